Context: an optimization exercise on an open-source flow, tuned for small area, a short achievable clock period and few clock cycles. The choices shown serve that exercise and are no tape-out recipe. Where RTL was checked, it was by simulation tests only, not by an equivalence proof against the original. Order is by start time. A run may have started before the one above it ended, and the first run may already hold edits. The series may have gaps, and a smaller design here may also do less where the tests do not look. No functional check of the RTL was part of runs 4, 5 and 7. Power and IR drop assume default switching activity.

==> flow/design.v <==
module conv(
    input rst,
    input clk, 
    output reg M0_R_req, 
    output reg [31:0]M0_addr, 
    input [31:0]M0_R_data, 
    output reg [3:0]M0_W_req, 
    output [31:0]M0_W_data,
    output reg M1_R_req, 
    output reg [31:0]M1_addr, 
    input [31:0]M1_R_data, 
    output reg [3:0]M1_W_req, 
    output reg [31:0]M1_W_data,
    input start,
    output reg finish
);
    reg [31:0]window[8:0];
    reg [31:0]weight[8:0];
    reg [31:0]bias;
    reg [3:0]state;
    reg [4:0]weight_index;
    reg [5:0]window_index;
    reg [2:0]array_index;
    reg [9:0]window_head;
    reg [2:0]move_state;
    reg [2:0]cal_state;
    reg signed [63:0]product[8:0];
    reg signed [31:0]ans;
    reg [9:0]write_back_index;
    reg stall;
    reg send;
    integer i;
    assign M0_W_data = 32'd0;
    always@(posedge clk)begin
        if(rst)begin
            state <= 0;
            finish <= 0;
            M0_R_req <= 0;
            M0_W_req <= 0;
            M1_R_req <= 0;
            M1_W_req <= 0;
        end else begin
        if(start==1&&state==0)begin
            state <= 1;
            array_index <= 0;
            window_index <= 0;
            weight_index <= 0;
            window_head <= 0;
            move_state <= 0;
            cal_state <= 0;
            write_back_index <= 0;
            send <= 1;
            stall <= 1;
        end 
        if(state==1&&start==0)begin
            if(weight_index>=10)begin
                state <= 2;
                send <= 1;
            end else if(send)begin
                M0_R_req <= 1;
                M0_W_req <= 0;
                M0_addr <= (784+weight_index)*4;
                send <= 0;
            end else begin
                M0_R_req <= 0;
                M0_W_req <= 0;
                weight_index <= weight_index + 1;
                weight[weight_index-1] <= M0_R_data;
                send <= 1;
            end
        end else if(state==2)begin
            if(send)begin
                M0_R_req <= 1;
                M0_W_req <= 0;
                M0_addr <= 793*4;
                send <= 0;
            end else begin
                bias <= M0_R_data;
                send <= 1;
                state <= 3;
            end
        end else if(state==3)begin
            if(window_index>=58)begin
                send <= 1;
                state <= 4;
                window_index <= 0;
            end else if(send)begin
                M0_R_req <= 1;
                M0_W_req <= 0;
                M0_addr <= window_index*4;
                send <= 0;
            end else begin
                if(stall)begin
                    stall <= 0;
                end else begin
                if(window_index==1)begin
                    window_index <= 28;
                    array_index <= 3;
                end else if(window_index==29)begin
                    window_index <= 56;
                    array_index <= 6;
                end else begin
                    window_index <= window_index + 1;
                    array_index <= array_index + 1;
                end
                M0_R_req <= 0;
                window[array_index] = M0_R_data;
                send <= 1;
                stall <= 1;
                end
            end
        end else if(state==4)begin
            if(send==1)begin
                if(move_state==0)begin
                    M0_addr <= (window_head+2)*4;
                end else if(move_state==1)begin
                    M0_addr <= (window_head+30)*4;
                end else begin
                    M0_addr <= (window_head+58)*4;
                end               
                M0_R_req <= 1;
                M0_W_req <= 0;
                send <= 0;
            end else begin 
                if(stall)begin
                    stall <= 0;
                end else begin
                if(move_state==0)begin
                    window[2] <= M0_R_data;
                    move_state <= move_state + 1;
                end else if(move_state==1)begin
                    window[5] <= M0_R_data;
                    move_state <= move_state + 1;
                end else begin
                    window[8] <= M0_R_data;
                    move_state <= 0;
                    state <= 5;
                end
                send <= 1;
                stall <= 1;
                end
            end
        end else if(state==5)begin
            if(cal_state==0)begin
                for(i=0; i<9; i=i+1)begin
                    product[i] <= $signed(window[i])*$signed(weight[i]);
                end
                cal_state <= 1;
            end else if(cal_state==1)begin
                for(i=0; i<9; i=i+1)begin
                    product[i][31:0] <= product[i][47:16];
                end
                cal_state <= 2;
            end else begin
                ans <= $signed(product[0][31:0])+$signed(product[1][31:0])+
                        $signed(product[2][31:0])+$signed(product[3][31:0])+
                        $signed(product[4][31:0])+$signed(product[5][31:0])+
                        $signed(product[6][31:0])+$signed(product[7][31:0])+
                        $signed(product[8][31:0]);
                cal_state <= 0;
                state <= 6;
            end
        end else if(state==6)begin
            M1_R_req <= 1;
            M1_W_req <= 4'b1111;
            M1_addr <= write_back_index*4;
            M1_W_data <= ans;
            state <= 7;
            write_back_index <= write_back_index + 1;
        end else if(state==7)begin
            if(write_back_index>=676)begin
                finish <= 1;
            end else begin
                window[0] <= window[1];
                window[1] <= window[2];
                window[3] <= window[4];
                window[4] <= window[5];
                window[6] <= window[7];
                window[7] <= window[8];
                if(window_head%28 >= 25)begin
                    window_head <= window_head + 3;
                    state <= 8;
                end else begin 
                    window_head <= window_head + 1;
                    state <= 4;
                end
            end
        end else if(state==8)begin
            if(window_index>=58)begin
                send <= 1;
                state <= 4;
                window_index <= 0;
            end else begin
                if(send)begin
                    M0_R_req <= 1;
                    M0_W_req <= 0;
                    M0_addr <= (window_head+window_index)*4;
                    send <= 0;
                end else begin
                    if(stall)begin
                        stall <= 0;
                    end else begin
                    if(window_index==1)begin
                        window_index <= 28;
                        array_index <= 3;
                    end else if(window_index==29)begin
                        window_index <= 56;
                        array_index <= 6;
                    end else begin
                        window_index <= window_index + 1;
                        array_index <= array_index + 1;
                    end
                    M0_R_req <= 0;
                    window[array_index] <= M0_R_data;
                    send <= 1;
                    stall <= 1;
                    end
                end
            end
        end
    end
    end
endmodule
==> flow/run.sh <==
#!/bin/bash
# synth_recipe.tcl (not shown) runs the flow's synth.tcl, then flattens the netlist and writes it again
# the make line also repeats each setting of config.mk as NAME=value (left out here)
make -C /OpenROAD-flow-scripts/flow DESIGN_CONFIG=/design/flow/config.mk WORK_HOME=/design/flow/orfs CLKGATE_MAP_FILE= SYNTH_SCRIPT=/design/flow/synth_recipe.tcl finish
==> flow/config.mk <==
export PLATFORM = sky130hd
export DESIGN_NAME = conv
export DESIGN_NICKNAME = conv
export VERILOG_FILES = /design/flow/design.v
export SDC_FILE = /design/flow/constraint.sdc
export NUM_CORES = 8
export LEC_CHECK = 0
export CAP_MARGIN = 20
export CORE_MARGIN = 2
export CORE_UTILIZATION = 40
export SLEW_MARGIN = 20
==> flow/constraint.sdc <==
create_clock -name core_clock -period 12.0 [get_ports {clk}]
set_input_delay 2.4000 -clock core_clock [delete_from_list [all_inputs] [get_ports {clk}]]
set_output_delay 2.4000 -clock core_clock [all_outputs]
set_load 0.01 [all_outputs]
==> impl_metrics.toml, run 1 <==
[status]
status = "no timing/DRC/antenna violations"

[timing]
worst_slew_margin_rel = 0.08498
setup_slack_ns = 2.461
tightest_slew_ns = 1.363
slew_violations = 0
setup_tns_ns = 0
rsz0062_at_grt = "no"
hold_ws_ns = 0.4074
hold_viol = 0
period_share = 0.7949
finalSetupViolCount = 0
fmax_mhz = 104.8
period_minus_slack_ns = 9.539
fin_worst_skew_ns = 0.1209

[placed_design]
dp_hpwl_um = 766400
placed_cell_area_sq_um = 319900
dp_slack_ns = 2.431
place_congestion = 0.9765
io_buffers = 98
dp_cells = 42240

[floorplanning]
io_pins = 206
initial_utilization = 0.4008
chipHeight_um = 881.2
dieWidth_um = 881.2
die_area_sq_um = 776500
core_area_sq_um = 767900
rows = 322

[yosys]
avgSynthCellArea_sq_um = 9.325
seq_area_frac_synth = 0.1114
synth_top_cell_by_area = "fa_1"
ys.flop_type = "edfxtp_1"
netlist.area_leader.share = 0.5052
syn_area_sq_um = 307800
synth_cells = 33010
netlist-cell-type-count = 87
yosysWarnings = 3
ys_async_sr_fraction = 0
ys_top_cells_by_area = "fa_1 (51%), edfxtp_1 (11%), inv_1 (10%)"
ys_ff_latch = 1146
synth_enable_flop_cells = 1135

[cells_and_area]
final_cell_mix = "inv_1 (8544), fa_1 (7767), nand2_1 (7281), and2_1 (1748), ha_1 (1566)"
drive_gt1_frac = 0.03154
syn2layout_area_growth_pct = 5.716
final_area_sq_um = 325400
fin_util = 0.4237
fin_cells = 42670
fin_nets = 41590
layout_commonest_cell = "inv_1"

[clocking]
insertion_delay_ns = 0.95
numCtsBuffers = 147
clockRootBuffer = "clkbuf_16"
cts_max_path_buffers = 4
cts.sinks = 1146
clk_pin_slew_ns = 0.07
cts_tree = "yes"
ctsResizeCount = 0
htree_levels = 4
post_cts_buffers = 0
holdBufCountCts = 0

[power_and_ir_drop]
fin_total_pwr_mw = 40.20
pwr-share-seq = 0.140
swShare = 0.4941
p_sw_mw = 19.86
worst_ir_drop_vdd_v = 0.0007094
clockPowerShare = 0.121
internal-power_mw = 20.34
power.density_nw_per_um2 = 123.5
leakage_nw = 164.3
p_comb_frac = 0.739

[job]
maxCapViolations = 0

[global_route]
antenna_found_initial = 121
grt_max_degree = 157
grt_pass1_wl_um = 1511000
gr-total-overflow = 0
grtUsageTotal = 0.2602
grt_pass1_vias = 238900

[worst_setup_path]
crit_fanout = 26
cp-end-kind = "flop"
criticalPathCategory = "flop to flop"
cp_slowest_cell = "a2111oi_1"
cp.required_ns = 12.62
cpMostUsedCell = "fa_1"
critPathMaxStageDelay_ns = 0.77
worstPathArrival_ns = 10.16
cp-start-kind = "flop"
path_buf_inv = 6
critPathTopFamily = "adder cells"

[detailed_routing]
viasPerCell = 5.181
ant_nets = 0
wl_per_cell_um = 23.18
drc = 0
totalWireLength_um = 989000
via_count = 221100
firstDrtPassIters = 9
drtIter0Drc = 18140

[worst_hold_path]
hp-class = "flop to flop"
## layout make-up
type	count	area (sq um)
Fill cell	75060	442500
Multi-Input combinational cell	21600	234900
Sequential cell	1146	34300
Inverter	8545	32070
Tap cell	10210	12770
Timing Repair Buffer	753	6010
Clock buffer	160	3769
Clock inverter	106	1200
Antenna cell	158	395.4
## power by group through the flow
| stage | sequential (mW) | combinational [mW] | clock [mW] |
|---|---|---|---|
| after floorplan | 5.64 | 21.0 | 0 |
| after global placement | 5.69 | 29.1 | 0 |
| after detailed placement | 5.69 | 29.3 | 0 |
| after CTS | 5.61 | 29.6 | 4.93 |
| after global routing | 5.62 | 32.9 | 5.04 |
| final | 5.61 | 29.7 | 4.86 |
## cells in the mapped netlist (all sizes together), types with 35 or more instances
master,n
a211oi,44
a21o,192
a21oi,379
a31oi,35
and2,1755
and3,35
buf,113
clkbuf,1678
edfxtp,1135
fa,7767
ha,1566
inv,8545
nand2,7293
nand2b,211
nand3,102
nor2,259
nor2b,64
nor3,77
o21a,83
o21ai,446
o21bai,58
xnor2,591
xor2,216
## logic make-up (layout without fill, tap and decap cells)
kind of cell | Yosys count | count (layout) | share of synthesized area
buffers and inverters | 10340 | 9564 | 0.1271
adder cells (fa/ha/maj) | 9333 | 9333 | 0.5688
multiplexers | 6 | 6 | 0.0002195
AND/OR/NAND/NOR | 9902 | 9902 | 0.1394
other | 1 | 233 | 0.00001218
XOR/XNOR | 807 | 807 | 0.02296
flip-flops | 1146 | 1146 | 0.1114
AO/OA/AOI/OAI | 1477 | 1477 | 0.02999
## flip-flops by register name (all words and copies together) (netlist names), 3 cells and up
register and count:
window 288, product 432, M0_W_req 4, state 4
M1_addr 10, window_index 6, write_back_index 10, window_head 10
M0_addr 11, weight_index 5, move_state 3, M1_W_data 32
array_index 3, cal_state 3, weight 288, ans 32
## worst paths after layout
kind                               start                       end  slack (ns)  depth (start not counted)
setup reg to reg  window[4][5]$_DFFE_PP_  product[4][46]$_DFFE_PP_        2.46                         26
setup / recovery  window[4][5]$_DFFE_PP_  product[4][46]$_DFFE_PP_        2.46                         26
hold reg to reg         ans[2]$_DFFE_PP_    M1_W_data[2]$_DFFE_PP_        0.41                          0
hold / removal          ans[2]$_DFFE_PP_    M1_W_data[2]$_DFFE_PP_        0.41                          0
## layer usage
metal / GRT usage / routed length (um) / up-vias
met3: 0.06623 / 99190 / 2030
li1: - / - / 92490
met1: 0.3326 / 376500 / 116600
met2: 0.4112 / 455200 / 9897
met4: 0.1316 / 57490 / 68
met5: 0.001846 / 644 / -
## worst register-to-register path, stage by stage (launching register included)
cell and delay, ns:
edfxtp_1 0.74, buf_4 0.50, nand2_1 0.16, fa_1 0.52, inv_1 0.06, fa_1 0.45
fa_1 0.53, fa_1 0.55, inv_1 0.05, fa_1 0.50, inv_1 0.04, ha_1 0.26
inv_1 0.05, fa_1 0.53, inv_1 0.05, fa_1 0.51, ha_1 0.38, a21o_1 0.20
a2111oi_1 0.77, a31oi_1 0.48, o21ai_1 0.48, o31a_1 0.25, o21ai_0 0.15, or4_1 0.46
a31o_2 0.26, a21oi_1 0.17, xnor2_1 0.08
Testbench counts, summed over its fixed seeds: cycles 319,424.
## Run 2: large edit since run 1, in outline
flow/design.v: 223 -> 2986 lines; modules unchanged: 0
  conv: edited, 223 -> 143 lines
  conv_mac: new, 2843 lines, shown in part
==> module conv as of run 2 <==
module conv(
    input rst,
    input clk,
    output M0_R_req,
    output [31:0] M0_addr,
    input [31:0] M0_R_data,
    output [3:0] M0_W_req,
    output [31:0] M0_W_data,
    output M1_R_req,
    output [31:0] M1_addr,
    input [31:0] M1_R_data,
    output [3:0] M1_W_req,
    output [31:0] M1_W_data,
    input start,
    output finish
);
    localparam ST_IDLE = 2'd0, ST_W = 2'd1, ST_P = 2'd2, ST_END = 2'd3;
    reg  [1:0]  st;
    reg         rreq;
    reg  [9:0]  ra;           
    reg  [3:0]  wk;           
    reg  [1:0]  ph;           
    reg  [4:0]  col;          
    reg         t1_w, t1_pz, t1_wf;
    reg         t2_pz, t2_wf, t3_wf;
    reg         wreq;
    reg  [9:0]  wa;           
    reg         fin;
    reg  [31:0] wdata;
    assign M0_R_req  = rreq;
    assign M0_addr   = {20'd0, ra, 2'b00};
    assign M0_W_req  = 4'd0;
    assign M0_W_data = 32'd0;
    assign M1_R_req  = wreq;
    assign M1_W_req  = {4{wreq}};
    assign M1_addr   = {20'd0, wa, 2'b00};
    assign M1_W_data = wdata;
    assign finish    = fin;
    reg [9:0] wtab;
    always @(*) begin
        case (wk)
            4'd1: wtab = 10'd784;
            4'd2: wtab = 10'd787;
            4'd3: wtab = 10'd791;
            4'd4: wtab = 10'd785;
            4'd5: wtab = 10'd788;
            4'd6: wtab = 10'd792;
            4'd7: wtab = 10'd786;
            default: wtab = 10'd789;
        endcase
    end
    always @(posedge clk) begin
        if (rst) begin
            st    <= ST_IDLE;
            rreq  <= 1'b0;
            t1_w  <= 1'b0;
            t1_wf <= 1'b0;
            t2_wf <= 1'b0;
            t3_wf <= 1'b0;
            wreq  <= 1'b0;
            fin   <= 1'b0;
        end else begin
            case (st)
                ST_IDLE: if (start) begin
                    st   <= ST_W;
                    rreq <= 1'b1;
                    ra   <= 10'd790;
                    wk   <= 4'd1;
                end
                ST_W: begin
                    if (wk == 4'd9) begin
                        st  <= ST_P;
                        ra  <= 10'd0;
                        ph  <= 2'd0;
                        col <= 5'd0;
                    end else begin
                        ra <= wtab;
                        wk <= wk + 4'd1;
                    end
                end
                ST_P: begin
                    if (ra == 10'd783 && ph == 2'd2) begin
                        st   <= ST_END;
                        rreq <= 1'b0;
                    end else if (ph == 2'd2) begin
                        ra  <= ra - 10'd55;
                        ph  <= 2'd0;
                        col <= (col == 5'd27) ? 5'd0 : col + 5'd1;
                    end else begin
                        ra <= ra + 10'd28;
                        ph <= ph + 2'd1;
                    end
                end
                default: ;
            endcase
            t1_w  <= (st == ST_W);
            t1_pz <= (st == ST_P) && (ph == 2'd0);
            t1_wf <= (st == ST_P) && (ph == 2'd2) && (col >= 5'd2);
            t2_pz <= t1_pz;
            t2_wf <= t1_wf;
            t3_wf <= t2_wf;
            wreq  <= t3_wf;
            if (st == ST_IDLE) wa <= 10'h3ff;
            else if (t3_wf) wa <= wa + 10'd1;
            if (wreq && wa == 10'd675) fin <= 1'b1;
        end
    end
    wire [32:0] x = {M0_R_data, 1'b0};
    reg  [15:0] bneg, bone, btwo;
    integer k;
    always @(posedge clk) begin
        for (k = 0; k < 16; k = k + 1) begin
            bneg[k] <= x[2*k+2];
            bone[k] <= x[2*k+1] ^ x[2*k];
            btwo[k] <= (x[2*k+2] ^ x[2*k+1]) & ~(x[2*k+1] ^ x[2*k]);
        end
    end
    reg [31:0] q00, q01, q02, q10, q11, q12, q20, q21, q22;
    always @(posedge clk) begin
        q00 <= q01; q01 <= q02; q02 <= t1_w ? q10 : q00;
        q10 <= q11; q11 <= q12; q12 <= t1_w ? q20 : q10;
        q20 <= q21; q21 <= q22; q22 <= t1_w ? M0_R_data : q20;
    end
    reg  [31:0] s0, c0, s1, c1, s2, c2;
    reg         k0, k1, k2;
    wire [31:0] ns0, nc0, ns1, nc1, ns2, nc2;
    wire        nk0, nk1, nk2;
    conv_mac m0(.neg(bneg), .one(bone), .two(btwo), .w(q00),
        .as(t2_pz ? 32'h00030000 : s0), .ac(t2_pz ? 32'd0 : c0), .ki(t2_pz ? 1'b0 : k0),
        .os(ns0), .oc(nc0), .ko(nk0));
    conv_mac m1(.neg(bneg), .one(bone), .two(btwo), .w(q10),
        .as(t2_pz ? s0 : s1), .ac(t2_pz ? c0 : c1), .ki(t2_pz ? k0 : k1),
        .os(ns1), .oc(nc1), .ko(nk1));
    conv_mac m2(.neg(bneg), .one(bone), .two(btwo), .w(q20),
        .as(t2_pz ? s1 : s2), .ac(t2_pz ? c1 : c2), .ki(t2_pz ? k1 : k2),
        .os(ns2), .oc(nc2), .ko(nk2));
    always @(posedge clk) begin
        s0 <= ns0; c0 <= nc0; k0 <= nk0;
        s1 <= ns1; c1 <= nc1; k1 <= nk1;
        s2 <= ns2; c2 <= nc2; k2 <= nk2;
        wdata <= s2 + c2 + {31'd0, k2};
    end
endmodule
==> module conv_mac as of run 2, first 136 of 2843 lines <==
module conv_mac(
  input [15:0] neg, input [15:0] one, input [15:0] two,
  input [31:0] w, input [31:0] as, input [31:0] ac, input ki,
  output [31:0] os, output [31:0] oc, output ko);
  wire t1;
  wire t2;
  wire t3;
  wire t4;
  wire t5;
  wire t6;
  wire t7;
  wire t8;
  wire t9;
  wire t10;
  wire t11;
  wire t12;
  wire t13;
  wire t14;
  wire t15;
  wire t16;
  wire t17;
  wire t18;
  wire t19;
  wire t20;
  wire t21;
  wire t22;
  wire t23;
  wire t24;
  wire t25;
  wire t26;
  wire t27;
  wire t28;
  wire t29;
  wire t30;
  wire t31;
  wire t32;
  wire t33;
  wire t34;
  wire t35;
  wire t36;
  wire t37;
  wire t38;
  wire t39;
  wire t40;
  wire t41;
  wire t42;
  wire t43;
  wire t44;
  wire t45;
  wire t46;
  wire t47;
  wire t48;
  wire t49;
  wire t50;
  wire t51;
  wire t52;
  wire t53;
  wire t54;
  wire t55;
  wire t56;
  wire t57;
  wire t58;
  wire t59;
  wire t60;
  wire t61;
  wire t62;
  wire t63;
  wire t64;
  wire t65;
  wire t66;
  wire t67;
  wire t68;
  wire t69;
  wire t70;
  wire t71;
  wire t72;
  wire t73;
  wire t74;
  wire t75;
  wire t76;
  wire t77;
  wire t78;
  wire t79;
  wire t80;
  wire t81;
  wire t82;
  wire t83;
  wire t84;
  wire t85;
  wire t86;
  wire t87;
  wire t88;
  wire t89;
  wire t90;
  wire t91;
  wire t92;
  wire t93;
  wire t94;
  wire t95;
  wire t96;
  wire t97;
  wire t98;
  wire t99;
  wire t100;
  wire t101;
  wire t102;
  wire t103;
  wire t104;
  wire t105;
  wire t106;
  wire t107;
  wire t108;
  wire t109;
  wire t110;
  wire t111;
  wire t112;
  wire t113;
  wire t114;
  wire t115;
  wire t116;
  wire t117;
  wire t118;
  wire t119;
  wire t120;
  wire t121;
  wire t122;
  wire t123;
  wire t124;
  wire t125;
  wire t126;
  wire t127;
  wire t128;
  wire t129;
  wire t130;
  wire t131;
  wire t132;
==> run 2 against run 1 <==
Compared with the run above: sequential cell count fell by 541; clock-buffer cell count shrank 68; final area is 75% lower; core utilization grew 0.58 points; synthesized cell count shrank 77%; area after synthesis shrank 75%; setup slack gained 3.4 ns; sequential share of layout area is 5.1 points higher; clock skew fell by 0.038 ns; first-iteration DRC count is 60% lower; critical path type unchanged; highest routed layer unchanged.
==> impl_metrics.toml, run 2 <==
[status]
status = "no timing/DRC/antenna violations"

[floorplanning]
chipHeight_um = 439.3
io_pins = 206
core_area_sq_um = 188000
die_area_sq_um = 193000
rows = 159
dieWidth_um = 439.3
initial_utilization = 0.4031

[yosys]
ys.flop_type = "dfxtp_1"
seq_area_frac_synth = 0.1642
synth_common_cells = "a22oi_1 (1317), fa_1 (1274), xor2_1 (963), inv_1 (864), clkbuf_1 (660)"
synth_cells = 7442
synth-simple-area-share = 0.02226
netlist.area_leader.share = 0.3365
ys_top_cells_by_area = "fa_1 (34%), dfxtp_1 (15%), a22oi_1 (13%)"
synth_xor_area_frac = 0.1716
ys_ff_latch = 605
yosysWarnings = 1
synth_fa_ha_area_frac = 0.3682
ys_async_sr_fraction = 0
syn_area_sq_um = 75780
yosysMostFrequentCell = "a22oi_1"
synth_compound_area_frac = 0.1478
synth_top_cell_by_area = "fa_1"
synth_top_family_by_area = "adder cells"
synth_mux_area_frac = 0.03391
avgSynthCellArea_sq_um = 10.18
netlist-cell-type-count = 66
synth_enable_flop_cells = 33

[clocking]
clockRootBuffer = "clkbuf_16"
insertion_delay_ns = 0.78
post_cts_buffers = 0
numCtsBuffers = 75
htree_levels = 3
ctsResizeCount = 0
clk_pin_slew_ns = 0.06
cts.sinks = 605
cts_max_path_buffers = 3
cts_tree = "yes"
holdBufCountCts = 0

[timing]
hold_viol = 0
finalSetupViolCount = 0
rsz0062_at_grt = "no"
period_share = 0.5113
period_minus_slack_ns = 6.135
worst_slew_margin_rel = 0.2185
slew_violations = 0
fin_worst_skew_ns = 0.08251
tightest_slew_ns = 1.172
setup_tns_ns = 0
fmax_mhz = 163.0

[cells_and_area]
drive_gt1_frac = 0.07771
fin_nets = 8509
multi_input_area_sq_um = 56670
syn2layout_area_growth_pct = 6.555
final_cell_mix = "a22oi_1 (1317), fa_1 (1274), xor2_1 (963), inv_1 (864), xnor2_1 (522)"
fillers = 17780
final-seq-area_sq_um = 12610
layout_commonest_cell = "a22oi_1"

[placed_design]
place_congestion = 0.9388
io_buffers = 93
dp_hpwl_um = 173500

[worst_setup_path]
crit_fanout = 40
worstPathArrival_ns = 6.73
cp-end-kind = "flop"
cp.required_ns = 12.60
cp-start-kind = "flop"
criticalPathCategory = "flop to flop"

[job]
maxCapViolations = 0

[global_route]
gr-total-overflow = 0
grt_pass1_vias = 63190
grt_max_degree = 86
grt_pass1_wl_um = 427400
grtUsageTotal = 0.2992
antenna_found_initial = 2

[worst_hold_path]
hp-class = "flop to flop"

[detailed_routing]
firstDrtPassIters = 8
drc = 0
ant_nets = 0
viasPerCell = 6.223
wl_per_cell_um = 30.40
via_count = 59350
drtIter0Drc = 7206
totalWireLength_um = 289900
==> run 2: cell count changes after synthesis, moves of 747 or more <==
| cell | previous run | this run |
|---|---|---|
| inv_1 | 8545 | 864 |
| nand2_1 | 7293 | 120 |
| fa_1 | 7767 | 1274 |
| and2_1 | 1755 | 10 |
| ha_1 | 1566 | 192 |
| a22oi_1 | 10 | 1317 |
| edfxtp_1 | 1135 | 33 |
| clkbuf_1 | 1678 | 660 |
| xor2_1 | 216 | 963 |
==> run 2: area by class of cell <==
type	count	share of cell area
Tap cell	2495	0.03866
Antenna cell	3	0.00009297
Inverter	865	0.04024
Clock inverter	48	0.008475
Sequential cell	605	0.1562
Multi-Input combinational cell	5146	0.7018
Clock buffer	92	0.02478
Timing Repair Buffer	283	0.02981
==> run 2: layer usage <==
| layer | track usage | share of wire |
|---|---|---|
| met5 | 0 | 0.00037 |
| met4 | 0.1389 | 0.056 |
| met3 | 0.1058 | 0.15 |
| met2 | 0.4518 | 0.43 |
| met1 | 0.3822 | 0.37 |
==> run 2: logic make-up (layout without fill, tap and decap cells) <==
family	count (synthesis)	in the layout
buffers and inverters	1770	1288
AO/OA/AOI/OAI	1530	1530
other	1	83
multiplexers	237	237
adder cells (fa/ha/maj)	1466	1466
AND/OR/NAND/NOR	348	348
XOR/XNOR	1485	1485
flip-flops	605	605
==> run 2: worst paths after layout <==
path                   startpoint               to  slack [ns]  cells after the start
setup / recovery  bneg[2]$_DFF_P_    s1[9]$_DFF_P_        5.86                     12
hold / removal    q02[31]$_DFF_P_  q01[31]$_DFF_P_        0.29                      0
setup reg to reg  bneg[2]$_DFF_P_    s1[9]$_DFF_P_        5.86                     12
hold reg to reg   q02[31]$_DFF_P_  q01[31]$_DFF_P_        0.29                      0
==> run 2: critical path: stages, from the launching register on <==
cell,delay [ns]
dfxtp_4,0.73
buf_4,0.86
buf_4,0.78
xor2_1,0.18
fa_1,0.53
inv_1,0.06
fa_1,0.52
inv_1,0.08
fa_1,0.57
fa_1,0.45
fa_1,0.62
inv_1,0.08
fa_1,0.45
==> run 2: through the flow <==
stage	setup slack [ns]	hold WS [ns]	area, sq um	std cells	utilization
2_1_floorplan	7.150	0.3096	76080	7521	-
4_1_cts	5.977	0.2755	80720	9533	0.4294
5_1_grt	5.864	0.3078	80740	9534	0.4295
3_3_place_gp	6.106	0.3097	78040	9393	0.4151
3_5_place_dp	6.059	0.3120	78040	9393	0.4151
6_report	5.865	0.2861	80750	9537	0.4295
Testbench counts for the RTL of run 2, summed over its fixed seeds: cycles 70,336.
Power of run 2 is left out: the tool's default activity adds up to more than one toggle a clock period on the data nets, which glitch-free logic cannot reach.
## Run 3: large edit since run 2, in outline
flow/design.v: 2986 -> 2595 lines; modules unchanged: 0
  conv: edited, 143 -> 163 lines
  conv_mac_h: new, 910 lines, not shown
  conv_mac_l: new, 1522 lines, shown in part
  removed: conv_mac
==> module conv as of run 3 <==
module conv(
    input rst,
    input clk,
    output M0_R_req,
    output [31:0] M0_addr,
    input [31:0] M0_R_data,
    output [3:0] M0_W_req,
    output [31:0] M0_W_data,
    output M1_R_req,
    output [31:0] M1_addr,
    input [31:0] M1_R_data,
    output [3:0] M1_W_req,
    output [31:0] M1_W_data,
    input start,
    output finish
);
    localparam ST_IDLE = 2'd0, ST_W = 2'd1, ST_P = 2'd2, ST_END = 2'd3;
    reg  [1:0]  st;
    reg         rreq;
    reg  [9:0]  ra;           
    reg  [3:0]  wk;           
    reg  [1:0]  ph;           
    reg  [4:0]  col;          
    reg         t1_w, t1_pz, t1_wf;
    reg         t2_pz, t2_wf, t3_pz, t3_wf, t4_wf;
    reg         wreq;
    reg  [9:0]  wa;           
    reg         fin;
    reg  [31:0] wdata;
    assign M0_R_req  = rreq;
    assign M0_addr   = {20'd0, ra, 2'b00};
    assign M0_W_req  = 4'd0;
    assign M0_W_data = 32'd0;
    assign M1_R_req  = wreq;
    assign M1_W_req  = {4{wreq}};
    assign M1_addr   = {20'd0, wa, 2'b00};
    assign M1_W_data = wdata;
    assign finish    = fin;
    reg [9:0] wtab;
    always @(*) begin
        case (wk)
            4'd1: wtab = 10'd784;
            4'd2: wtab = 10'd787;
            4'd3: wtab = 10'd791;
            4'd4: wtab = 10'd785;
            4'd5: wtab = 10'd788;
            4'd6: wtab = 10'd792;
            4'd7: wtab = 10'd786;
            default: wtab = 10'd789;
        endcase
    end
    always @(posedge clk) begin
        if (rst) begin
            st    <= ST_IDLE;
            rreq  <= 1'b0;
            t1_w  <= 1'b0;
            t1_wf <= 1'b0;
            t2_wf <= 1'b0;
            t3_wf <= 1'b0;
            t4_wf <= 1'b0;
            wreq  <= 1'b0;
            fin   <= 1'b0;
        end else begin
            case (st)
                ST_IDLE: if (start) begin
                    st   <= ST_W;
                    rreq <= 1'b1;
                    ra   <= 10'd790;
                    wk   <= 4'd1;
                end
                ST_W: begin
                    if (wk == 4'd9) begin
                        st  <= ST_P;
                        ra  <= 10'd0;
                        ph  <= 2'd0;
                        col <= 5'd0;
                    end else begin
                        ra <= wtab;
                        wk <= wk + 4'd1;
                    end
                end
                ST_P: begin
                    if (ra == 10'd783 && ph == 2'd2) begin
                        st   <= ST_END;
                        rreq <= 1'b0;
                    end else if (ph == 2'd2) begin
                        ra  <= ra - 10'd55;
                        ph  <= 2'd0;
                        col <= (col == 5'd27) ? 5'd0 : col + 5'd1;
                    end else begin
                        ra <= ra + 10'd28;
                        ph <= ph + 2'd1;
                    end
                end
                default: ;
            endcase
            t1_w  <= (st == ST_W);
            t1_pz <= (st == ST_P) && (ph == 2'd0);
            t1_wf <= (st == ST_P) && (ph == 2'd2) && (col >= 5'd2);
            t2_pz <= t1_pz;
            t2_wf <= t1_wf;
            t3_pz <= t2_pz;
            t3_wf <= t2_wf;
            t4_wf <= t3_wf;
            wreq  <= t4_wf;
            if (st == ST_IDLE) wa <= 10'h3ff;
            else if (t4_wf) wa <= wa + 10'd1;
            if (wreq && wa == 10'd675) fin <= 1'b1;
        end
    end
    wire [32:0] x = {M0_R_data, 1'b0};
    reg  [15:0] bneg, bone, btwo;
    reg  [7:0]  lneg, lone, ltwo;
    integer k;
    always @(posedge clk) begin
        for (k = 0; k < 16; k = k + 1) begin
            bneg[k] <= x[2*k+2];
            bone[k] <= x[2*k+1] ^ x[2*k];
            btwo[k] <= (x[2*k+2] ^ x[2*k+1]) & ~(x[2*k+1] ^ x[2*k]);
        end
        lneg <= bneg[7:0];
        lone <= bone[7:0];
        ltwo <= btwo[7:0];
    end
    wire [15:0] hneg = {bneg[15:8], 8'd0}, hone = {bone[15:8], 8'd0}, htwo = {btwo[15:8], 8'd0};
    wire [15:0] gneg = {8'd0, lneg}, gone = {8'd0, lone}, gtwo = {8'd0, ltwo};
    reg [31:0] q00, q01, q02, q10, q11, q12, q20, q21, q22;
    always @(posedge clk) begin
        q00 <= q01; q01 <= q02; q02 <= t1_w ? q10 : q00;
        q10 <= q11; q11 <= q12; q12 <= t1_w ? q20 : q10;
        q20 <= q21; q21 <= q22; q22 <= t1_w ? M0_R_data : q20;
    end
    reg  [31:0] hs0, hc0, hs1, hc1, hs2, hc2;
    wire [31:0] nhs0, nhc0, nhs1, nhc1, nhs2, nhc2;
    conv_mac_h h0(.neg(hneg), .one(hone), .two(htwo), .w(q00), .os(nhs0), .oc(nhc0));
    conv_mac_h h1(.neg(hneg), .one(hone), .two(htwo), .w(q10), .os(nhs1), .oc(nhc1));
    conv_mac_h h2(.neg(hneg), .one(hone), .two(htwo), .w(q20), .os(nhs2), .oc(nhc2));
    reg  [31:0] s0, c0, s1, c1, s2, c2;
    reg  [3:0]  g0, p0, g1, p1, g2, p2;
    wire [31:0] ns0, nc0, ns1, nc1, ns2, nc2;
    wire [3:0]  ng0, np0, ng1, np1, ng2, np2;
    wire k0 = g0[3] | (p0[3] & g0[2]) | (p0[3] & p0[2] & g0[1]) | (p0[3] & p0[2] & p0[1] & g0[0]);
    wire k1 = g1[3] | (p1[3] & g1[2]) | (p1[3] & p1[2] & g1[1]) | (p1[3] & p1[2] & p1[1] & g1[0]);
    wire k2 = g2[3] | (p2[3] & g2[2]) | (p2[3] & p2[2] & g2[1]) | (p2[3] & p2[2] & p2[1] & g2[0]);
    conv_mac_l m0(.neg(gneg), .one(gone), .two(gtwo), .w(q02), .x0(hs0), .x1(hc0),
        .x2(t3_pz ? 32'h00030000 : s0), .x3(t3_pz ? 32'd0 : c0), .ki(t3_pz ? 1'b0 : k0),
        .os(ns0), .oc(nc0), .og(ng0), .op(np0));
    conv_mac_l m1(.neg(gneg), .one(gone), .two(gtwo), .w(q12), .x0(hs1), .x1(hc1),
        .x2(t3_pz ? s0 : s1), .x3(t3_pz ? c0 : c1), .ki(t3_pz ? k0 : k1),
        .os(ns1), .oc(nc1), .og(ng1), .op(np1));
    conv_mac_l m2(.neg(gneg), .one(gone), .two(gtwo), .w(q22), .x0(hs2), .x1(hc2),
        .x2(t3_pz ? s1 : s2), .x3(t3_pz ? c1 : c2), .ki(t3_pz ? k1 : k2),
        .os(ns2), .oc(nc2), .og(ng2), .op(np2));
    always @(posedge clk) begin
        hs0 <= nhs0; hc0 <= nhc0;
        hs1 <= nhs1; hc1 <= nhc1;
        hs2 <= nhs2; hc2 <= nhc2;
        s0 <= ns0; c0 <= nc0; g0 <= ng0; p0 <= np0;
        s1 <= ns1; c1 <= nc1; g1 <= ng1; p1 <= np1;
        s2 <= ns2; c2 <= nc2; g2 <= ng2; p2 <= np2;
        wdata <= s2 + c2 + {31'd0, k2};
    end
endmodule
==> module conv_mac_l as of run 3, first 131 of 1522 lines <==
module conv_mac_l(
  input [15:0] neg, input [15:0] one, input [15:0] two,
  input [31:0] w, input [31:0] x0, input [31:0] x1, input [31:0] x2, input [31:0] x3, input ki,
  output [31:0] os, output [31:0] oc, output [3:0] og, output [3:0] op);
  wire t1;
  wire t2;
  wire t3;
  wire t4;
  wire t5;
  wire t6;
  wire t7;
  wire t8;
  wire t9;
  wire t10;
  wire t11;
  wire t12;
  wire t13;
  wire t14;
  wire t15;
  wire t16;
  wire t17;
  wire t18;
  wire t19;
  wire t20;
  wire t21;
  wire t22;
  wire t23;
  wire t24;
  wire t25;
  wire t26;
  wire t27;
  wire t28;
  wire t29;
  wire t30;
  wire t31;
  wire t32;
  wire t33;
  wire t34;
  wire t35;
  wire t36;
  wire t37;
  wire t38;
  wire t39;
  wire t40;
  wire t41;
  wire t42;
  wire t43;
  wire t44;
  wire t45;
  wire t46;
  wire t47;
  wire t48;
  wire t49;
  wire t50;
  wire t51;
  wire t52;
  wire t53;
  wire t54;
  wire t55;
  wire t56;
  wire t57;
  wire t58;
  wire t59;
  wire t60;
  wire t61;
  wire t62;
  wire t63;
  wire t64;
  wire t65;
  wire t66;
  wire t67;
  wire t68;
  wire t69;
  wire t70;
  wire t71;
  wire t72;
  wire t73;
  wire t74;
  wire t75;
  wire t76;
  wire t77;
  wire t78;
  wire t79;
  wire t80;
  wire t81;
  wire t82;
  wire t83;
  wire t84;
  wire t85;
  wire t86;
  wire t87;
  wire t88;
  wire t89;
  wire t90;
  wire t91;
  wire t92;
  wire t93;
  wire t94;
  wire t95;
  wire t96;
  wire t97;
  wire t98;
  wire t99;
  wire t100;
  wire t101;
  wire t102;
  wire t103;
  wire t104;
  wire t105;
  wire t106;
  wire t107;
  wire t108;
  wire t109;
  wire t110;
  wire t111;
  wire t112;
  wire t113;
  wire t114;
  wire t115;
  wire t116;
  wire t117;
  wire t118;
  wire t119;
  wire t120;
  wire t121;
  wire t122;
  wire t123;
  wire t124;
  wire t125;
  wire t126;
  wire t127;
removed: flow/run.sh
==> flow/flow/run.sh (new file) <==
#!/bin/bash
# Layout flow: the standard synthesis, then a netlist pass that removes
# the inverters Yosys leaves between full-adder cells (fixpol.py, checked by
# random simulation against the synthesized netlist in nlsim.py), then the
# standard ORFS layout with timing repair asked to leave extra setup slack.
set -euo pipefail
W=$(pwd)
R=$W/orfs/results/$FLOW_PLATFORM/conv/base
MARGIN=${MARGIN:-8}
bash standard.sh synth > synth.log 2>&1
cp "$R/1_2_yosys.v" "$W/synth_standard.v"
python3 flow/fixpol.py "$W/synth_standard.v" "$W/synth_fixpol.v" 200 > fixpol.log 2>&1
python3 flow/nlsim.py "$W/synth_standard.v" "$W/synth_fixpol.v" 1024 > nlsim.log 2>&1
cp "$W/synth_fixpol.v" "$R/1_2_yosys.v"
rm -f "$R/1_synth.odb"
export SETUP_SLACK_MARGIN=$MARGIN
bash standard.sh > layout.log 2>&1
==> flow/flow/fixpol.py (new file) <==
#!/usr/bin/env python3
"""Remove inverters between full adders in a Yosys netlist of sky130hd cells.

A full adder with all inputs complemented gives complemented outputs, so each
fa cell may be used in either polarity. This picks polarities (and the
polarity of xor/xnor gates) to minimise the signals that need an inverter,
drops the netlist's inverters and buffers, and inserts one inverter per
signal that is still needed in complemented form.

usage: fixpol.py IN.v OUT.v
"""
import re, sys, random

P = "sky130_fd_sc_hd__"
OUTPINS = {"X", "Y", "Q", "Q_N", "SUM", "COUT", "HI", "LO"}
# complementary cell: base -> (complement base, its output pin, its drive strengths)
COMP = {
    'a2111o': ('a2111oi', 'Y', ['0', '1', '2', '4']),
    'a2111oi': ('a2111o', 'X', ['1', '2', '4']),
    'a211o': ('a211oi', 'Y', ['1', '2', '4']),
    'a211oi': ('a211o', 'X', ['1', '2', '4']),
    'a21bo': ('a21boi', 'Y', ['0', '1', '2', '4']),
    'a21boi': ('a21bo', 'X', ['1', '2', '4']),
    'a21o': ('a21oi', 'Y', ['1', '2', '4']),
    'a21oi': ('a21o', 'X', ['1', '2', '4']),
    'a221o': ('a221oi', 'Y', ['1', '2', '4']),
    'a221oi': ('a221o', 'X', ['1', '2', '4']),
    'a22o': ('a22oi', 'Y', ['1', '2', '4']),
    'a22oi': ('a22o', 'X', ['1', '2', '4']),
    'a2bb2o': ('a2bb2oi', 'Y', ['1', '2', '4']),
    'a2bb2oi': ('a2bb2o', 'X', ['1', '2', '4']),
    'a311o': ('a311oi', 'Y', ['1', '2', '4']),
    'a311oi': ('a311o', 'X', ['1', '2', '4']),
    'a31o': ('a31oi', 'Y', ['1', '2', '4']),
    'a31oi': ('a31o', 'X', ['1', '2', '4']),
    'a32o': ('a32oi', 'Y', ['1', '2', '4']),
    'a32oi': ('a32o', 'X', ['1', '2', '4']),
    'a41o': ('a41oi', 'Y', ['1', '2', '4']),
    'a41oi': ('a41o', 'X', ['1', '2', '4']),
    'and2': ('nand2', 'Y', ['1', '2', '4', '8']),
    'nand2': ('and2', 'X', ['0', '1', '2', '4']),
    'and2b': ('nand2b', 'Y', ['1', '2', '4']),
    'nand2b': ('and2b', 'X', ['1', '2', '4']),
    'and3': ('nand3', 'Y', ['1', '2', '4']),
    'nand3': ('and3', 'X', ['1', '2', '4']),
    'and3b': ('nand3b', 'Y', ['1', '2', '4']),
    'nand3b': ('and3b', 'X', ['1', '2', '4']),
    'and4': ('nand4', 'Y', ['1', '2', '4']),
    'nand4': ('and4', 'X', ['1', '2', '4']),
    'and4b': ('nand4b', 'Y', ['1', '2', '4']),
    'nand4b': ('and4b', 'X', ['1', '2', '4']),
    'and4bb': ('nand4bb', 'Y', ['1', '2', '4']),
    'nand4bb': ('and4bb', 'X', ['1', '2', '4']),
    'or2': ('nor2', 'Y', ['1', '2', '4', '8']),
    'nor2': ('or2', 'X', ['0', '1', '2', '4']),
    'or2b': ('nor2b', 'Y', ['1', '2', '4']),
    'nor2b': ('or2b', 'X', ['1', '2', '4']),
    'or3': ('nor3', 'Y', ['1', '2', '4']),
    'nor3': ('or3', 'X', ['1', '2', '4']),
    'or3b': ('nor3b', 'Y', ['1', '2', '4']),
    'nor3b': ('or3b', 'X', ['1', '2', '4']),
    'or4': ('nor4', 'Y', ['1', '2', '4']),
    'nor4': ('or4', 'X', ['1', '2', '4']),
    'or4b': ('nor4b', 'Y', ['1', '2', '4']),
    'nor4b': ('or4b', 'X', ['1', '2', '4']),
    'or4bb': ('nor4bb', 'Y', ['1', '2', '4']),
    'nor4bb': ('or4bb', 'X', ['1', '2', '4']),
    'o2111a': ('o2111ai', 'Y', ['1', '2', '4']),
    'o2111ai': ('o2111a', 'X', ['1', '2', '4']),
    'o211a': ('o211ai', 'Y', ['1', '2', '4']),
    'o211ai': ('o211a', 'X', ['1', '2', '4']),
    'o21a': ('o21ai', 'Y', ['0', '1', '2', '4']),
    'o21ai': ('o21a', 'X', ['1', '2', '4']),
    'o21ba': ('o21bai', 'Y', ['1', '2', '4']),
    'o21bai': ('o21ba', 'X', ['1', '2', '4']),
    'o221a': ('o221ai', 'Y', ['1', '2', '4']),
    'o221ai': ('o221a', 'X', ['1', '2', '4']),
    'o22a': ('o22ai', 'Y', ['1', '2', '4']),
    'o22ai': ('o22a', 'X', ['1', '2', '4']),
    'o2bb2a': ('o2bb2ai', 'Y', ['1', '2', '4']),
    'o2bb2ai': ('o2bb2a', 'X', ['1', '2', '4']),
    'o311a': ('o311ai', 'Y', ['0', '1', '2', '4']),
    'o311ai': ('o311a', 'X', ['1', '2', '4']),
    'o31a': ('o31ai', 'Y', ['1', '2', '4']),
    'o31ai': ('o31a', 'X', ['1', '2', '4']),
    'o32a': ('o32ai', 'Y', ['1', '2', '4']),
    'o32ai': ('o32a', 'X', ['1', '2', '4']),
    'o41a': ('o41ai', 'Y', ['1', '2', '4']),
    'o41ai': ('o41a', 'X', ['1', '2', '4']),
    'mux2': ('mux2i', 'Y', ['1', '2', '4']),
    'mux2i': ('mux2', 'X', ['1', '2', '4', '8']),
    'xor2': ('xnor2', 'Y', ['1', '2', '4']),
    'xnor2': ('xor2', 'X', ['1', '2', '4']),
    'xor3': ('xnor3', 'X', ['1', '2', '4']),
    'xnor3': ('xor3', 'X', ['1', '2', '4']),
}



def esc(n):
    return n + " " if n.startswith("\\") else n


def main():
    src = open(sys.argv[1]).read()
    m = re.search(r"^\s*%s" % P, src, re.M)
    head = src[:m.start()]
    body = src[m.start():]
    tail_i = body.rindex("endmodule")
    tail = body[tail_i:]
    body = body[:tail_i]
    cells = []
    for cm in re.finditer(r"(?:\(\*.*?\*\)\s*)*(%s\w+)\s+(\\\S+ |\S+)\s*\((.*?)\);" % P, body, re.S):
        typ, name, pins = cm.group(1), cm.group(2), cm.group(3)
        pl = [(a, b.strip()) for a, b in re.findall(r"\.(\w+)\(\s*(\\\S+ |[^()\s]+)\s*\)", pins)]
        cells.append([typ, name, pl])
    assert "assign" not in re.sub(r"\(\*.*?\*\)", "", body)
    outports = set()
    for mm in re.finditer(r"^\s*output\s+(?:\[(\d+):(\d+)\]\s+)?(\S+);", head, re.M):
        if mm.group(1):
            for i in range(int(mm.group(2)), int(mm.group(1)) + 1):
                outports.add("%s[%d]" % (mm.group(3), i))
        else:
            outports.add(mm.group(3))

    def base(t):
        return re.sub(r"_\d+$", "", t[len(P):])

    drv = {}
    for ci, (t, n, pl) in enumerate(cells):
        for p, net in pl:
            if p in OUTPINS:
                drv[net] = (ci, p)
    transparent = {}
    for ci, (t, n, pl) in enumerate(cells):
        b = base(t)
        if b in ("inv", "buf", "clkbuf", "clkinv"):
            d = dict(pl)
            o = d.get("Y", d.get("X"))
            if o in outports:
                continue
            transparent[ci] = (d["A"], 1 if b in ("inv", "clkinv") else 0)

    memo = {}

    def root(net):
        if net in memo:
            return memo[net]
        d = drv.get(net)
        if d is None or d[0] not in transparent:
            r = (net, 0)
        else:
            a, par = transparent[d[0]]
            ra, pa = root(a)
            r = (ra, pa ^ par)
        memo[net] = r
        return r

    # loads: (cell, pinindex, root, parity)
    loads = []
    rootloads = {}
    for ci, (t, n, pl) in enumerate(cells):
        if ci in transparent:
            continue
        for pi, (p, net) in enumerate(pl):
            if p in OUTPINS or p == "CLK" or not (net in drv):
                continue
            r, par = root(net)
            li = len(loads)
            loads.append((ci, pi, r, par))
            rootloads.setdefault(r, []).append(li)
    # output ports driven through transparent cells are kept: their inputs are loads
    flip = {}   # ci -> 0/1 for fa cells and xor/xnor
    fa = [ci for ci, c in enumerate(cells) if base(c[0]) == "fa"]
    xo = [ci for ci, c in enumerate(cells) if base(c[0]) in COMP]
    for ci in fa + xo:
        flip[ci] = 0
    isfa = set(fa)

    def xdrv(r):
        d = drv.get(r)
        if d is None:
            return 0
        return flip.get(d[0], 0)

    def need(li):
        ci, pi, r, par = loads[li]
        v = par ^ xdrv(r)
        if ci in isfa:
            v ^= flip[ci]
        return v

    def rcost(r):
        return 1 if any(need(li) for li in rootloads.get(r, [])) else 0

    def touched(ci):
        rs = set()
        t, n, pl = cells[ci]
        for p, net in pl:
            if p in OUTPINS:
                rs.add(net)
            elif ci in isfa and net in drv:
                rs.add(root(net)[0])
        return rs

    allroots = set(rootloads)
    cost0 = sum(rcost(r) for r in allroots)
    order = fa + xo
    # simulated annealing on single flips
    rng = random.Random(1)
    cur = cost0
    best = cur
    bestflip = dict(flip)
    T = 2.0
    steps = int(sys.argv[3]) * len(order) if len(sys.argv) > 3 else 200 * len(order)
    for s in range(steps):
        T = 2.0 * (1 - s / steps) + 0.01
        ci = order[rng.randrange(len(order))]
        rs = touched(ci)
        before = sum(rcost(r) for r in rs)
        flip[ci] ^= 1
        after = sum(rcost(r) for r in rs)
        d = after - before
        if d <= 0 or rng.random() < pow(2.718, -d / T):
            cur += d
            if cur < best:
                best = cur
                bestflip = dict(flip)
        else:
            flip[ci] ^= 1
    flip.update(bestflip)
    cost1 = sum(rcost(r) for r in allroots)
    ninv_old = sum(1 for ci in transparent if transparent[ci][1])
    sys.stderr.write("fixpol: %d fa, %d xor; transparent cells %d (%d inverters); "
                     "inverted signals before %d after %d\n"
                     % (len(fa), len(xo), len(transparent), ninv_old, cost0, cost1))
    # rewrite
    newwires = []
    invnet = {}
    out = []
    k = 0
    for r in sorted(allroots):
        if any(need(li) for li in rootloads[r]):
            k += 1
            w = "_polinv_%d_" % k
            invnet[r] = w
            newwires.append(w)
            out.append("  %sinv_1 _polinvc_%d_ (\n    .A(%s),\n    .Y(%s)\n  );" % (P, k, esc(r), w))
    conn = {}
    for li in range(len(loads)):
        ci, pi, r, par = loads[li]
        conn[(ci, pi)] = invnet[r] if need(li) else r
    for ci, (t, n, pl) in enumerate(cells):
        if ci in transparent:
            continue
        b = base(t)
        oldout = None
        if flip.get(ci) and b != "fa":
            cb, cout, sizes = COMP[b]
            sz = t.rsplit("_", 1)[1]
            if sz not in sizes:
                sz = "1" if "1" in sizes else sizes[0]
            t = P + cb + "_" + sz
            oldout = [p for p, net in pl if p in OUTPINS]
            assert len(oldout) == 1
            oldout = oldout[0]
        pins = []
        for pi, (p, net) in enumerate(pl):
            if p == oldout:
                p = cout
            pins.append("    .%s(%s)" % (p, esc(conn.get((ci, pi), net))))
        out.append("  %s %s (\n%s\n  );" % (t, n, ",\n".join(pins)))
    decl = "".join("  wire %s;\n" % w for w in newwires)
    open(sys.argv[2], "w").write(head + decl + "\n".join(out) + "\n" + tail)


main()
==> flow/flow/nlsim.py (new file) <==
#!/usr/bin/env python3
"""Compare two sky130hd gate netlists of the same module by random simulation of
their combinational logic, with flip-flop outputs (matched by instance name)
and primary inputs as free variables.

usage: nlsim.py A.v B.v [npatterns]
"""
import re, sys, random

LIB = "/OpenROAD-flow-scripts/flow/platforms/sky130hd/lib/sky130_fd_sc_hd__tt_025C_1v80.lib"


def load_lib():
    txt = open(LIB).read()
    funcs = {}
    for cm in re.finditer(r'\n\s*cell\s*\(\s*"?(sky130_fd_sc_hd__\w+)"?\s*\)', txt):
        name = cm.group(1)
        start = cm.end()
        nxt = txt.find("\n    cell (", start)
        body = txt[start: nxt if nxt > 0 else len(txt)]
        f = {}
        for pm in re.finditer(r'pin\s*\(\s*"?(\w+)"?\s*\)\s*\{', body):
            seg = body[pm.end(): pm.end() + 3000]
            fm = re.search(r'function\s*:\s*"([^"]*)"', seg.split("pin (")[0])
            if fm and re.search(r'direction\s*:\s*"?output', seg.split("pin (")[0]):
                f[pm.group(1)] = fm.group(1)
        funcs[name] = f
    return funcs


def pyexpr(e):
    e = e.replace("!", " ~").replace("&", " & ").replace("|", " | ").replace("^", " ^ ")
    e = re.sub(r"\b([A-Za-z_]\w*)\b", r"v['\1']", e)
    e = re.sub(r"\)\s+v\[", ") & v[", e)  # implicit and
    e = re.sub(r"(v\['\w+'\])\s+(?=v\[|\(|~)", r"\1 & ", e)
    return e


def parse(fn):
    src = open(fn).read()
    cells = []
    for cm in re.finditer(r"(sky130_fd_sc_hd__\w+)\s+(\\\S+ |\S+)\s*\((.*?)\);", src, re.S):
        pl = [(a, b.strip()) for a, b in re.findall(r"\.(\w+)\(\s*(\\\S+ |[^()\s]+)\s*\)", cm.group(3))]
        cells.append((cm.group(1), cm.group(2).strip(), pl))
    return cells


def simulate(cells, funcs, pats, N):
    mask = (1 << N) - 1
    val = {"1'h0": 0, "1'h1": mask, "1'b0": 0, "1'b1": mask}
    ffq = {}
    drv = {}
    for ci, (t, n, pl) in enumerate(cells):
        for p, net in pl:
            if p in funcs.get(t, {}) or p in ("Q", "Q_N"):
                drv[net] = ci
    outs = {}
    # flops: Q is a free variable keyed by instance name
    for ci, (t, n, pl) in enumerate(cells):
        d = dict(pl)
        if "CLK" in d:
            q = d.get("Q")
            val[q] = pats(n)
    memo = {}

    def get(net):
        if net in val:
            return val[net]
        if net not in drv:
            val[net] = pats("in:" + net)
            return val[net]
        ci = drv[net]
        t, n, pl = cells[ci]
        d = dict(pl)
        v = {}
        for p, x in pl:
            if p not in funcs[t]:
                v[p] = get(x)
        for p, x in pl:
            if p in funcs[t]:
                val[x] = eval(pyexpr(funcs[t][p]), {"v": v}) & mask
        return val[net]

    sys.setrecursionlimit(100000)
    res = {}
    for ci, (t, n, pl) in enumerate(cells):
        d = dict(pl)
        if "CLK" in d:
            for p in ("D", "DE"):
                if p in d:
                    res[n + "." + p] = get(d[p])
    return res, get


def main():
    funcs = load_lib()
    N = int(sys.argv[3]) if len(sys.argv) > 3 else 2048
    a = parse(sys.argv[1]); b = parse(sys.argv[2])
    seeds = {}

    def pats(key):
        if key not in seeds:
            seeds[key] = random.Random(key).getrandbits(N)
        return seeds[key]

    ra, ga = simulate(a, funcs, pats, N)
    rb, gb = simulate(b, funcs, pats, N)
    bad = 0
    for k in ra:
        if k not in rb or ra[k] != rb[k]:
            bad += 1
            if bad < 10:
                print("MISMATCH", k)
    # primary outputs
    src = open(sys.argv[1]).read()
    pos = []
    for mm in re.finditer(r"^\s*output\s+(?:\[(\d+):(\d+)\]\s+)?(\S+);", src, re.M):
        if mm.group(1):
            pos += ["%s[%d]" % (mm.group(3), i) for i in range(int(mm.group(2)), int(mm.group(1)) + 1)]
        else:
            pos.append(mm.group(3))
    for p in pos:
        try:
            if ga(p) != gb(p):
                bad += 1
                print("MISMATCH port", p)
        except KeyError:
            pass
    print("compared %d flop inputs, %d ports, %d mismatches" % (len(ra), len(pos), bad))
    sys.exit(1 if bad else 0)


main()
==> flow/standard.sh (new file) <==
#!/bin/bash
# synth_recipe.tcl (not shown) runs the flow's synth.tcl, then flattens the netlist and writes it again
# the make line also repeats each setting of config.mk as NAME=value (left out here)
make -C /OpenROAD-flow-scripts/flow DESIGN_CONFIG=/design/flow/config.mk WORK_HOME=/design/flow/orfs CLKGATE_MAP_FILE= SYNTH_SCRIPT=/design/flow/synth_recipe.tcl "${@:-finish}"
==> run 3 against run 2 <==
Compared with the run above: die area down 1.2%; largest cell class unchanged; routed wire length shrank 4.8%; setup slack improved by 2.2 ns; clock skew decreased by 0.026 ns; first-iteration DRC count about the same; via count decreased by 3.1%; clock-buffer cell count rose by 31; global-route usage decreased by 1.8 points; area after synthesis is 1.2% lower; critical path type unchanged; sequential share of layout area rose by 4.3 points.
==> impl_metrics.toml, run 3 <==
[cells_and_area]
syn2layout_area_growth_pct = 16.06
layout_commonest_cell = "a22oi_1"
drive_gt1_frac = 0.1344
fin_nets = 8120
final_area_sq_um = 86890
fillers = 16780
final_cell_mix = "a22oi_1 (1321), xnor2_1 (1320), fa_1 (1100), dfxtp_1 (673), ha_1 (202)"

[timing]
rsz0062_at_grt = "yes"
fin_worst_skew_ns = 0.05609
period_share = 0.3303
period_minus_slack_ns = 3.963
hold_viol = 0
slew_violations = 0
worst_slew_margin_rel = 0.3218
finalSetupViolCount = 0
setup_tns_ns = 0
tightest_slew_ns = 1.016
fmax_mhz = 252.3

[worst_setup_path]
cp-startpoint = "lneg[1]$_DFF_P_"
cp-end-kind = "flop"
worstPathArrival_ns = 4.58
cp-start-kind = "flop"
cp-endpoint = "s0[18]$_DFF_P_"
cp.required_ns = 12.61
r2r_slack_ns = 8.04
crit_fanout = 34
regToRegStartpoint = "lneg[1]$_DFF_P_"
criticalPathCategory = "flop to flop"
r2r_end = "s0[18]$_DFF_P_"
reg2reg_depth = 8

[detailed_routing]
drtIter0Drc = 7203
totalWireLength_um = 275900
viasPerCell = 6.289
wl_per_cell_um = 30.16
wl_met3_um = 33840
ant_nets = 0
firstDrtPassIters = 7
dr_wl_met2_um = 120000
drc = 0
met1_length_um = 103300
via_count = 57530
top_layer_used = "met5"

[placed_design]
io_buffers = 93
dp_hpwl_um = 162200
placed_cell_area_sq_um = 80250
place_congestion = 0.8762

[yosys]
synth_cells = 6133
yosysWarnings = 1
syn_area_sq_um = 74870
avgSynthCellArea_sq_um = 12.21

[clocking]
cts_tree = "yes"
clockRootBuffer = "clkbuf_16"
numCtsBuffers = 98
htree_levels = 3
insertion_delay_ns = 0.78
holdBufCountCts = 0
cts_max_path_buffers = 3
clk_pin_slew_ns = 0.07
cts.sinks = 833

[global_route]
grt_pass1_vias = 61390
grt_pass1_wl_um = 403300
antenna_found_initial = 5
grtUsageTotal = 0.2810
grt_max_degree = 70
gr-total-overflow = 0

[floorplanning]
io_pins = 206
chipHeight_um = 436.6
core_area_sq_um = 185600
die_area_sq_um = 190600
initial_utilization = 0.4033
dieWidth_um = 436.6
rows = 158

[worst_hold_path]
hp-class = "flop to flop"

[job]
maxCapViolations = 0

[status]
status = "no timing/DRC/antenna violations"
[run 3: area by class of cell]
type	instances	area, sq um	share of cell area
Antenna cell	3	7.507	0.00008640
Clock buffer	123	2668	0.03070
Clock inverter	61	858.3	0.009878
Inverter	84	315.3	0.003629
Multi-Input combinational cell	5211	57860	0.6660
Sequential cell	833	17280	0.1989
Tap cell	2480	3103	0.03571
Timing Repair Buffer	353	4791	0.05514
[run 3: what timing repair did]
item / 4_1_cts / 5_1_grt
gates cloned: 17 / 8
pin swaps: 1 / 0
endpoints found under the setup margin: 384 / 132
endpoints found under the hold margin: 0 / 0
resized for setup: 258 / 77
setup buffers: 89 / 30
[run 3: per-stage QoR]
step | worst slack (ns) | hold WS, ns | util | std cells
2_1_floorplan | 5.411 | 0.3089 | - | 6212
3_3_place_gp | 6.791 | 0.3092 | 0.4323 | 8817
3_5_place_dp | 6.747 | 0.3118 | 0.4323 | 8817
4_1_cts | 8.000 | 0.3115 | 0.4641 | 9107
5_1_grt | 7.866 | 0.3169 | 0.4680 | 9145
6_report | 8.037 | 0.3177 | 0.4681 | 9148
[run 3: worst min-delay path by stage]
stage | from | to | slack (ns) | cells after the start
6_report | q21[23]$_DFF_P_ | q20[23]$_DFF_P_ | 0.32 | 0
5_1_grt | q21[3]$_DFF_P_ | q20[3]$_DFF_P_ | 0.32 | 0
4_1_cts | q01[5]$_DFF_P_ | q00[5]$_DFF_P_ | 0.31 | 0
3_5_place_dp | bneg[7]$_DFF_P_ | lneg[7]$_DFF_P_ | 0.31 | 0
3_3_place_gp | bone[2]$_DFF_P_ | lone[2]$_DFF_P_ | 0.31 | 0
2_1_floorplan | bneg[0]$_DFF_P_ | lneg[0]$_DFF_P_ | 0.31 | 0
[run 3: critical path: stages (launching register included)]
cell	delay, ns
dfxtp_4	0.38
buf_16	0.25
buf_16	0.29
xor2_1	0.26
fa_1	0.50
fa_2	0.59
fa_1	0.43
fa_2	0.55
fa_2	0.43
[run 3: metal layers]
layer | up-vias | track usage
li1 | 22790 | -
met1 | 29590 | 0.3616
met2 | 4144 | 0.4207
met3 | 997 | 0.08452
met4 | 5 | 0.1570
met5 | - | 0.001260
Testbench counts for the RTL of run 3, summed over its fixed seeds: cycles 70,368.
Power of run 3 is left out for the same reason.
==> run 4, diff against run 3 <==
--- a/flow/design.v
+++ b/flow/design.v
@@ -21,8 +21,14 @@
     reg  [3:0]  wk;           
     reg  [1:0]  ph;           
     reg  [4:0]  col;          
-    reg         t1_w, t1_pz, t1_wf;
-    reg         t2_pz, t2_wf, t3_pz, t3_wf, t4_wf;
+    reg  [3:0]  p9;           
+    reg         t1_w;
+    reg  [2:0]  sq0;          
+    reg  [3:0]  sq1;
+    reg  [4:0]  sq2;
+    reg  [3:0]  fq0;          
+    reg  [4:0]  fq1;
+    reg  [5:0]  fq2;
     reg         wreq;
     reg  [9:0]  wa;           
     reg         fin;
@@ -39,33 +45,34 @@
     reg [9:0] wtab;
     always @(*) begin
         case (wk)
-            4'd1: wtab = 10'd784;
-            4'd2: wtab = 10'd787;
-            4'd3: wtab = 10'd791;
-            4'd4: wtab = 10'd785;
-            4'd5: wtab = 10'd788;
-            4'd6: wtab = 10'd792;
-            4'd7: wtab = 10'd786;
-            default: wtab = 10'd789;
+            4'd1: wtab = 10'd787;
+            4'd2: wtab = 10'd790;
+            4'd3: wtab = 10'd785;
+            4'd4: wtab = 10'd788;
+            4'd5: wtab = 10'd791;
+            4'd6: wtab = 10'd786;
+            4'd7: wtab = 10'd789;
+            default: wtab = 10'd792;
         endcase
     end
+    wire pix = (st == ST_P);
+    wire wf  = pix && (ph == 2'd2) && (col >= 5'd2);
     always @(posedge clk) begin
         if (rst) begin
-            st    <= ST_IDLE;
-            rreq  <= 1'b0;
-            t1_w  <= 1'b0;
-            t1_wf <= 1'b0;
-            t2_wf <= 1'b0;
-            t3_wf <= 1'b0;
-            t4_wf <= 1'b0;
-            wreq  <= 1'b0;
-            fin   <= 1'b0;
+            st   <= ST_IDLE;
+            rreq <= 1'b0;
+            t1_w <= 1'b0;
+            fq0  <= 4'd0;
+            fq1  <= 5'd0;
+            fq2  <= 6'd0;
+            wreq <= 1'b0;
+            fin  <= 1'b0;
         end else begin
             case (st)
                 ST_IDLE: if (start) begin
                     st   <= ST_W;
                     rreq <= 1'b1;
-                    ra   <= 10'd790;
+                    ra   <= 10'd784;
                     wk   <= 4'd1;
                 end
                 ST_W: begin
@@ -74,12 +81,14 @@
                         ra  <= 10'd0;
                         ph  <= 2'd0;
                         col <= 5'd0;
+                        p9  <= 4'd0;
                     end else begin
                         ra <= wtab;
                         wk <= wk + 4'd1;
                     end
                 end
                 ST_P: begin
+                    p9 <= (p9 == 4'd8) ? 4'd0 : p9 + 4'd1;
                     if (ra == 10'd783 && ph == 2'd2) begin
                         st   <= ST_END;
                         rreq <= 1'b0;
@@ -94,47 +103,49 @@
                 end
                 default: ;
             endcase
-            t1_w  <= (st == ST_W);
-            t1_pz <= (st == ST_P) && (ph == 2'd0);
-            t1_wf <= (st == ST_P) && (ph == 2'd2) && (col >= 5'd2);
-            t2_pz <= t1_pz;
-            t2_wf <= t1_wf;
-            t3_pz <= t2_pz;
-            t3_wf <= t2_wf;
-            t4_wf <= t3_wf;
-            wreq  <= t4_wf;
+            t1_w <= (st == ST_W);
+            fq0  <= {fq0[2:0], wf && (p9 == 4'd8)};
+            fq1  <= {fq1[3:0], wf && (p9 == 4'd2)};
+            fq2  <= {fq2[4:0], wf && (p9 == 4'd5)};
+            wreq <= fq0[3] | fq1[4] | fq2[5];
             if (st == ST_IDLE) wa <= 10'h3ff;
-            else if (t4_wf) wa <= wa + 10'd1;
+            else if (fq0[3] | fq1[4] | fq2[5]) wa <= wa + 10'd1;
             if (wreq && wa == 10'd675) fin <= 1'b1;
         end
     end
+    always @(posedge clk) begin
+        sq0 <= {sq0[1:0], pix && (p9 == 4'd0)};
+        sq1 <= {sq1[2:0], pix && (p9 == 4'd3)};
+        sq2 <= {sq2[3:0], pix && (p9 == 4'd6)};
+    end
+    wire st0 = sq0[2], st1 = sq1[3], st2 = sq2[4];
     wire [32:0] x = {M0_R_data, 1'b0};
-    reg  [15:0] bneg, bone, btwo;
-    reg  [7:0]  lneg, lone, ltwo;
+    reg  [15:0] e0n, e0o, e0t, e1n, e1o, e1t, e2n, e2o, e2t;
+    reg  [7:0]  e3n, e3o, e3t;
     integer k;
     always @(posedge clk) begin
         for (k = 0; k < 16; k = k + 1) begin
-            bneg[k] <= x[2*k+2];
-            bone[k] <= x[2*k+1] ^ x[2*k];
-            btwo[k] <= (x[2*k+2] ^ x[2*k+1]) & ~(x[2*k+1] ^ x[2*k]);
+            e0n[k] <= x[2*k+2];
+            e0o[k] <= x[2*k+1] ^ x[2*k];
+            e0t[k] <= (x[2*k+2] ^ x[2*k+1]) & ~(x[2*k+1] ^ x[2*k]);
         end
-        lneg <= bneg[7:0];
-        lone <= bone[7:0];
-        ltwo <= btwo[7:0];
-    end
-    wire [15:0] hneg = {bneg[15:8], 8'd0}, hone = {bone[15:8], 8'd0}, htwo = {btwo[15:8], 8'd0};
-    wire [15:0] gneg = {8'd0, lneg}, gone = {8'd0, lone}, gtwo = {8'd0, ltwo};
-    reg [31:0] q00, q01, q02, q10, q11, q12, q20, q21, q22;
+        e1n <= e0n; e1o <= e0o; e1t <= e0t;
+        e2n <= e1n; e2o <= e1o; e2t <= e1t;
+        e3n <= e2n[7:0]; e3o <= e2o[7:0]; e3t <= e2t[7:0];
+    end
+    reg [31:0] r0, r1, r2, r3, r4, r5, r6, r7, r8;
     always @(posedge clk) begin
-        q00 <= q01; q01 <= q02; q02 <= t1_w ? q10 : q00;
-        q10 <= q11; q11 <= q12; q12 <= t1_w ? q20 : q10;
-        q20 <= q21; q21 <= q22; q22 <= t1_w ? M0_R_data : q20;
+        r0 <= r1; r1 <= r2; r2 <= r3; r3 <= r4; r4 <= r5;
+        r5 <= r6; r6 <= r7; r7 <= r8; r8 <= t1_w ? M0_R_data : r0;
     end
     reg  [31:0] hs0, hc0, hs1, hc1, hs2, hc2;
     wire [31:0] nhs0, nhc0, nhs1, nhc1, nhs2, nhc2;
-    conv_mac_h h0(.neg(hneg), .one(hone), .two(htwo), .w(q00), .os(nhs0), .oc(nhc0));
-    conv_mac_h h1(.neg(hneg), .one(hone), .two(htwo), .w(q10), .os(nhs1), .oc(nhc1));
-    conv_mac_h h2(.neg(hneg), .one(hone), .two(htwo), .w(q20), .os(nhs2), .oc(nhc2));
+    conv_mac_h h0(.neg({e0n[15:8], 8'd0}), .one({e0o[15:8], 8'd0}), .two({e0t[15:8], 8'd0}),
+        .w(r8), .os(nhs0), .oc(nhc0));
+    conv_mac_h h1(.neg({e1n[15:8], 8'd0}), .one({e1o[15:8], 8'd0}), .two({e1t[15:8], 8'd0}),
+        .w(r4), .os(nhs1), .oc(nhc1));
+    conv_mac_h h2(.neg({e2n[15:8], 8'd0}), .one({e2o[15:8], 8'd0}), .two({e2t[15:8], 8'd0}),
+        .w(r0), .os(nhs2), .oc(nhc2));
     reg  [31:0] s0, c0, s1, c1, s2, c2;
     reg  [3:0]  g0, p0, g1, p1, g2, p2;
     wire [31:0] ns0, nc0, ns1, nc1, ns2, nc2;
@@ -142,15 +153,22 @@
     wire k0 = g0[3] | (p0[3] & g0[2]) | (p0[3] & p0[2] & g0[1]) | (p0[3] & p0[2] & p0[1] & g0[0]);
     wire k1 = g1[3] | (p1[3] & g1[2]) | (p1[3] & p1[2] & g1[1]) | (p1[3] & p1[2] & p1[1] & g1[0]);
     wire k2 = g2[3] | (p2[3] & g2[2]) | (p2[3] & p2[2] & g2[1]) | (p2[3] & p2[2] & p2[1] & g2[0]);
-    conv_mac_l m0(.neg(gneg), .one(gone), .two(gtwo), .w(q02), .x0(hs0), .x1(hc0),
-        .x2(t3_pz ? 32'h00030000 : s0), .x3(t3_pz ? 32'd0 : c0), .ki(t3_pz ? 1'b0 : k0),
+    conv_mac_l m0(.neg({8'd0, e1n[7:0]}), .one({8'd0, e1o[7:0]}), .two({8'd0, e1t[7:0]}),
+        .w(r7), .x0(hs0), .x1(hc0),
+        .x2(st0 ? 32'h00030000 : s0), .x3(st0 ? 32'd0 : c0), .ki(st0 ? 1'b0 : k0),
         .os(ns0), .oc(nc0), .og(ng0), .op(np0));
-    conv_mac_l m1(.neg(gneg), .one(gone), .two(gtwo), .w(q12), .x0(hs1), .x1(hc1),
-        .x2(t3_pz ? s0 : s1), .x3(t3_pz ? c0 : c1), .ki(t3_pz ? k0 : k1),
+    conv_mac_l m1(.neg({8'd0, e2n[7:0]}), .one({8'd0, e2o[7:0]}), .two({8'd0, e2t[7:0]}),
+        .w(r3), .x0(hs1), .x1(hc1),
+        .x2(st1 ? 32'h00030000 : s1), .x3(st1 ? 32'd0 : c1), .ki(st1 ? 1'b0 : k1),
         .os(ns1), .oc(nc1), .og(ng1), .op(np1));
-    conv_mac_l m2(.neg(gneg), .one(gone), .two(gtwo), .w(q22), .x0(hs2), .x1(hc2),
-        .x2(t3_pz ? s1 : s2), .x3(t3_pz ? c1 : c2), .ki(t3_pz ? k1 : k2),
+    conv_mac_l m2(.neg({8'd0, e3n}), .one({8'd0, e3o}), .two({8'd0, e3t}),
+        .w(r8), .x0(hs2), .x1(hc2),
+        .x2(st2 ? 32'h00030000 : s2), .x3(st2 ? 32'd0 : c2), .ki(st2 ? 1'b0 : k2),
         .os(ns2), .oc(nc2), .og(ng2), .op(np2));
+    wire f0 = fq0[3], f1 = fq1[4], f2 = fq2[5];
+    wire [31:0] os = ({32{f0}} & s0) | ({32{f1}} & s1) | ({32{f2}} & s2);
+    wire [31:0] oc = ({32{f0}} & c0) | ({32{f1}} & c1) | ({32{f2}} & c2);
+    wire        ok = (f0 & k0) | (f1 & k1) | (f2 & k2);
     always @(posedge clk) begin
         hs0 <= nhs0; hc0 <= nhc0;
         hs1 <= nhs1; hc1 <= nhc1;
@@ -158,7 +176,7 @@
         s0 <= ns0; c0 <= nc0; g0 <= ng0; p0 <= np0;
         s1 <= ns1; c1 <= nc1; g1 <= ng1; p1 <= np1;
         s2 <= ns2; c2 <= nc2; g2 <= ng2; p2 <= np2;
-        wdata <= s2 + c2 + {31'd0, k2};
+        wdata <= os + oc + {31'd0, ok};
     end
 endmodule
 module conv_mac_h(
--- a/flow/config.mk
+++ b/flow/config.mk
@@ -8,4 +8,6 @@
 export CAP_MARGIN = 20
 export CORE_MARGIN = 2
 export CORE_UTILIZATION = 40
+export CTS_CLUSTER_DIAMETER = 120
+export CTS_CLUSTER_SIZE = 22
 export SLEW_MARGIN = 20
==> run 4 against run 3 <==
Compared with the run above: sequential share of layout area grew 3.3 points; clock skew rose by 0.0074 ns; clock-buffer cell count is 68 lower; via count increased by 1.8%; die area grew 2.9%; setup slack worse by 0.058 ns; routed wire length up 6.6%; first-iteration DRC count is 7.6% higher; area after synthesis increased by 2.9%; core utilization fell by 2.4 points; critical path type unchanged; critical endpoint is now wdata[25]$_DFF_P_.
==> impl_metrics.toml, run 4 <==
[status]
status = "no timing/DRC/antenna violations"

[worst_setup_path]
cp.required_ns = 12.59
worstPathArrival_ns = 4.61
crit_chain = "buf_8 > a222oi_1 > inv_1 > ha_1 > nand3_1 > nor4_4 > o311a_4 > or3_4 > and2_2 > a21o_1 > xor2_2"
critPathTopFamily = "simple AND/OR/NAND/NOR gates"
cp-startpoint = "fq0[3]$_SDFF_PP0_"
r2r_end = "wdata[25]$_DFF_P_"
critPathMaxStageDelay_ns = 0.63
cp-start-kind = "flop"
cp-end-kind = "flop"
cp-endpoint = "wdata[25]$_DFF_P_"
regToRegStartpoint = "fq0[3]$_SDFF_PP0_"
cp_slowest_cell = "nor4_4"
criticalPathCategory = "flop to flop"
path_buf_inv = 2
r2r_slack_ns = 7.98
path_depth = 11
reg2reg_depth = 11
crit_fanout = 67

[clocking]
clk_pin_slew_ns = 0.09
insertion_delay_ns = 0.76
cts_tree = "yes"
clockRootBuffer = "clkbuf_16"
htree_levels = 2
holdBufCountCts = 0
cts.sinks = 953
numCtsBuffers = 52
cts_max_path_buffers = 3

[placed_design]
dp_hpwl_um = 191500
io_buffers = 93
place_congestion = 0.9308
dp_slack_ns = 7.369

[global_route]
grt_pass1_wl_um = 422800
gr-total-overflow = 0
grtUsageTotal = 0.2895
antenna_found_initial = 21
grt_max_degree = 68
grt_pass1_vias = 62170

[cells_and_area]
multi_input_area_sq_um = 56960
fillers = 17600
final-seq-area_sq_um = 19740
final_cell_mix = "xnor2_1 (1352), a22oi_1 (1326), fa_1 (1266), dfxtp_1 (767), ha_1 (207)"
fin_nets = 8248
syn2layout_area_growth_pct = 10.66
fin_util = 0.4441
layout_commonest_cell = "xnor2_1"
drive_gt1_frac = 0.07784

[timing]
period_minus_slack_ns = 4.021
fin_worst_skew_ns = 0.06352
setup_tns_ns = 0
tightest_slew_ns = 1.193
worst_slew_margin_rel = 0.2050
fmax_mhz = 248.7
rsz0062_at_grt = "yes"
slew_violations = 0
setup_slack_ns = 7.979
finalSetupViolCount = 0
hold_viol = 0
period_share = 0.3351

[floorplanning]
io_pins = 206
dieWidth_um = 442.9
core_area_sq_um = 192000
die_area_sq_um = 196100
chipHeight_um = 442.9
rows = 161
initial_utilization = 0.4013

[detailed_routing]
viasPerCell = 6.317
drtIter0Drc = 7747
drc = 0
wl_per_cell_um = 31.75
firstDrtPassIters = 10
ant_nets = 0
totalWireLength_um = 294300
via_count = 58540

[job]
maxCapViolations = 0

[worst_hold_path]
hp-class = "flop to flop"
min-delay-start = "e0t[5]$_DFF_P_"
hold_depth = 0

[yosys]
yosysWarnings = 1
avgSynthCellArea_sq_um = 12.15
synth_cells = 6340
syn_area_sq_um = 77050
-- run 4: worst min-delay path by stage --
| stage | end | slack, ns |
|---|---|---|
| finish | e1t[5]$_DFF_P_ | 0.30 |
| global route | e1t[5]$_DFF_P_ | 0.32 |
| CTS | e1t[5]$_DFF_P_ | 0.29 |
| detailed placement | e1n[6]$_DFF_P_ | 0.31 |
| global placement | r0[7]$_DFF_P_ | 0.31 |
| floorplan | e1n[0]$_DFF_P_ | 0.31 |
-- run 4: cell type report --
cell class	count	share of cell area
Clock buffer	55	0.01539
Timing Repair Buffer	317	0.03833
Multi-Input combinational cell	5237	0.6681
Antenna cell	22	0.0006457
Clock inverter	12	0.002539
Sequential cell	953	0.2315
Inverter	145	0.006384
Tap cell	2526	0.03707
-- run 4: per-stage QoR --
| step | instance area [sq um] | cells | hold slack, ns |
|---|---|---|---|
| floorplan | 77370 | 6419 | 0.3095 |
| global placement | 82220 | 9129 | 0.3100 |
| detailed placement | 82220 | 9129 | 0.3120 |
| CTS | 84100 | 9213 | 0.2893 |
| global route | 85230 | 9254 | 0.3173 |
| finish | 85260 | 9267 | 0.2968 |
-- run 4: layer usage --
metal | GRT usage | wire length [um] | share of wire | up-vias
li1 | - | - | - | 23160
met4 | 0.1801 | 21890 | 0.074 | 8
met2 | 0.4395 | 128200 | 0.44 | 4052
met3 | 0.08682 | 36070 | 0.12 | 1019
met5 | 0 | 57 | 0.00019 | -
met1 | 0.3608 | 108000 | 0.37 | 30300
-- run 4: timing repair --
action / 4_1_cts / 5_1_grt
cloned: 0 / 7
endpoints found under the setup margin: 218 / 115
setup buffers: 17 / 25
pin swaps: 3 / 14
resized for setup: 167 / 167
-- run 4: worst register-to-register path, cell delays in order, from the launching register on --
cell and delay [ns]:
dfxtp_2 0.33, buf_8 0.18, a222oi_1 0.57, inv_1 0.09, ha_1 0.44, nand3_1 0.30
nor4_4 0.63, o311a_4 0.38, or3_4 0.24, and2_2 0.21, a21o_1 0.19, xor2_2 0.34
Power of run 4 is left out for the same reason.
==> run 5, diff against run 4 <==
--- a/flow/design.v
+++ b/flow/design.v
@@ -169,6 +169,7 @@
     wire [31:0] os = ({32{f0}} & s0) | ({32{f1}} & s1) | ({32{f2}} & s2);
     wire [31:0] oc = ({32{f0}} & c0) | ({32{f1}} & c1) | ({32{f2}} & c2);
     wire        ok = (f0 & k0) | (f1 & k1) | (f2 & k2);
+    wire [32:0] osum = {os, 1'b1} + {oc, ok};
     always @(posedge clk) begin
         hs0 <= nhs0; hc0 <= nhc0;
         hs1 <= nhs1; hc1 <= nhc1;
@@ -176,7 +177,7 @@
         s0 <= ns0; c0 <= nc0; g0 <= ng0; p0 <= np0;
         s1 <= ns1; c1 <= nc1; g1 <= ng1; p1 <= np1;
         s2 <= ns2; c2 <= nc2; g2 <= ng2; p2 <= np2;
-        wdata <= os + oc + {31'd0, ok};
+        wdata <= osum[32:1];
     end
 endmodule
 module conv_mac_h(
==> flow/flow/run.sh (replaced) <==
#!/bin/bash
# Layout flow: the standard synthesis, then a netlist pass that removes
# the inverters Yosys leaves between full-adder cells (fixpol.py; the result
# is compared with the synthesized netlist by random simulation in
# nlsim.py), then the standard ORFS layout. Timing repair is asked to leave
# extra setup slack (so the achieved period shrinks) and ports are buffered
# with buf_4 cells.
set -euo pipefail
W=$(pwd)
R=$W/orfs/results/$FLOW_PLATFORM/conv/base
MARGIN=8
PORTBUF=sky130_fd_sc_hd__buf_4
if [[ -f flow/params.sh ]]; then source flow/params.sh; fi
bash standard.sh synth > synth.log 2>&1
cp "$R/1_2_yosys.v" "$W/synth_standard.v"
python3 flow/fixpol.py "$W/synth_standard.v" "$W/synth_fixpol.v" 200 > fixpol.log 2>&1
python3 flow/nlsim.py "$W/synth_standard.v" "$W/synth_fixpol.v" 1024 > nlsim.log 2>&1
cp "$W/synth_fixpol.v" "$R/1_2_yosys.v"
rm -f "$R/1_synth.odb"
export SETUP_SLACK_MARGIN=$MARGIN
export BUFFER_PORTS_ARGS="-buffer_cell $PORTBUF"
bash standard.sh > layout.log 2>&1
==> flow/flow/params.sh (new file) <==
MARGIN=8.3
==> run 5 against run 4 <==
Compared with the run above: critical path depth decreased by 2; hold slack got worse by 0.030 ns; non-clock buffer count increased by 292; final area increased by 7.0%; area after synthesis increased by 0.27%; routed wire length increased by 13%; setup slack improved by 0.22 ns; clock skew increased by 0.023 ns; critical path type unchanged; largest cell class unchanged; first-iteration DRC count increased by 15%; register-to-register slack improved by 0.22 ns.
==> impl_metrics.toml, run 5 <==
[cells_and_area]
drive_gt1_frac = 0.1637
layout_commonest_cell = "xnor2_1"
final_cell_mix = "xnor2_1 (1340), fa_1 (1233), a22oi_1 (1210), dfxtp_1 (707), buf_4 (328)"
fin_util = 0.4746
syn2layout_area_growth_pct = 18.05
fin_nets = 8589

[yosys]
syn_area_sq_um = 77250
avgSynthCellArea_sq_um = 12.09
yosysWarnings = 1
synth_cells = 6388

[worst_setup_path]
reg2reg_depth = 9
cpMostUsedCell = "fa_1"
cp.required_ns = 12.64
r2r_end = "s1[16]$_DFF_P_"
regToRegStartpoint = "e2o[6]$_DFF_P_"
critPathMaxStageDelay_ns = 0.59
criticalPathCategory = "flop to flop"
r2r_slack_ns = 8.20
crit_chain = "buf_4 > buf_12 > a22oi_1 > xnor2_1 > fa_1 > fa_1 > fa_1 > fa_1 > fa_1"
cp-end-kind = "flop"
cp_slowest_cell = "fa_1"
cp-start-kind = "flop"
crit_fanout = 8
worstPathArrival_ns = 4.45

[timing]
finalSetupViolCount = 0
setup_tns_ns = 0
rsz0062_at_grt = "yes"
slew_violations = 0
fin_worst_skew_ns = 0.08642
tightest_slew_ns = 1.297
fmax_mhz = 262.9
period_share = 0.3169
hold_viol = 0
worst_slew_margin_rel = 0.1352
period_minus_slack_ns = 3.803

[floorplanning]
chipHeight_um = 443.5
initial_utilization = 0.4020
rows = 161
dieWidth_um = 443.5
die_area_sq_um = 196700
io_pins = 206
core_area_sq_um = 192200

[global_route]
grtUsageTotal = 0.3229
antenna_found_initial = 34
grt_pass1_vias = 64530
gr-total-overflow = 0
grt_max_degree = 70
grt_pass1_wl_um = 461600

[worst_hold_path]
min-delay-start = "e0t[2]$_DFF_P_"
whs_endpoint = "e1t[2]$_DFF_P_"
hold_depth = 0
hp-class = "flop to flop"

[detailed_routing]
totalWireLength_um = 331100
drtIter0Drc = 8914
via_count = 62340
viasPerCell = 6.485
firstDrtPassIters = 10
wl_per_cell_um = 34.44
drc = 0
ant_nets = 0

[status]
status = "no timing/DRC/antenna violations"

[clocking]
holdBufCountCts = 0
cts_tree = "yes"
insertion_delay_ns = 0.78
htree_levels = 2
clk_pin_slew_ns = 0.10
cts.sinks = 953
cts_max_path_buffers = 3
numCtsBuffers = 53
clockRootBuffer = "clkbuf_16"

[placed_design]
io_buffers = 93
place_congestion = 0.9405
dp_hpwl_um = 198000

[job]
maxCapViolations = 0
## run 5: cell types whose count changed in the layout (fill, tap and decap cells not counted), moves of 22 or more
cell             change
a22oi_1            -116
buf_16              +22
buf_12             +137
dfxtp_1             -60
clkdlybuf4s50_1     -34
dfxtp_4             +79
fa_2                +32
buf_4              +192
fa_1                -33
a22oi_2            +117
dlygate4sd2_1       -57
xnor2_2             +28
## run 5: worst max path at each step
stage	start	end	slack (ns)	depth (start not counted)
6_report	e2o[6]$_DFF_P_	s1[16]$_DFF_P_	8.20	9
5_1_grt	e2o[6]$_DFF_P_	s1[16]$_DFF_P_	8.16	9
4_1_cts	wa[9]$_SDFFCE_PP1P_	M1_addr[11]	8.22	1
3_5_place_dp	fq1[4]$_SDFF_PP0_	wdata[23]$_DFF_P_	7.33	16
3_3_place_gp	fq1[4]$_SDFF_PP0_	wdata[23]$_DFF_P_	7.34	16
2_1_floorplan	e0n[10]$_DFF_P_	hs0[31]$_DFF_P_	8.30	10
## run 5: worst max-delay path: cells and delay by family (launching register included)
family,cells,cell delay (ns)
adder cells (fa/ha/maj),5,2.54
flip-flops,1,0.42
buffers and inverters,2,0.30
AO/OA/AOI/OAI,1,0.24
XOR/XNOR,1,0.15
## run 5: per-stage QoR
stage                     instances  hold slack [ns]  cell area [sq um]  setup slack, ns
after floorplan                6467           0.3095              77680            8.302
after global placement         9161           0.3099              82130            7.337
after detailed placement       9161           0.3120              82140            7.333
after CTS                      9419           0.2778              87650            8.223
after global routing           9603           0.2890              91170            8.158
final                          9613           0.2667              91200            8.197
## run 5: repair_timing
item	CTS	global route
gates resized for setup	360	358
cloned	7	16
pin swaps	44	241
endpoints found under the setup margin	238	197
buffers inserted	175	159
## run 5: layout make-up
class                           count  area [sq um]
Inverter                          148         555.5
Timing Repair Buffer              609          7729
Clock inverter                     14         209.0
Antenna cell                       19         47.55
Multi-Input combinational cell   5282         58100
Clock buffer                       62          1380
Fill cell                       17100        101000
Sequential cell                   953         20010
Tap cell                         2526          3161
## run 5: routing by layer
layer  up-vias  wire, um  GRT usage
met3      1552     43900    0.09792
met1     31680    114700     0.3960
met4        18     33270     0.2571
met2      5138    138900     0.4714
li1      23950         -          -
met5         -       328          0
Power of run 5 is left out for the same reason.
==> run 6, diff against run 5 <==
--- a/flow/design.v
+++ b/flow/design.v
@@ -57,60 +57,61 @@
     end
     wire pix = (st == ST_P);
     wire wf  = pix && (ph == 2'd2) && (col >= 5'd2);
+    reg  [1:0]  st_n;
+    always @(*) begin
+        st_n = st;
+        case (st)
+            ST_IDLE: if (start) st_n = ST_W;
+            ST_W:    if (wk == 4'd9) st_n = ST_P;
+            ST_P:    if (ra == 10'd783 && ph == 2'd2) st_n = ST_END;
+            default: ;
+        endcase
+        if (rst) st_n = ST_IDLE;
+    end
+    wire winc = fq0[3] | fq1[4] | fq2[5];
     always @(posedge clk) begin
+        st   <= st_n;
+        rreq <= (st_n == ST_W) || (st_n == ST_P);
+        case (st)
+            ST_IDLE: begin
+                ra <= 10'd784;
+                wk <= 4'd1;
+            end
+            ST_W: begin
+                ra  <= (wk == 4'd9) ? 10'd0 : wtab;
+                wk  <= wk + 4'd1;
+                ph  <= 2'd0;
+                col <= 5'd0;
+                p9  <= 4'd0;
+            end
+            default: begin
+                p9 <= (p9 == 4'd8) ? 4'd0 : p9 + 4'd1;
+                if (ph == 2'd2) begin
+                    ra  <= ra - 10'd55;
+                    ph  <= 2'd0;
+                    col <= (col == 5'd27) ? 5'd0 : col + 5'd1;
+                end else begin
+                    ra <= ra + 10'd28;
+                    ph <= ph + 2'd1;
+                end
+            end
+        endcase
         if (rst) begin
-            st   <= ST_IDLE;
-            rreq <= 1'b0;
             t1_w <= 1'b0;
             fq0  <= 4'd0;
             fq1  <= 5'd0;
             fq2  <= 6'd0;
             wreq <= 1'b0;
+            wa   <= 10'h3ff;
             fin  <= 1'b0;
         end else begin
-            case (st)
-                ST_IDLE: if (start) begin
-                    st   <= ST_W;
-                    rreq <= 1'b1;
-                    ra   <= 10'd784;
-                    wk   <= 4'd1;
-                end
-                ST_W: begin
-                    if (wk == 4'd9) begin
-                        st  <= ST_P;
-                        ra  <= 10'd0;
-                        ph  <= 2'd0;
-                        col <= 5'd0;
-                        p9  <= 4'd0;
-                    end else begin
-                        ra <= wtab;
-                        wk <= wk + 4'd1;
-                    end
-                end
-                ST_P: begin
-                    p9 <= (p9 == 4'd8) ? 4'd0 : p9 + 4'd1;
-                    if (ra == 10'd783 && ph == 2'd2) begin
-                        st   <= ST_END;
-                        rreq <= 1'b0;
-                    end else if (ph == 2'd2) begin
-                        ra  <= ra - 10'd55;
-                        ph  <= 2'd0;
-                        col <= (col == 5'd27) ? 5'd0 : col + 5'd1;
-                    end else begin
-                        ra <= ra + 10'd28;
-                        ph <= ph + 2'd1;
-                    end
-                end
-                default: ;
-            endcase
             t1_w <= (st == ST_W);
             fq0  <= {fq0[2:0], wf && (p9 == 4'd8)};
             fq1  <= {fq1[3:0], wf && (p9 == 4'd2)};
             fq2  <= {fq2[4:0], wf && (p9 == 4'd5)};
-            wreq <= fq0[3] | fq1[4] | fq2[5];
-            if (st == ST_IDLE) wa <= 10'h3ff;
-            else if (fq0[3] | fq1[4] | fq2[5]) wa <= wa + 10'd1;
-            if (wreq && wa == 10'd675) fin <= 1'b1;
+            wreq <= winc;
+            wa   <= (st == ST_IDLE) ? 10'h3ff : wa + {9'd0, winc};
+            fin  <= fin | (wreq && wa == 10'd675);
         end
     end
     always @(posedge clk) begin
--- a/flow/config.mk
+++ b/flow/config.mk
@@ -7,7 +7,7 @@
 export LEC_CHECK = 0
 export CAP_MARGIN = 20
 export CORE_MARGIN = 2
-export CORE_UTILIZATION = 40
+export CORE_UTILIZATION = 55
 export CTS_CLUSTER_DIAMETER = 120
 export CTS_CLUSTER_SIZE = 22
 export SLEW_MARGIN = 20
==> run 6 against run 5 <==
Compared with the run above: final area down 0.84%; sequential share of layout area about the same; non-clock buffer count up 31; largest cell class unchanged; sequential cell count unchanged.
==> impl_metrics.toml, run 6 <==
[yosys]
syn_area_sq_um = 76890
synth_cells = 6358
avgSynthCellArea_sq_um = 12.09
yosysWarnings = 1

[detailed_routing]
ant_nets = 0
viasPerCell = 6.956
totalWireLength_um = 325800
wl_per_cell_um = 36.40
drtIter0Drc = 9107
via_count = 62260
drc = 0
firstDrtPassIters = 12

[worst_setup_path]
crit_fanout = 9
crit_chain = "buf_4 > a22oi_1 > xnor2_1 > fa_1 > fa_1 > fa_1 > fa_1 > fa_1"
reg2reg_depth = 8
cp-end-kind = "flop"
cpMostUsedCell = "fa_1"
path_depth = 8
path_buf_inv = 1
cp-start-kind = "flop"
cp_slowest_cell = "fa_1"
worstPathArrival_ns = 4.39
critPathTopFamily = "adder cells"
critPathMaxStageDelay_ns = 0.58
cp.required_ns = 12.61
criticalPathCategory = "flop to flop"

[global_route]
antenna_found_initial = 29
grt_pass1_wl_um = 454700
grt_pass1_vias = 63410
grt_max_degree = 69
grtUsageTotal = 0.4468
gr-total-overflow = 0

[cells_and_area]
layout_commonest_cell = "xnor2_1"
final_cell_mix = "xnor2_1 (1332), fa_1 (1238), a22oi_1 (1209), dfxtp_1 (728), buf_4 (360)"
drive_gt1_frac = 0.1663
fin_util = 0.6497
syn2layout_area_growth_pct = 17.61
final_area_sq_um = 90430
fin_cells = 8951
fin_nets = 8585

[placed_design]
dp_hpwl_um = 189200
place_congestion = 1.008
io_buffers = 93
dp_cells = 8481
placed_cell_area_sq_um = 80960

[floorplanning]
initial_utilization = 0.5524
io_pins = 206
dieWidth_um = 377.9
rows = 137
chipHeight_um = 377.9
die_area_sq_um = 142800
core_area_sq_um = 139200

[timing]
hold_viol = 0
slew_violations = 0
period_share = 0.3148
setup_tns_ns = 0
worst_slew_margin_rel = 0.3145
fin_worst_skew_ns = 0.04461
period_minus_slack_ns = 3.777
tightest_slew_ns = 1.027
rsz0062_at_grt = "yes"
fmax_mhz = 264.7
finalSetupViolCount = 0

[clocking]
cts_tree = "yes"
cts_max_path_buffers = 3
htree_levels = 2
cts.sinks = 953
clockRootBuffer = "clkbuf_16"
clk_pin_slew_ns = 0.11
numCtsBuffers = 52
insertion_delay_ns = 0.74

[worst_hold_path]
hp-class = "flop to flop"
hold_depth = 0

[job]
maxCapViolations = 0

[status]
status = "no timing/DRC/antenna violations"
## run 6: changes by cell type in the layout (fill, tap and decap cells not counted), moves of 7 or more
| cell | previous run | this run |
|---|---|---|
| a21o_1 | 27 | 20 |
| buf_12 | 160 | 169 |
| buf_4 | 328 | 360 |
| buf_6 | 58 | 38 |
| bufbuf_16 | 0 | 8 |
| dfxtp_1 | 707 | 728 |
| diode_2 | 19 | 10 |
| edfxtp_1 | 35 | 17 |
| o21a_1 | 13 | 4 |
| xnor2_1 | 1340 | 1332 |
| xor2_1 | 119 | 131 |
## run 6: area by class of cell
cell class,count,area (sq um)
inverter,148,555.5
antenna,10,25.02
multi-input combinational,5252,57920
timing repair buffer,640,8233
fill,11040,48760
clock buffer,59,1338
sequential,953,19840
tap,1876,2347
clock inverter,13,173.9
## run 6: final timing paths
| path | endpoint | slack [ns] | from |
|---|---|---|---|
| setup / recovery | s0[20]$_DFF_P_ | 8.22 | e1t[5]$_DFF_P_ |
| hold / removal | r1[24]$_DFF_P_ | 0.32 | r2[24]$_DFF_P_ |
| setup reg to reg | s0[20]$_DFF_P_ | 8.22 | e1t[5]$_DFF_P_ |
| hold reg to reg | r1[24]$_DFF_P_ | 0.32 | r2[24]$_DFF_P_ |
## run 6: stage by stage
step | setup WS [ns] | hold slack [ns]
finish | 8.223 | 0.3202
global route | 8.171 | 0.3289
CTS | 8.272 | 0.3210
detailed placement | 7.138 | 0.3118
global placement | 7.164 | 0.3099
floorplan | 8.301 | 0.3095
## run 6: metal layers
| metal | wire length [um] | up-vias | GRT usage |
|---|---|---|---|
| li1 | - | 23860 | - |
| met1 | 114200 | 31680 | 0.5645 |
| met2 | 135700 | 5227 | 0.6404 |
| met3 | 47120 | 1482 | 0.1661 |
| met4 | 28530 | 16 | 0.2944 |
| met5 | 261 | - | 0.008919 |
## run 6: worst register-to-register path, stage by stage (launching register included)
cell	delay [ns]
dfxtp_4	0.48
buf_4	0.25
a22oi_1	0.11
xnor2_1	0.27
fa_1	0.51
fa_1	0.58
fa_1	0.46
fa_1	0.57
fa_1	0.42
## run 6: what timing repair did
item,CTS,global route
resized for setup,337,333
pin swaps,22,232
endpoints found under the setup margin,225,189
cloned,9,17
endpoints found under the hold margin,0,0
buffers inserted,211,151
hold buffers,0,0
Testbench counts for the RTL of run 6, summed over its fixed seeds: cycles 70,432.
Power of run 6 is not shown: the default activity estimate is doubtful for this run.
## Run 7: large edit since run 6, in outline
flow/design.v: 2615 -> 2608 lines; modules unchanged: 0
  conv: edited, 183 -> 181 lines
  conv_mac_h: edited, 910 -> 868 lines, not shown
  conv_mac_l: edited, 1522 -> 1559 lines, shown in part
==> module conv as of run 7 <==
module conv(
    input rst,
    input clk,
    output M0_R_req,
    output [31:0] M0_addr,
    input [31:0] M0_R_data,
    output [3:0] M0_W_req,
    output [31:0] M0_W_data,
    output M1_R_req,
    output [31:0] M1_addr,
    input [31:0] M1_R_data,
    output [3:0] M1_W_req,
    output [31:0] M1_W_data,
    input start,
    output finish
);
    localparam ST_IDLE = 2'd0, ST_W = 2'd1, ST_P = 2'd2, ST_END = 2'd3;
    reg  [1:0]  st;
    reg         rreq;
    reg  [9:0]  ra;           
    reg  [3:0]  wk;           
    reg  [1:0]  ph;           
    reg  [4:0]  col;          
    reg  [3:0]  p9;           
    reg         t1_w;
    reg  [2:0]  sq0;          
    reg  [2:0]  sq1;
    reg  [2:0]  sq2;
    reg  [3:0]  fq0;          
    reg  [3:0]  fq1;
    reg  [3:0]  fq2;
    reg         wreq;
    reg  [9:0]  wa;           
    reg         fin;
    reg  [31:0] wdata;
    assign M0_R_req  = rreq;
    assign M0_addr   = {20'd0, ra, 2'b00};
    assign M0_W_req  = 4'd0;
    assign M0_W_data = 32'd0;
    assign M1_R_req  = wreq;
    assign M1_W_req  = {4{wreq}};
    assign M1_addr   = {20'd0, wa, 2'b00};
    assign M1_W_data = wdata;
    assign finish    = fin;
    reg [9:0] wtab;
    always @(*) begin
        case (wk)
            4'd1: wtab = 10'd787;
            4'd2: wtab = 10'd790;
            4'd3: wtab = 10'd785;
            4'd4: wtab = 10'd788;
            4'd5: wtab = 10'd791;
            4'd6: wtab = 10'd786;
            4'd7: wtab = 10'd789;
            default: wtab = 10'd792;
        endcase
    end
    wire pix = (st == ST_P);
    wire wf  = pix && (ph == 2'd2) && (col >= 5'd2);
    reg  [1:0]  st_n;
    always @(*) begin
        st_n = st;
        case (st)
            ST_IDLE: if (start) st_n = ST_W;
            ST_W:    if (wk == 4'd9) st_n = ST_P;
            ST_P:    if (ra == 10'd783 && ph == 2'd2) st_n = ST_END;
            default: ;
        endcase
        if (rst) st_n = ST_IDLE;
    end
    wire winc = fq0[3] | fq1[3] | fq2[3];
    always @(posedge clk) begin
        st   <= st_n;
        rreq <= (st_n == ST_W) || (st_n == ST_P);
        case (st)
            ST_IDLE: begin
                ra <= 10'd784;
                wk <= 4'd1;
            end
            ST_W: begin
                ra  <= (wk == 4'd9) ? 10'd0 : wtab;
                wk  <= wk + 4'd1;
                ph  <= 2'd0;
                col <= 5'd0;
                p9  <= 4'd0;
            end
            default: begin
                p9 <= (p9 == 4'd8) ? 4'd0 : p9 + 4'd1;
                if (ph == 2'd2) begin
                    ra  <= ra - 10'd55;
                    ph  <= 2'd0;
                    col <= (col == 5'd27) ? 5'd0 : col + 5'd1;
                end else begin
                    ra <= ra + 10'd28;
                    ph <= ph + 2'd1;
                end
            end
        endcase
        if (rst) begin
            t1_w <= 1'b0;
            fq0  <= 4'd0;
            fq1  <= 4'd0;
            fq2  <= 4'd0;
            wreq <= 1'b0;
            wa   <= 10'h3ff;
            fin  <= 1'b0;
        end else begin
            t1_w <= (st == ST_W);
            fq0  <= {fq0[2:0], wf && (p9 == 4'd8)};
            fq1  <= {fq1[2:0], wf && (p9 == 4'd2)};
            fq2  <= {fq2[2:0], wf && (p9 == 4'd5)};
            wreq <= winc;
            wa   <= (st == ST_IDLE) ? 10'h3ff : wa + {9'd0, winc};
            fin  <= fin | (wreq && wa == 10'd675);
        end
    end
    always @(posedge clk) begin
        sq0 <= {sq0[1:0], pix && (p9 == 4'd0)};
        sq1 <= {sq1[1:0], pix && (p9 == 4'd3)};
        sq2 <= {sq2[1:0], pix && (p9 == 4'd6)};
    end
    wire st0 = sq0[2], st1 = sq1[2], st2 = sq2[2];
    wire [32:0] xs = {M0_R_data[31], M0_R_data};
    wire [32:0] ny = -xs;
    wire [33:0] ny3 = -({xs[32], xs} + {xs, 1'b0});
    reg  [32:0] y0, y1;
    reg  [33:0] z0, z1;
    always @(posedge clk) begin
        y0 <= ny;  z0 <= ny3;
        y1 <= y0;  z1 <= z0;
    end
    reg  [47:0] wdig;
    integer j;
    always @(*) begin
        for (j = 0; j < 16; j = j + 1) begin
            wdig[3*j]   = M0_R_data[2*j] & ~M0_R_data[2*j+1];
            wdig[3*j+1] = ~M0_R_data[2*j] & M0_R_data[2*j+1];
            wdig[3*j+2] = M0_R_data[2*j] & M0_R_data[2*j+1];
        end
    end
    reg [47:0] r0, r1, r2, r3, r4, r5, r6, r7, r8;
    always @(posedge clk) begin
        r0 <= r1; r1 <= r2; r2 <= r3; r3 <= r4; r4 <= r5;
        r5 <= r6; r6 <= r7; r7 <= r8; r8 <= t1_w ? wdig : r0;
    end
    reg  [31:0] hs0, hc0, hs1, hc1, hs2, hc2;
    wire [31:0] nhs0, nhc0, nhs1, nhc1, nhs2, nhc2;
    conv_mac_h h0(.d(r8), .y(y0), .y3(z0), .os(nhs0), .oc(nhc0));
    conv_mac_h h1(.d(r5), .y(y0), .y3(z0), .os(nhs1), .oc(nhc1));
    conv_mac_h h2(.d(r2), .y(y0), .y3(z0), .os(nhs2), .oc(nhc2));
    reg  [31:0] s0, c0, s1, c1, s2, c2;
    reg  [3:0]  g0, p0, g1, p1, g2, p2;
    wire [31:0] ns0, nc0, ns1, nc1, ns2, nc2;
    wire [3:0]  ng0, np0, ng1, np1, ng2, np2;
    wire k0 = g0[3] | (p0[3] & g0[2]) | (p0[3] & p0[2] & g0[1]) | (p0[3] & p0[2] & p0[1] & g0[0]);
    wire k1 = g1[3] | (p1[3] & g1[2]) | (p1[3] & p1[2] & g1[1]) | (p1[3] & p1[2] & p1[1] & g1[0]);
    wire k2 = g2[3] | (p2[3] & g2[2]) | (p2[3] & p2[2] & g2[1]) | (p2[3] & p2[2] & p2[1] & g2[0]);
    conv_mac_l m0(.d(r7), .y(y1), .y3(z1), .x0(hs0), .x1(hc0),
        .x2(st0 ? 32'h0008fffd : s0), .x3(st0 ? 32'd0 : c0), .ki(st0 ? 1'b0 : k0),
        .os(ns0), .oc(nc0), .og(ng0), .op(np0));
    conv_mac_l m1(.d(r4), .y(y1), .y3(z1), .x0(hs1), .x1(hc1),
        .x2(st1 ? 32'h0008fffd : s1), .x3(st1 ? 32'd0 : c1), .ki(st1 ? 1'b0 : k1),
        .os(ns1), .oc(nc1), .og(ng1), .op(np1));
    conv_mac_l m2(.d(r1), .y(y1), .y3(z1), .x0(hs2), .x1(hc2),
        .x2(st2 ? 32'h0008fffd : s2), .x3(st2 ? 32'd0 : c2), .ki(st2 ? 1'b0 : k2),
        .os(ns2), .oc(nc2), .og(ng2), .op(np2));
    wire f0 = fq0[3], f1 = fq1[3], f2 = fq2[3];
    wire [31:0] os = ({32{f0}} & s0) | ({32{f1}} & s1) | ({32{f2}} & s2);
    wire [31:0] oc = ({32{f0}} & c0) | ({32{f1}} & c1) | ({32{f2}} & c2);
    wire        ok = (f0 & k0) | (f1 & k1) | (f2 & k2);
    wire [32:0] osum = {os, 1'b1} + {oc, ok};
    always @(posedge clk) begin
        hs0 <= nhs0; hc0 <= nhc0;
        hs1 <= nhs1; hc1 <= nhc1;
        hs2 <= nhs2; hc2 <= nhc2;
        s0 <= ns0; c0 <= nc0; g0 <= ng0; p0 <= np0;
        s1 <= ns1; c1 <= nc1; g1 <= ng1; p1 <= np1;
        s2 <= ns2; c2 <= nc2; g2 <= ng2; p2 <= np2;
        wdata <= osum[32:1];
    end
endmodule
==> module conv_mac_l as of run 7, first 133 of 1559 lines <==
module conv_mac_l(
  input [47:0] d, input [32:0] y, input [33:0] y3,
  input [31:0] x0, input [31:0] x1, input [31:0] x2, input [31:0] x3, input ki,
  output [31:0] os, output [31:0] oc, output [3:0] og, output [3:0] op);
  wire t1;
  wire t2;
  wire t3;
  wire t4;
  wire t5;
  wire t6;
  wire t7;
  wire t8;
  wire t9;
  wire t10;
  wire t11;
  wire t12;
  wire t13;
  wire t14;
  wire t15;
  wire t16;
  wire t17;
  wire t18;
  wire t19;
  wire t20;
  wire t21;
  wire t22;
  wire t23;
  wire t24;
  wire t25;
  wire t26;
  wire t27;
  wire t28;
  wire t29;
  wire t30;
  wire t31;
  wire t32;
  wire t33;
  wire t34;
  wire t35;
  wire t36;
  wire t37;
  wire t38;
  wire t39;
  wire t40;
  wire t41;
  wire t42;
  wire t43;
  wire t44;
  wire t45;
  wire t46;
  wire t47;
  wire t48;
  wire t49;
  wire t50;
  wire t51;
  wire t52;
  wire t53;
  wire t54;
  wire t55;
  wire t56;
  wire t57;
  wire t58;
  wire t59;
  wire t60;
  wire t61;
  wire t62;
  wire t63;
  wire t64;
  wire t65;
  wire t66;
  wire t67;
  wire t68;
  wire t69;
  wire t70;
  wire t71;
  wire t72;
  wire t73;
  wire t74;
  wire t75;
  wire t76;
  wire t77;
  wire t78;
  wire t79;
  wire t80;
  wire t81;
  wire t82;
  wire t83;
  wire t84;
  wire t85;
  wire t86;
  wire t87;
  wire t88;
  wire t89;
  wire t90;
  wire t91;
  wire t92;
  wire t93;
  wire t94;
  wire t95;
  wire t96;
  wire t97;
  wire t98;
  wire t99;
  wire t100;
  wire t101;
  wire t102;
  wire t103;
  wire t104;
  wire t105;
  wire t106;
  wire t107;
  wire t108;
  wire t109;
  wire t110;
  wire t111;
  wire t112;
  wire t113;
  wire t114;
  wire t115;
  wire t116;
  wire t117;
  wire t118;
  wire t119;
  wire t120;
  wire t121;
  wire t122;
  wire t123;
  wire t124;
  wire t125;
  wire t126;
  wire t127;
  wire t128;
  wire t129;
--- a/flow/flow/fixpol.py
+++ b/flow/flow/fixpol.py
@@ -163,7 +163,7 @@
         if ci in transparent:
             continue
         for pi, (p, net) in enumerate(pl):
-            if p in OUTPINS or p == "CLK" or not (net in drv):
+            if p in OUTPINS or p == "CLK":
                 continue
             r, par = root(net)
             li = len(loads)
@@ -173,24 +173,28 @@
     flip = {}   # ci -> 0/1 for fa cells and xor/xnor
     fa = [ci for ci, c in enumerate(cells) if base(c[0]) == "fa"]
     xo = [ci for ci, c in enumerate(cells) if base(c[0]) in COMP]
-    for ci in fa + xo:
+    ha = [ci for ci, c in enumerate(cells) if base(c[0]) == "ha"]
+    for ci in fa + xo + ha:
         flip[ci] = 0
     isfa = set(fa)
+    isha = set(ha)
 
     def xdrv(r):
         d = drv.get(r)
-        if d is None:
+        if d is None or d[0] in isha:
             return 0
         return flip.get(d[0], 0)
 
     def need(li):
         ci, pi, r, par = loads[li]
         v = par ^ xdrv(r)
-        if ci in isfa:
+        if ci in isfa or ci in isha:
             v ^= flip[ci]
         return v
 
     def rcost(r):
+        if r in ("1'h0", "1'h1", "1'b0", "1'b1"):
+            return 0
         return 1 if any(need(li) for li in rootloads.get(r, [])) else 0
 
     def touched(ci):
@@ -198,14 +202,15 @@
         t, n, pl = cells[ci]
         for p, net in pl:
             if p in OUTPINS:
-                rs.add(net)
-            elif ci in isfa and net in drv:
+                if ci not in isha:
+                    rs.add(net)
+            elif (ci in isfa or ci in isha) and net in drv:
                 rs.add(root(net)[0])
         return rs
 
     allroots = set(rootloads)
     cost0 = sum(rcost(r) for r in allroots)
-    order = fa + xo
+    order = fa + xo + ha
     # simulated annealing on single flips
     rng = random.Random(1)
     cur = cost0
@@ -231,15 +236,19 @@
     flip.update(bestflip)
     cost1 = sum(rcost(r) for r in allroots)
     ninv_old = sum(1 for ci in transparent if transparent[ci][1])
-    sys.stderr.write("fixpol: %d fa, %d xor; transparent cells %d (%d inverters); "
+    sys.stderr.write("fixpol: %d fa, %d other, %d ha (%d split); transparent cells %d (%d inverters); "
                      "inverted signals before %d after %d\n"
-                     % (len(fa), len(xo), len(transparent), ninv_old, cost0, cost1))
+                     % (len(fa), len(xo), len(ha), sum(flip[c] for c in ha), len(transparent), ninv_old, cost0, cost1))
     # rewrite
     newwires = []
     invnet = {}
     out = []
     k = 0
+    CONST = {"1'h0": "1'h1", "1'h1": "1'h0", "1'b0": "1'b1", "1'b1": "1'b0"}
     for r in sorted(allroots):
+        if r in CONST:
+            invnet[r] = CONST[r]
+            continue
         if any(need(li) for li in rootloads[r]):
             k += 1
             w = "_polinv_%d_" % k
@@ -254,6 +263,13 @@
         if ci in transparent:
             continue
         b = base(t)
+        if flip.get(ci) and b == "ha":
+            d = dict((p, esc(conn.get((ci, pi), net))) for pi, (p, net) in enumerate(pl))
+            out.append("  %sxor2_1 %s (\n    .A(%s),\n    .B(%s),\n    .X(%s)\n  );"
+                       % (P, n.rstrip() + "_hx" if not n.startswith("\\") else n.rstrip() + "_hx ", d["A"], d["B"], d["SUM"]))
+            out.append("  %snor2_1 %s (\n    .A(%s),\n    .B(%s),\n    .Y(%s)\n  );"
+                       % (P, n.rstrip() + "_hn" if not n.startswith("\\") else n.rstrip() + "_hn ", d["A"], d["B"], d["COUT"]))
+            continue
         oldout = None
         if flip.get(ci) and b != "fa":
             cb, cout, sizes = COMP[b]
==> flow/flow/params.sh (replaced) <==
MARGIN=8.0
PORTBUF=sky130_fd_sc_hd__buf_2
--- a/flow/config.mk
+++ b/flow/config.mk
@@ -7,7 +7,8 @@
 export LEC_CHECK = 0
 export CAP_MARGIN = 20
 export CORE_MARGIN = 2
-export CORE_UTILIZATION = 55
+export CORE_UTILIZATION = 50
 export CTS_CLUSTER_DIAMETER = 120
 export CTS_CLUSTER_SIZE = 22
+export MIN_ROUTING_LAYER = met2
 export SLEW_MARGIN = 20
==> run 7 against run 6 <==
Compared with the run above: the flow now stops in global routing; synthesized cell count is 14% lower; area after synthesis shrank 4.6%.
==> impl_metrics.toml, run 7 <==
[placed_design]
place_congestion = 1.062
dp_slack_ns = 6.479
placed_cell_area_sq_um = 78020
io_buffers = 93
dp_hpwl_um = 203400

[floorplanning]
rows = 140
initial_utilization = 0.5039
chipHeight_um = 387.0
io_pins = 206
dieWidth_um = 387.0

[global_route]
grt_pass1_wl_um = 579100
gr-total-overflow = 10
grt_max_degree = 68
grt_pass1_vias = 102500
grtUsageTotal = 0.7879

[clocking]
holdBufCountCts = 0
cts_max_path_buffers = 3
htree_levels = 2
clockRootBuffer = "clkbuf_16"
numCtsBuffers = 56

[yosys]
synth_cells = 5440
syn_area_sq_um = 73350
avgSynthCellArea_sq_um = 13.48
yosysWarnings = 1

[status]
status = "stopped before the end"
lastStage = "global routing"
run.stop_error = "[ERROR GRT-0116] Global routing finished with congestion. Check the congestion regions in the DRC Viewer."
## run 7: repair_timing
item,CTS
setup endpoints to repair,118
resized for setup,99
buffers inserted,30
pin swaps,30
## run 7: worst max path at each step
stage	startpoint	endpoint	slack (ns)	cells past startpoint
CTS	M0_R_data[3]	z0[32]$_DFF_P_	7.67	12
detailed placement	M0_R_data[2]	z0[31]$_DFF_P_	6.48	13
floorplan	M0_R_data[3]	z0[32]$_DFF_P_	7.21	11
global placement	M0_R_data[2]	z0[32]$_DFF_P_	6.50	13
## run 7: per-layer routing
metal | overflow | track usage
met1 | - | -
met2 | 0 | 0.8245
met3 | 1 | 0.8699
met4 | 8 | 0.6169
met5 | 1 | 0.5869
## run 7: per-stage QoR
stage / std cells / utilization
4_1_cts: 7767 / 0.5525
2_1_floorplan: 5519 / -
3_3_place_gp: 7655 / 0.5360
3_5_place_dp: 7655 / 0.5360
==> run 8, diff against run 7 <==
==> flow/design.v: back to that of run 6 <==
--- a/flow/config.mk
+++ b/flow/config.mk
@@ -7,8 +7,7 @@
 export LEC_CHECK = 0
 export CAP_MARGIN = 20
 export CORE_MARGIN = 2
-export CORE_UTILIZATION = 50
+export CORE_UTILIZATION = 55
 export CTS_CLUSTER_DIAMETER = 120
 export CTS_CLUSTER_SIZE = 22
-export MIN_ROUTING_LAYER = met2
 export SLEW_MARGIN = 20
==> run 8 against run 7 <==
Compared with the run above: synthesized cell count rose by 18%; now clean on timing, DRC and antenna; area after synthesis rose by 4.5%.
==> impl_metrics.toml, run 8 <==
[timing]
rsz0062_at_grt = "no"
tightest_slew_ns = 1.171
fin_worst_skew_ns = 0.07754
setup_tns_ns = 0
worst_slew_margin_rel = 0.2184
finalSetupViolCount = 0
hold_viol = 0
period_minus_slack_ns = 3.960
period_share = 0.3300
slew_violations = 0
fmax_mhz = 252.5

[detailed_routing]
wl_per_cell_um = 34.31
ant_nets = 0
viasPerCell = 6.786
drtIter0Drc = 7484
firstDrtPassIters = 9
totalWireLength_um = 298800
via_count = 59090
drc = 0

[cells_and_area]
layout_commonest_cell = "a22oi_1"
fin_nets = 8228
drive_gt1_frac = 0.09344
syn2layout_area_growth_pct = 9.702
final_cell_mix = "a22oi_1 (1326), fa_1 (1267), xnor2_1 (1211), dfxtp_1 (778), xor2_1 (386)"

[global_route]
grtUsageTotal = 0.4128
gr-total-overflow = 0
antenna_found_initial = 24
grt_pass1_vias = 61570
grt_pass1_wl_um = 425200
grt_max_degree = 65

[floorplanning]
core_area_sq_um = 139000
chipHeight_um = 377.4
io_pins = 206
rows = 137
dieWidth_um = 377.4
initial_utilization = 0.5515
die_area_sq_um = 142400

[placed_design]
io_buffers = 93
place_congestion = 0.9495
dp_hpwl_um = 189900

[worst_setup_path]
cp-end-kind = "flop"
worstPathArrival_ns = 4.53
cp-start-kind = "flop"
cp.required_ns = 12.57
r2r_end = "hs1[31]$_DFF_P_"
regToRegStartpoint = "e1t[12]$_DFF_P_"
criticalPathCategory = "flop to flop"
reg2reg_depth = 11
crit_fanout = 24
r2r_slack_ns = 8.04

[job]
maxCapViolations = 0

[clocking]
cts_max_path_buffers = 3
clockRootBuffer = "clkbuf_16"
insertion_delay_ns = 0.75
cts.sinks = 953
htree_levels = 2
numCtsBuffers = 52
clk_pin_slew_ns = 0.09
holdBufCountCts = 0
cts_tree = "yes"

[worst_hold_path]
hold_depth = 0
hp-class = "flop to flop"
whs_endpoint = "r1[29]$_DFF_P_"
min-delay-start = "r2[29]$_DFF_P_"

[yosys]
syn_area_sq_um = 76670
synth_cells = 6408
yosysWarnings = 1
avgSynthCellArea_sq_um = 11.96

[status]
status = "no timing/DRC/antenna violations"
run 8: what timing repair did:
action	in CTS	in global routing
setup buffers	2	42
setup endpoints to repair	155	116
pin swaps	2	18
resized for setup	121	223
gates cloned	1	16
run 8: how the worst max path moves through the flow:
stage	cells after the start	from	end
global route	11	e2t[3]$_DFF_P_	g1[3]$_DFF_P_
finish	11	e1t[12]$_DFF_P_	hs1[31]$_DFF_P_
global placement	13	fq2[5]$_SDFF_PP0_	wdata[21]$_DFF_P_
CTS	13	fq2[5]$_SDFF_PP0_	wdata[31]$_DFF_P_
floorplan	8	e1o[5]$_DFF_P_	s0[21]$_DFF_P_
detailed placement	13	fq2[5]$_SDFF_PP0_	wdata[21]$_DFF_P_
run 8: layout make-up:
class                   instances  area, sq um
clock inverters                14        198.9
inverters                      92        345.3
fillers                     11470        54910
repair buffers                343         3385
diodes                         15        37.54
clock buffers                  57         1351
flip-flops and latches        953        19580
well taps                    1876         2347
multi-input cells            5358        56860
run 8: layer usage:
layer / track usage / vias up / wire (um)
met1: 0.5285 / 30320 / 107500
met4: 0.2620 / 10 / 23090
met3: 0.1410 / 1035 / 41180
li1: - / 23350 / -
met2: 0.5983 / 4383 / 126800
met5: 0 / - / 164
run 8: per-stage QoR:
stage          utilization  cell area, sq um  hold WS [ns]  setup slack, ns  cells
3_5_place_dp        0.5803             80680        0.3120            7.042   8561
4_1_cts             0.5942             82610        0.3046            7.973   8635
3_3_place_gp        0.5803             80680        0.3103            7.060   8561
6_report            0.6050             84110        0.2783            8.040   8708
2_1_floorplan            -             77000        0.3095            8.096   6487
5_1_grt             0.6048             84080        0.3184            7.991   8695
run 8: critical path, cell delays in order (launching register included):
cell and delay [ns]:
dfxtp_2 0.90, a22oi_1 0.18, xor2_1 0.21, fa_1 0.52, inv_1 0.05, fa_1 0.48, fa_1 0.45, xnor2_1 0.20
xnor2_1 0.16, xnor2_1 0.16, xnor2_1 0.10, xnor2_1 0.32
Testbench counts for the RTL of run 8, summed over its fixed seeds: cycles 70,432.
Power of run 8 is not shown: the default activity estimate is doubtful for this run.
==> run 9, diff against run 8 <==
--- a/flow/config.mk
+++ b/flow/config.mk
@@ -7,7 +7,7 @@
 export LEC_CHECK = 0
 export CAP_MARGIN = 20
 export CORE_MARGIN = 2
-export CORE_UTILIZATION = 55
+export CORE_UTILIZATION = 65
 export CTS_CLUSTER_DIAMETER = 120
 export CTS_CLUSTER_SIZE = 22
 export SLEW_MARGIN = 20
==> run 9 against run 8 <==
Compared with the run above: register-to-register slack got worse by 0.02 ns; fmax decreased by 0.40%; area after synthesis unchanged; sequential cell count unchanged; final cell count decreased by 4.3%; global-route usage increased by 5.8 points; setup slack got worse by 0.016 ns; clock-buffer cell count decreased by 2; critical path depth increased by 1; non-clock buffer count decreased by 27; routed wire length decreased by 3.6%; die area decreased by 15%; critical path type unchanged.
==> impl_metrics.toml, run 9 <==
[worst_setup_path]
cpMostUsedCell = "a21oi_1"
cp-end-kind = "flop"
reg2reg_depth = 12
cp-startpoint = "fq1[4]$_SDFF_PP0_"
criticalPathCategory = "flop to flop"
cp.required_ns = 12.55
cp-start-kind = "flop"
cp-endpoint = "wdata[21]$_DFF_P_"
crit_chain = "and3_1 > a22o_1 > nor3_2 > fa_1 > nand2b_1 > a21oi_1 > o32a_1 > a21o_2 > a21oi_1 > o21bai_1 > a21oi_1 > xnor2_2"
r2r_end = "wdata[21]$_DFF_P_"
critPathMaxStageDelay_ns = 0.59
cp_slowest_cell = "dfxtp_4"
regToRegStartpoint = "fq1[4]$_SDFF_PP0_"
crit_fanout = 23
r2r_slack_ns = 8.02
worstPathArrival_ns = 4.53

[detailed_routing]
viasPerCell = 7.233
drc = 0
wl_per_cell_um = 34.55
drtIter0Drc = 8586
firstDrtPassIters = 8
totalWireLength_um = 287900
ant_nets = 0
via_count = 60270

[floorplanning]
rows = 126
io_pins = 206
dieWidth_um = 347.4
core_area_sq_um = 117500
chipHeight_um = 347.4
die_area_sq_um = 120700
initial_utilization = 0.6528

[cells_and_area]
fillers = 8630
final_cell_mix = "a22oi_1 (1327), fa_1 (1267), xnor2_1 (1211), dfxtp_1 (777), xor2_1 (386)"
fin_nets = 8199
drive_gt1_frac = 0.08847
layout_commonest_cell = "a22oi_1"
syn2layout_area_growth_pct = 8.422

[worst_hold_path]
hold_depth = 0
hp-class = "flop to flop"

[clocking]
insertion_delay_ns = 0.73
holdBufCountCts = 0
cts.sinks = 953
clockRootBuffer = "clkbuf_16"
htree_levels = 2
clk_pin_slew_ns = 0.09
numCtsBuffers = 50
cts_tree = "yes"
cts_max_path_buffers = 3

[global_route]
top_usage_layer = "met2"
grt_util_met3 = 0.1793
grt_pass1_wl_um = 415100
grt_pass1_vias = 62470
grtUsageTotal = 0.4707
use_met2 = 0.6743
grt_max_degree = 66
gr-total-overflow = 0
antenna_found_initial = 23
grtUsageMet1 = 0.5920

[job]
maxCapViolations = 0

[yosys]
syn_area_sq_um = 76670
yosysWarnings = 1
avgSynthCellArea_sq_um = 11.96
synth_cells = 6408

[timing]
finalSetupViolCount = 0
fin_worst_skew_ns = 0.04588
fmax_mhz = 251.5
setup_tns_ns = 0
period_share = 0.3313
rsz0062_at_grt = "no"
hold_viol = 0
period_minus_slack_ns = 3.976
slew_violations = 0
setup_slack_ns = 8.024
tightest_slew_ns = 1.215
worst_slew_margin_rel = 0.1901

[placed_design]
dp_hpwl_um = 182300
io_buffers = 93
place_congestion = 0.9738
dp_slack_ns = 7.217

[status]
status = "no timing/DRC/antenna violations"
run 9: metrics by stage:
stage | cells | util | instance area, sq um | hold WS, ns
final | 8333 | 0.7078 | 83130 | 0.3025
after floorplan | 6487 | - | 77000 | 0.3095
after global placement | 8211 | 0.6827 | 80180 | 0.3098
after CTS | 8276 | 0.6967 | 81830 | 0.3143
after global routing | 8319 | 0.7075 | 83090 | 0.3116
after detailed placement | 8211 | 0.6827 | 80180 | 0.3120
run 9: metal layers:
layer,vias up,wire length (um)
met4,12,24510
met1,30200,96770
met5,-,129
li1,23310,-
met3,1420,45940
met2,5324,120600
run 9: cell type report:
cell class / instances / area, sq um / area share
multi-input cells: 5358 / 56820 / 0.6836
flip-flops and latches: 953 / 19580 / 0.2355
repair buffers: 316 / 3008 / 0.03618
diodes: 15 / 37.54 / 0.0004515
clock inverters: 8 / 125.1 / 0.001505
inverters: 92 / 345.3 / 0.004154
well taps: 1536 / 1922 / 0.02312
clock buffers: 55 / 1290 / 0.01552
run 9: worst min-delay path by stage:
| stage | startpoint | endpoint | slack (ns) |
|---|---|---|---|
| after floorplan | e0n[0]$_DFF_P_ | e1n[0]$_DFF_P_ | 0.31 |
| after detailed placement | e0t[2]$_DFF_P_ | e1t[2]$_DFF_P_ | 0.31 |
| after global placement | e0n[2]$_DFF_P_ | e1n[2]$_DFF_P_ | 0.31 |
| after CTS | r2[5]$_DFF_P_ | r1[5]$_DFF_P_ | 0.31 |
| after global routing | r2[5]$_DFF_P_ | r1[5]$_DFF_P_ | 0.31 |
| final | r2[5]$_DFF_P_ | r1[5]$_DFF_P_ | 0.30 |
run 9: critical path, delay by kind of cell, from the launching register on:
family / cells / cell delay, ns
AOI/OAI and AO/OA: 7 / 1.73
and+or+nand+nor: 3 / 0.64
DFF: 1 / 0.59
xor gates and xnor gates: 1 / 0.42
adders and majority gates: 1 / 0.41
run 9: repair_timing:
action,in CTS,in global routing
gates cloned,0,6
endpoints found under the setup margin,165,115
pin swaps,2,6
buffers inserted,2,35
gates resized for setup,98,185
Power of run 9 is not shown: the default activity estimate is doubtful for this run.

what the ideal ports hide:
The results above use ideal ports. As a check the final layouts listed here were re-extracted and re-timed, cells and wires unchanged. Step 1 (the two cells are an assumption about what drives the block):
set clk [get_ports {clk}]
set_driving_cell -lib_cell sky130_fd_sc_hd__clkbuf_16 $clk
set_driving_cell -lib_cell sky130_fd_sc_hd__buf_2 [delete_from_list [all_inputs] $clk]
Step 2 adds t to the input delays and takes it off the output delays; t is the mean of the earliest and latest rising clock arrival at the registers after step 1. Input paths then give back, and output paths get back, about the clock's delay inside the block. a / b / c = no drivers / after step 1 / after step 2; a / b = the first two.
| run | t, ns | setup WS [ns] | worst hold slack (ns) | worst setup path at the end | worst slew at a driven data input, ns |
|---|---|---|---|---|---|
| run 1 | 1.015 | 2.461 / 2.461 / 2.461 | 0.407 / 0.407 / 0.407 | register to register | 0.04 |
| run 2 | 0.829 | 5.865 / 5.865 / 5.865 | 0.286 / 0.286 / 0.286 | register to register | 0.07 |
| run 3 | 0.836 | 8.037 / 7.981 / 7.666 | 0.318 / 0.318 / 0.318 | input to register | 0.06 |
| run 4 | 0.816 | 7.979 / 7.962 / 7.564 | 0.297 / 0.297 / 0.297 | input to register | 0.05 |
| run 5 | 0.826 | 8.197 / 8.157 / 7.815 | 0.267 / 0.267 / 0.267 | input to register | 0.19 |
| run 6 | 0.801 | 8.223 / 8.223 / 8.223 | 0.320 / 0.320 / 0.320 | register to register | 0.10 |
| run 8 | 0.797 | 8.040 / 8.040 / 8.040 | 0.278 / 0.278 / 0.278 | register to register | 0.04 |
| run 9 | 0.800 | 8.024 / 8.024 / 8.024 | 0.302 / 0.302 / 0.302 | register to register | 0.04 |
After both steps every run listed still meets setup and hold. The setup slack of run 4, which loses most, moves by -0.017 ns with the drivers and by -0.415 ns with both steps.
